Context: an optimization exercise on an open-source flow, tuned for small area. The choices shown serve that exercise and are no tape-out recipe. Function was checked by simulation only, so behaviour that the tests miss may differ from the original. Runs are listed by start time; runs that overlapped did not see each other's results, and the first one shown may already differ from the original design. The series may have gaps, and a smaller design here may also do less where the tests do not look. No driver is modelled on the clock port, so clocking that relies on it looks cheaper here than on a real chip.

### flow/design.v
module registro #(
    parameter DATA_WIDTH = 8
) (
    input  wire [DATA_WIDTH-1:0] D,
    input  wire                  clk,
    input  wire                  ena,
    input  wire                  reset_n,
    output reg  [DATA_WIDTH-1:0] Q
);
   always @(posedge clk) begin
      if (!reset_n)
        Q <= {DATA_WIDTH{1'b0}};
      else if (ena)
        Q <= D;
   end
endmodule
module registro8 (
    input  wire [7:0] D,
    input  wire       clk,
    input  wire       ena,
    input  wire       reset_n,
    output reg  [7:0] Q
);
   always @(posedge clk) begin
      if (!reset_n)
        Q <= 8'h00;
      else if (ena)
        Q <= D;
   end
endmodule
module codificador (
    input  wire [7:0] input_,
    output wire       output_
);
   wire [3:0] sum;
   assign sum = {3'b000, input_[0]} + {3'b000, input_[1]} + {3'b000, input_[2]} +
                {3'b000, input_[3]} + {3'b000, input_[4]} + {3'b000, input_[5]} +
                {3'b000, input_[6]} + {3'b000, input_[7]};
   assign output_ = ~sum[0];
endmodule
module contador104us #(
    parameter DATA_WIDTH = 8,
    parameter MAX_NUM    = 157
) (
    input  wire clk,
    input  wire ena,
    input  wire reset_n,
    output wire out_cont
);
   wire [DATA_WIDTH-1:0] s1, s2, s3;
   wire                  s4;
   registro #(.DATA_WIDTH(DATA_WIDTH))
     f1 (.D(s2), .clk(clk), .ena(ena), .reset_n(reset_n), .Q(s1));
   assign s4 = (s1 == MAX_NUM) ? 1'b1 : 1'b0;
   assign s2 = s4 ? {DATA_WIDTH{1'b0}} : s3;
   assign s3 = s1 + 1'b1;
   assign out_cont = s4;
endmodule
module usart_trans_sm (
    input  wire       clk,
    input  wire       reset_n,
    input  wire       ena_in,
    input  wire       in_cont,
    output reg        ena_cont,
    output reg  [3:0] control_mux
);
   localparam IDLE  = 4'd0;
   localparam START = 4'd1;
   localparam D0    = 4'd2;
   localparam D1    = 4'd3;
   localparam D2    = 4'd4;
   localparam D3    = 4'd5;
   localparam D4    = 4'd6;
   localparam D5    = 4'd7;
   localparam D6    = 4'd8;
   localparam D7    = 4'd9;
   localparam P     = 4'd10;
   reg [3:0] CS, NS;
   always @(posedge clk) begin
      if (!reset_n)
        CS <= IDLE;
      else
        CS <= NS;
   end
   always @(*) begin
      case (CS)
        IDLE:    NS = ena_in  ? START : IDLE;
        START:   NS = in_cont ? D0    : START;
        D0:      NS = in_cont ? D1    : D0;
        D1:      NS = in_cont ? D2    : D1;
        D2:      NS = in_cont ? D3    : D2;
        D3:      NS = in_cont ? D4    : D3;
        D4:      NS = in_cont ? D5    : D4;
        D5:      NS = in_cont ? D6    : D5;
        D6:      NS = in_cont ? D7    : D6;
        D7:      NS = in_cont ? P     : D7;
        P:       NS = in_cont ? IDLE  : P;
        default: NS = IDLE;
      endcase
   end
   always @(*) begin
      case (CS)
        IDLE:    begin ena_cont = 1'b0; control_mux = 4'b0000; end
        START:   begin ena_cont = 1'b1; control_mux = 4'b0001; end
        D0:      begin ena_cont = 1'b1; control_mux = 4'b0010; end
        D1:      begin ena_cont = 1'b1; control_mux = 4'b0011; end
        D2:      begin ena_cont = 1'b1; control_mux = 4'b0100; end
        D3:      begin ena_cont = 1'b1; control_mux = 4'b0101; end
        D4:      begin ena_cont = 1'b1; control_mux = 4'b0110; end
        D5:      begin ena_cont = 1'b1; control_mux = 4'b0111; end
        D6:      begin ena_cont = 1'b1; control_mux = 4'b1000; end
        D7:      begin ena_cont = 1'b1; control_mux = 4'b1001; end
        P:       begin ena_cont = 1'b1; control_mux = 4'b1010; end
        default: begin ena_cont = 1'b0; control_mux = 4'b0000; end
      endcase
   end
endmodule
module usart_trans #(
    parameter DATA_WIDTH = 7,
    parameter MAX_NUM    = 105
) (
    input  wire [7:0] data_in,
    input  wire       ena_in,
    input  wire       clk,
    input  wire       reset_n,
    output reg        data_out
);
   wire [7:0] s1;
   wire [3:0] s2;
   wire       s3, s4, s5;
   wire       start = 1'b0;
   wire       idle  = 1'b1;
   registro8 f1 (.D(data_in), .clk(clk), .ena(ena_in), .reset_n(reset_n), .Q(s1));
   codificador f2 (.input_(s1), .output_(s5));
   usart_trans_sm f3 (.clk(clk), .reset_n(reset_n), .ena_in(ena_in), .in_cont(s4),
                      .ena_cont(s3), .control_mux(s2));
   contador104us #(.DATA_WIDTH(DATA_WIDTH), .MAX_NUM(MAX_NUM))
     f4 (.clk(clk), .ena(s3), .reset_n(reset_n), .out_cont(s4));
   always @(*) begin
      case (s2)
        4'b0000: data_out = idle;
        4'b0001: data_out = start;
        4'b0010: data_out = s1[0];
        4'b0011: data_out = s1[1];
        4'b0100: data_out = s1[2];
        4'b0101: data_out = s1[3];
        4'b0110: data_out = s1[4];
        4'b0111: data_out = s1[5];
        4'b1000: data_out = s1[6];
        4'b1001: data_out = s1[7];
        4'b1010: data_out = s5;
        default: data_out = idle;
      endcase
   end
endmodule
module avr109rx (
		 input rst,
		 input clk,
		 output[7:0] rx_data,
		 output rx_avail,
		 input rxd,
		 input rx_enabled
		 );
   parameter CLK_FREQUENCY = 1000000;
   parameter BAUD_RATE = 19200;
   function integer log2;
      input integer value;
      begin
         value = value-1;
         for (log2=0; value>0; log2=log2+1)
           value = value>>1;
      end
   endfunction
   localparam BAUDDIV = (CLK_FREQUENCY / BAUD_RATE);
   localparam LOG2_BAUDDIV = log2(BAUDDIV);
   reg [7:0] rxshift_d, rxshift_q;
   reg 	     rx_active_d, rx_active_q;
   reg 	     rx_done_d, rx_done_q;
   reg [3:0] rxcnt_d,   rxcnt_q;
   reg [LOG2_BAUDDIV-1:0] rxbaud_d, rxbaud_q;
   assign rx_data = rxshift_q;
   assign rx_avail = rx_done_q;
   always @(*) begin
      rx_active_d = rx_active_q;
      rx_done_d = 1'b0;
      if (rx_active_q) begin
	 rxshift_d = rxshift_q;
	 rxcnt_d = rxcnt_q;
	 if (rxbaud_q == BAUDDIV-1) begin
	    if (rxcnt_q == 9) begin
	       if (rxd) begin
		  rx_active_d = 1'b0;
		  rx_done_d = 1'b1;
	       end
	    end else begin
	       rxshift_d = {rxd, rxshift_q[7:1]};
	       rxcnt_d = rxcnt_q + 1;
	    end
	    rxbaud_d = 0;
	 end else begin
	    rxbaud_d = rxbaud_q + 1;
	 end
      end else begin
	 rxshift_d = {8{1'b0}};
	 rxcnt_d = 0;
	 rxbaud_d = BAUDDIV/2;
	 if (~rxd) begin
	    rx_active_d = 1'b1;
	 end
      end
   end
   always @(posedge clk) begin
      if (rst | ~rx_enabled) begin
	 rxshift_q <= {8{1'b0}};
	 rx_active_q <= 1'b0;
	 rx_done_q <= 1'b0;
	 rxcnt_q <= 0;
	 rxbaud_q <= 0;
      end else begin
	 rxshift_q <= rxshift_d;
	 rx_active_q <= rx_active_d;
	 rx_done_q <= rx_done_d;
	 rxcnt_q <= rxcnt_d;
	 rxbaud_q <= rxbaud_d;
      end
   end
endmodule  
module avr109tx (
		 input rst,
		 input clk,
		 input[7:0] tx_data,
		 input tx_avail,
		 output txd,
		 output tx_ready
		 );
   parameter CLK_FREQUENCY = 1000000;
   parameter BAUD_RATE = 19200;
   function integer log2;
      input integer value;
      begin
         value = value-1;
         for (log2=0; value>0; log2=log2+1)
           value = value>>1;
      end
   endfunction
   localparam BAUDDIV = (CLK_FREQUENCY / BAUD_RATE);
   localparam LOG2_BAUDDIV = log2(BAUDDIV);
   reg [8:0] 		txshift_d, txshift_q;
   reg [3:0] 	   txcnt_d, txcnt_q;
   reg		   tx_active_d, tx_active_q;
   reg [LOG2_BAUDDIV-1:0] txbaud_d, txbaud_q;
   assign txd = txshift_q[0];
   assign tx_ready = ~tx_active_q;
   always @(*) begin
      txshift_d = txshift_q;
      txcnt_d = txcnt_q;
      tx_active_d = tx_active_q;
      txbaud_d = txbaud_q;
      if (tx_active_q) begin
	 if (txbaud_q == BAUDDIV-1) begin
	    txshift_d = {1'b1, txshift_q[8:1]};
	    if (txcnt_q == 9)
	       tx_active_d = 0;
	    txcnt_d = txcnt_q + 1;
	    txbaud_d = 0;
	 end else begin
	    txbaud_d = txbaud_q + 1;
	 end
      end else if (tx_avail) begin
	 txshift_d = {tx_data, 1'b0};
	 txcnt_d = 0;
	 txbaud_d = 0;
	 tx_active_d = 1;
      end
   end
   always @(posedge clk) begin
      if (rst) begin
	 txshift_q <= 9'b111111111;
	 txcnt_q <= 4'b0;
	 tx_active_q <= 1'b0;
	 txbaud_q <= {LOG2_BAUDDIV{1'b0}};
      end else begin
	 txshift_q <= txshift_d;
	 txcnt_q <= txcnt_d;
	 tx_active_q <= tx_active_d;
	 txbaud_q <= txbaud_d;
      end
   end
endmodule  
module avr109 (
	       input rst,
	       input clk,
	       input rxd,
	       output txd,
	       output intercept_mode,
	       output prog_mode,
	       output[15:0] prog_addr,
	       output[15:0] prog_data,
	       input[15:0] prog_data_in,
	       output prog_low,
	       output prog_high,
	       output[7:0] debug
	       );
   parameter CLK_FREQUENCY = 1000000;
   parameter BAUD_RATE = 9600;
   parameter VERSION_HIGH = "1";
   parameter VERSION_LOW = "0";
   reg 	     tx_avail_d, tx_avail_q;
   reg [7:0] tx_data_d, tx_data_q;
   reg [4:0] state_d, state_q;
   reg [7:0] cnt_d, cnt_q;
   reg [15:0] addr_d, addr_q;
   reg 	      prog_strobe;
   reg        prog_mode_d, prog_mode_q;
   wire       tx_ready;
   wire       rx_avail;
   wire [7:0] rx_data;
   wire       rx_enabled;
   wire       send_ok;
   assign     prog_addr = {1'b0,addr_q[15:1]};
   assign     prog_data = {rx_data,rx_data};
   assign     prog_mode = prog_mode_q;
   assign     prog_low = prog_strobe & ~addr_q[0];
   assign     prog_high = prog_strobe & addr_q[0];
   assign     send_ok = tx_ready & ~tx_avail_q;
   assign debug = {intercept_mode, rxd, txd, state_q};
   localparam STATE_INACTIVE    = 0;
   localparam STATE_ATTACHING   = 1;
   localparam STATE_IDLE        = 2;
   localparam STATE_BAD_COMMAND = 3;
   localparam STATE_GET_V_HIGH  = 4;
   localparam STATE_GET_V_LOW   = 5;
   localparam STATE_SEND_Y      = 6;
   localparam STATE_GET_BS_Y    = 7;
   localparam STATE_GET_BS_HI   = 8;
   localparam STATE_GET_BS_LO   = 9;
   localparam STATE_SEND_00     = 10;
   localparam STATE_IGNORE_DATA = 11;
   localparam STATE_ACK_CMD     = 12;
   localparam STATE_SET_ADDR_HI = 13;
   localparam STATE_SET_ADDR_LO = 14;
   localparam STATE_SET_CNT_HI  = 16;
   localparam STATE_SET_CNT_LO  = 17;
   localparam STATE_CHECK_FLASH = 18;
   localparam STATE_PROG_GET    = 19;
   localparam STATE_PROG_PUT    = 20;
   localparam STATE_EXIT1       = 21;
   localparam STATE_EXIT2       = 22;
   localparam STATE_SET_CNT_HI2  = 24;
   localparam STATE_SET_CNT_LO2  = 25;
   localparam STATE_CHECK_FLASH2 = 26;
   localparam STATE_READ_GET    = 27;
   localparam STATE_READ_PUT    = 28;
	assign     intercept_mode = (state_q >= STATE_IDLE);
   avr109tx #(.CLK_FREQUENCY(CLK_FREQUENCY), .BAUD_RATE(BAUD_RATE))
            avr109tx_inst(.rst(rst), .clk(clk),
			  .tx_data(tx_data_q), .tx_avail(tx_avail_q),
			  .txd(txd), .tx_ready(tx_ready));
   avr109rx #(.CLK_FREQUENCY(CLK_FREQUENCY), .BAUD_RATE(BAUD_RATE))
            avr109rx_inst(.rst(rst), .clk(clk),
			  .rx_data(rx_data), .rx_avail(rx_avail),
			  .rxd(rxd), .rx_enabled(rx_enabled));
   assign rx_enabled = 1'b1;
   always @(*) begin
      tx_avail_d = 0;
      tx_data_d = 8'h00;
      state_d = state_q;
      cnt_d = cnt_q;
      addr_d = addr_q;
      prog_strobe = 1'b0;
      prog_mode_d = prog_mode_q;
      case (state_q)
	STATE_INACTIVE: begin
	   cnt_d = 0;
	   prog_mode_d = 0;
	   if (rx_avail & (rx_data == 8'h1b))
	     state_d = STATE_ATTACHING;
	end
	STATE_ATTACHING: begin
	   if (rx_avail) begin
	      if (rx_data != ((cnt_q&1)? 8'h1b : 8'haa))
		state_d = STATE_INACTIVE;
	      else begin
		 cnt_d[2:0] = cnt_q[2:0] + 1;
		 if (cnt_q[2:0] == 5)
		   state_d = STATE_IDLE;
	      end
	   end
	end
	STATE_IDLE: begin
	   if (rx_avail) begin
	      case (rx_data)
		8'h0a, 8'h1b: ;
		8'h41: state_d = STATE_SET_ADDR_HI;
		8'h42: state_d = STATE_SET_CNT_HI;
		8'h45: state_d = STATE_EXIT1;
		8'h4c: begin
		   prog_mode_d = 1'b0;
		   state_d = STATE_ACK_CMD;
		end
		8'h50: begin
		   prog_mode_d = 1'b1;
		   state_d = STATE_ACK_CMD;
		end
		8'h54: state_d = STATE_IGNORE_DATA;
		8'h56: state_d = STATE_GET_V_HIGH;
		8'h61: state_d = STATE_SEND_Y;
		8'h62: state_d = STATE_GET_BS_Y;
		8'h67: state_d = STATE_SET_CNT_HI2;
		8'h74: state_d = STATE_SEND_00;
		default: state_d = STATE_BAD_COMMAND;
	      endcase  
	   end
	end
	STATE_BAD_COMMAND: begin
	   if (send_ok) begin
	      tx_data_d = 8'h3f;
	      tx_avail_d = 1'b1;
	      state_d = STATE_IDLE;
	   end
	end
	STATE_GET_V_HIGH: begin
	   if (send_ok) begin
	      tx_data_d = VERSION_HIGH;
	      tx_avail_d = 1'b1;
	      state_d = STATE_GET_V_LOW;
	   end
	end
	STATE_GET_V_LOW: begin
	   if (send_ok) begin
	      tx_data_d = VERSION_LOW;
	      tx_avail_d = 1'b1;
	      state_d = STATE_IDLE;
	   end
	end
	STATE_SEND_Y: begin
	   if (send_ok) begin
	      tx_data_d = 8'h59;
	      tx_avail_d = 1'b1;
	      state_d = STATE_IDLE;
	   end
	end
	STATE_GET_BS_Y: begin
	   if (send_ok) begin
	      tx_data_d = 8'h59;
	      tx_avail_d = 1'b1;
	      state_d = STATE_GET_BS_HI;
	   end
	end
	STATE_GET_BS_HI: begin
	   if (send_ok) begin
	      tx_data_d = 8'h00;
	      tx_avail_d = 1'b1;
	      state_d = STATE_GET_BS_LO;
	   end
	end
	STATE_GET_BS_LO: begin
	   if (send_ok) begin
	      tx_data_d = 8'hff;
	      tx_avail_d = 1'b1;
	      state_d = STATE_IDLE;
	   end
	end
	STATE_SEND_00: begin
	   if (send_ok) begin
	      tx_data_d = 8'h00;
	      tx_avail_d = 1'b1;
	      state_d = STATE_IDLE;
	   end
	end
	STATE_IGNORE_DATA: begin
	   if (rx_avail)
	     state_d = STATE_ACK_CMD;
	end
	STATE_ACK_CMD: begin
	   if (send_ok) begin
	      tx_data_d = 8'h0d;
	      tx_avail_d = 1'b1;
	      state_d = STATE_IDLE;
	   end
	end
	STATE_SET_ADDR_HI: begin
	   if (rx_avail) begin
	      addr_d[15:8] = rx_data;
	      state_d = STATE_SET_ADDR_LO;
	   end
	end
	STATE_SET_ADDR_LO: begin
	   if (rx_avail) begin
	      addr_d[7:0] = rx_data;
	      state_d = STATE_ACK_CMD;
	   end
	end
	STATE_SET_CNT_HI: begin
	   if (rx_avail) begin
	      if (rx_data == 0)
		state_d = STATE_SET_CNT_LO;
	      else
		state_d = STATE_BAD_COMMAND;
	   end
	end
	STATE_SET_CNT_LO: begin
	   if (rx_avail) begin
	      cnt_d = rx_data;
	      state_d = STATE_CHECK_FLASH;
	   end
	end
	STATE_CHECK_FLASH: begin
	   if (rx_avail) begin
	      if (rx_data == 8'h46)
		state_d = (cnt_q == 0? STATE_ACK_CMD : STATE_PROG_GET);
	      else
		state_d = STATE_BAD_COMMAND;
	   end
	end
	STATE_PROG_GET: begin
	   if (rx_avail) begin
	      cnt_d = cnt_q - 1;
	      state_d = STATE_PROG_PUT;
	      prog_strobe = 1'b1;
	   end
	end
	STATE_PROG_PUT: begin
	   addr_d = addr_q + 1;
	   state_d = (cnt_q == 0? STATE_ACK_CMD : STATE_PROG_GET);
	end
	STATE_SET_CNT_HI2: begin
	   if (rx_avail) begin
	      if (rx_data == 0)
		state_d = STATE_SET_CNT_LO2;
	      else
		state_d = STATE_BAD_COMMAND;
	   end
	end
	STATE_SET_CNT_LO2: begin
	   if (rx_avail) begin
	      cnt_d = rx_data;
	      state_d = STATE_CHECK_FLASH2;
	   end
	end
	STATE_CHECK_FLASH2: begin
	   if (rx_avail) begin
	      if (rx_data == 8'h46)
		state_d = (cnt_q == 0? STATE_IDLE : STATE_READ_GET);
	      else
		state_d = STATE_BAD_COMMAND;
	   end
	end
	STATE_READ_GET: begin
	   tx_data_d = (addr_q[0]? prog_data_in[15:8]:prog_data_in[7:0]);
	   if (send_ok) begin
	      tx_avail_d = 1'b1;
	      cnt_d = cnt_q - 1;
	      state_d = STATE_READ_PUT;
	   end
	end
	STATE_READ_PUT: begin
	   addr_d = addr_q + 1;
	   state_d = (cnt_q == 0? STATE_IDLE : STATE_READ_GET);
	end
	STATE_EXIT1: begin
	   if (send_ok) begin
	      tx_data_d = 8'h0d;
	      tx_avail_d = 1'b1;
	      state_d = STATE_EXIT2;
	   end
	end
	STATE_EXIT2: begin
	   if (send_ok)
	     state_d = STATE_INACTIVE;
	end
      endcase  
   end
   always @(posedge clk) begin
      if (rst) begin
	 tx_avail_q <= 1'b0;
	 tx_data_q <= 8'h00;
	 state_q <= STATE_INACTIVE;
	 cnt_q <= 0;
	 addr_q <= 0;
	 prog_mode_q <= 1'b0;
      end else begin
	 tx_avail_q <= tx_avail_d;
	 tx_data_q <= tx_data_d;
	 state_q <= state_d;
	 cnt_q <= cnt_d;
	 addr_q <= addr_d;
	 prog_mode_q <= prog_mode_d;
      end
   end
endmodule  
module AVR_109 (
    input  wire [7:0]  data_in,
    input  wire        ena_in,
    input  wire        clk,
    input  wire        reset_n,
    input  wire [15:0] prog_data_in,
    output wire        prog_mode,
    output wire [15:0] prog_addr,
    output wire [15:0] prog_data,
    output wire        prog_low,
    output wire        prog_high,
    output wire        txd,
    output wire        intercept_mode,
    output wire [7:0]  debug
);
   wire s1, s2;
   usart_trans f1 (.data_in(data_in), .ena_in(ena_in), .clk(clk), .reset_n(reset_n),
                   .data_out(s1));
   assign s2 = ~reset_n;
   avr109 f2 (.rst(s2), .clk(clk), .rxd(s1), .txd(txd), .intercept_mode(intercept_mode),
              .prog_mode(prog_mode), .prog_addr(prog_addr), .prog_data(prog_data),
              .prog_data_in(prog_data_in), .prog_low(prog_low), .prog_high(prog_high),
              .debug(debug));
endmodule
### flow/constraint.sdc
create_clock -name core_clock -period 4.0 [get_ports {clk}]
set_input_delay 0.8000 -clock core_clock [delete_from_list [all_inputs] [get_ports {clk}]]
set_output_delay 0.8000 -clock core_clock [all_outputs]
set_load 0.01 [all_outputs]
### flow/run.sh
#!/bin/bash
# synth_recipe.tcl (not shown) runs the flow's synth.tcl, then flattens the netlist and writes it again
# the make line also repeats each setting of config.mk as NAME=value (left out here)
make -C /OpenROAD-flow-scripts/flow DESIGN_CONFIG=/design/flow/config.mk WORK_HOME=/design/flow/orfs CLKGATE_MAP_FILE= SYNTH_SCRIPT=/design/flow/synth_recipe.tcl finish
### flow/config.mk
export PLATFORM = sky130hd
export DESIGN_NAME = AVR_109
export DESIGN_NICKNAME = AVR_109
export VERILOG_FILES = /design/flow/design.v
export SDC_FILE = /design/flow/constraint.sdc
export NUM_CORES = 4
export LEC_CHECK = 0
export CAP_MARGIN = 20
export CORE_MARGIN = 2
export CORE_UTILIZATION = 40
export SLEW_MARGIN = 20
==> impl_metrics.json, run 1 <==
{
  "grt_pass1_wl_um": 28000,
  "top_usage_layer": "met2",
  "cts.sinks": 105,
  "drt_iter0_markers": 516,
  "grtUsageMet2": 0.301,
  "slew_headroom": 0.425,
  "grt_usage": 0.195,
  "worst_slew_pin_slew_ps": 854,
  "synth_warnings": 7,
  "die_area_um2": 17500,
  "skew_ps": 8.13,
  "row_count": 46,
  "hold_viol": 0,
  "use_met3": 0.0323,
  "wl_per_cell_um": 16.0,
  "die_x_um": 132,
  "gp_congestion": 0.961,
  "cts_max_path_buffers": 2,
  "avgSynthCellArea_um2": 7.77,
  "clock-root-buffer": "clkbuf_16",
  "ys_types": 82,
  "post-cts-setup-buffers": 0,
  "syn-num-nets": 888,
  "port_buffers": 70,
  "ctsResizeCount": 0,
  "synth.top_cells.by_area": "dfxtp_1, nand2_1, a21oi_1, nor2_1, o21ai_0",
  "syn_to_final_growth_pct": 13.7,
  "finalCritPeriodShare": 0.755,
  "cts_hold_buf": 0,
  "critical_path.startpoint_type": "flop",
  "grt_pass1_vias": 5429,
  "synthFlopType": "dfxtp_1",
  "synthMostInstantiatedCell": "dfxtp_1",
  "synth_edf_count": 0,
  "rsz0062_at_grt": "false",
  "grt_max_degree": 35,
  "die_h_um": 132,
  "antenna_cells": 0,
  "status": "no timing/DRC/antenna violations",
  "clk_pin_slew_ps": 70,
  "final_core_util": 0.468,
  "drive_gt1_frac": 0.0683,
  "synth_area_um2": 6590,
  "nNetsFinal": 899,
  "synthArstFlopShare": 0,
  "setup_violations": 0,
  "period_needed_ps": 3020,
  "fin_hold_ws_ps": 452,
  "start_util": 0.412,
  "criticalPathCategory": "reg2out",
  "hold_path.class": "reg2reg",
  "cp_data_required_time_ps": 3200,
  "fmax_mhz": 331,
  "drc": 0,
  "antenna_found_initial": 0,
  "htreeDepth": 3,
  "synth_area_leader_cell": "dfxtp_1",
  "nFillCells": 1630,
  "ioPinCount": 72,
  "end_kind": "output pin",
  "dr.pass1.iters": 5,
  "core_area_um2": 16000,
  "synth_cells": 848,
  "viasPerCell": 5.63,
  "tritoncts": "done",
  "tns_ps": 0,
  "yosysSeqAreaShare": 0.319,
  "arrival_ps": 2220,
  "drv_slew": 0,
  "cap_violations": 0,
  "vias": 6079,
  "worst_skew_pair.late_latency_ps": 360,
  "grt_overflow": 0,
  "yosys-top-cells-count": "dfxtp_1, nand2_1, nor2_1, a21oi_1, o21ai_0",
  "dp_hpwl_um": 12200,
  "ant_nets": 0,
  "drt_wl_total_um": 17200,
  "ys_ff_latch": 105,
  "cts_buffers": 9,
  "crit_path_max_fanout": 10,
  "synth_top_area_frac": 0.319,
  "gr-usage-met1": 0.274
}
-- flip-flops by register name, indices dropped and copies added (netlist names), 5 cells and up --
| signal | flops |
|---|---|
| f2.avr109rx_inst.rxshift_q | 8 |
| f1.f4.f1.Q | 7 |
| f2.avr109rx_inst.rxbaud_q | 7 |
| f2.tx_data_q | 8 |
| f2.addr_q | 16 |
| f2.avr109tx_inst.txbaud_q | 7 |
| f2.cnt_q | 8 |
| f2.avr109tx_inst.txshift_q | 9 |
| f1.f1.Q | 8 |
| f2.state_q | 5 |
-- cell families after synthesis --
kind of cell             Yosys count  synth area share
multiplexers                      29            0.0458
XOR/XNOR                          25            0.0332
AND/OR/NAND/NOR                  343             0.265
flip-flops                       105             0.319
adder cells (fa/ha/maj)           13            0.0247
buffers and inverters            105            0.0841
AO/OA/AOI/OAI                    227             0.227
other                              1          0.000569
-- stage by stage --
step           std cells  cell area (um^2)  setup slack, ps
2_1_floorplan        848              6590             1520
3_3_place_gp        1064              7190             1390
3_5_place_dp        1064              7190             1340
4_1_cts             1080              7490              980
5_1_grt             1080              7490              880
6_report            1080              7490              981
-- layer usage --
layer,part of all wire,up-vias
li1,-,3059
met1,0.49,2839
met2,0.44,147
met3,0.046,34
met4,0.023,0
met5,0,-
-- worst paths after layout --
kind	start	end	slack, ps	depth (start not counted)
setup / recovery	f2.state_q[0]	prog_high	980	4
hold reg to reg	f2.avr109tx_inst.txcnt_q[3]	f2.avr109tx_inst.txcnt_q[3]	450	1
hold / removal	f2.avr109tx_inst.txcnt_q[3]	f2.avr109tx_inst.txcnt_q[3]	450	1
setup reg to reg	f2.state_q[0]	f2.addr_q[7]	1270	7
-- layout make-up --
| cell class | instances | area, um^2 | area share |
|---|---|---|---|
| timing repair buffer | 85 | 813 | 0.109 |
| multi-input combinational | 638 | 3930 | 0.525 |
| tap | 216 | 270 | 0.0361 |
| inverter | 20 | 75.1 | 0.0100 |
| sequential | 105 | 2100 | 0.281 |
| clock buffer | 13 | 270 | 0.0361 |
| clock inverter | 3 | 28.8 | 0.00384 |
-- cell usage in the layout, fill, tap and decap left out, types with 6 or more instances in the layout --
| cell type | count |
|---|---|
| a21oi_1 | 72 |
| dfxtp_1 | 105 |
| mux2_2 | 9 |
| a211oi_1 | 11 |
| nand2b_1 | 13 |
| nor2b_1 | 8 |
| nand4_1 | 9 |
| xor2_1 | 13 |
| inv_1 | 19 |
| and3_1 | 8 |
| nand2_1 | 100 |
| xnor2_1 | 12 |
| clkbuf_16 | 9 |
| a22oi_1 | 8 |
| a31oi_1 | 10 |
| o21ai_0 | 47 |
| o22ai_1 | 10 |
| buf_4 | 15 |
| o211ai_1 | 14 |
| nor3_1 | 21 |
| ha_1 | 13 |
| nor4_1 | 6 |
| o31ai_1 | 8 |
| mux2i_1 | 20 |
| clkdlybuf4s50_1 | 70 |
| nand3_1 | 40 |
| nor2_1 | 82 |
| nand3b_1 | 7 |
-- critical path, stage by stage, from the launching register on --
cell	delay, ps
dfxtp_1	340
nand2_1	210
or2_1	420
nor4b_1	290
clkdlybuf4s50_1	590
Power of run 1 is not shown: the default activity estimate is doubtful for this run.
==> run 2, diff against run 1 <==
==> flow/design.v (replaced) <==
module AVR_109 (
    input  wire [7:0]  data_in,
    input  wire        ena_in,
    input  wire        clk,
    input  wire        reset_n,
    input  wire [15:0] prog_data_in,
    output wire        prog_mode,
    output wire [15:0] prog_addr,
    output wire [15:0] prog_data,
    output wire        prog_low,
    output wire        prog_high,
    output wire        txd,
    output wire        intercept_mode,
    output wire [7:0]  debug
);
   wire       rst = ~reset_n;
   wire       line, rx_avail, tx_idle, tx_avail;
   wire [7:0] rx_data, tx_data;
   wire [4:0] state;
   ut  u_ut  (.clk(clk), .rst(rst), .ena_in(ena_in), .data_in(data_in), .line(line));
   rxu u_rx  (.clk(clk), .rst(rst), .line(line), .rx_avail(rx_avail), .rx_data(rx_data));
   txu u_tx  (.clk(clk), .rst(rst), .tx_avail_d(tx_avail), .tx_data_d(tx_data),
              .txd(txd), .tx_idle(tx_idle));
   eng u_eng (.clk(clk), .rst(rst), .rx_avail(rx_avail), .rx_data(rx_data), .tx_idle(tx_idle),
              .prog_data_in(prog_data_in), .prog_mode(prog_mode), .prog_addr(prog_addr),
              .prog_low(prog_low), .prog_high(prog_high), .st(state),
              .intercept_mode(intercept_mode), .tx_avail_d(tx_avail), .tx_data_d(tx_data));
   assign prog_data = {rx_data, rx_data};
   assign debug     = {intercept_mode, line, txd, state};
endmodule
module ut(input clk, input rst, input ena_in, input [7:0] data_in, output reg line);
   reg [7:0] ut_data;
   reg [3:0] ut_cs;
   reg [6:0] ut_cnt;
   wire      ut_wrap = (ut_cnt == 7'd105);
   always @(posedge clk)
      if (ena_in) ut_data <= data_in;
   always @(posedge clk) begin
      if (rst)
         ut_cs <= 4'd0;
      else if (ut_cs == 4'd0)
         ut_cs <= {3'b000, ena_in};
      else if (ut_wrap)
         ut_cs <= (ut_cs == 4'd10) ? 4'd0 : ut_cs + 4'd1;
      ut_cnt <= (ut_cs == 4'd0 || ut_wrap) ? 7'd0 : ut_cnt + 7'd1;
   end
   always @(*) begin
      case (ut_cs)
        4'd0:    line = 1'b1;
        4'd1:    line = 1'b0;
        4'd2:    line = ut_data[0];
        4'd3:    line = ut_data[1];
        4'd4:    line = ut_data[2];
        4'd5:    line = ut_data[3];
        4'd6:    line = ut_data[4];
        4'd7:    line = ut_data[5];
        4'd8:    line = ut_data[6];
        4'd9:    line = ut_data[7];
        4'd10:   line = ~^ut_data;
        default: line = 1'b1;
      endcase
   end
endmodule
module rxu(input clk, input rst, input line, output rx_avail, output [7:0] rx_data);
   reg       rx_active;
   reg [9:0] rx_sr;
   reg [6:0] rx_baud;
   wire      rx_tick  = (rx_baud == 7'd103);
   assign rx_avail = ~rx_active & ~rx_baud[2];
   assign rx_data = rx_sr[9:2];
   always @(posedge clk) begin
      if (rst) begin
         rx_active  <= 1'b0;
         rx_baud[2] <= 1'b1;
      end else if (!rx_active) begin
         rx_active  <= ~line;
         rx_baud[2] <= 1'b1;
      end else begin
         if (rx_tick && rx_sr[0] && line)
            rx_active <= 1'b0;
         rx_baud[2] <= rx_tick ? 1'b0 : rx_baud[2] ^ (&rx_baud[1:0]);
      end
   end
   always @(posedge clk) begin
      if (!rx_active) begin
         rx_sr <= 10'b10_0000_0000;
         {rx_baud[6:3], rx_baud[1:0]} <= {4'b0110, 2'b00};
      end else begin
         if (rx_tick && !rx_sr[0])
            rx_sr <= {line, rx_sr[9:1]};
         if (rx_tick)
            {rx_baud[6:3], rx_baud[1:0]} <= 6'd0;
         else
            {rx_baud[6:3], rx_baud[1:0]} <= {rx_baud[6:3] + {3'd0, &rx_baud[2:0]}, rx_baud[1:0] + 2'd1};
      end
   end
endmodule
module txu(input clk, input rst, input tx_avail_d, input [7:0] tx_data_d, output txd, output tx_idle);
   reg [9:0] tx_sr;
   reg [6:0] tx_baud;
   reg       tx_pend;
   wire      tx_hi0   = ~|tx_sr[9:1];
   assign    tx_idle  = tx_hi0 & ~tx_sr[0];
   wire      tx_tick  = (tx_baud == 7'd103);
   assign    txd = tx_sr[0] | tx_hi0 | tx_pend;
   always @(posedge clk) begin
      tx_pend <= tx_avail_d;
      tx_baud <= (tx_pend || tx_idle || tx_tick) ? 7'd0 : tx_baud + 7'd1;
      if (rst)
         tx_sr <= 10'd0;
      else if (tx_avail_d)
         tx_sr <= {1'b1, tx_data_d, 1'b0};
      else if (tx_tick)
         tx_sr <= {1'b0, tx_sr[9:1]};
   end
endmodule
module eng(input clk, input rst, input rx_avail, input [7:0] rx_data, input tx_idle, input [15:0] prog_data_in, output prog_mode, output [15:0] prog_addr, output prog_low, output prog_high, output [4:0] st, output intercept_mode, output reg tx_avail_d, output reg [7:0] tx_data_d);
   reg [4:0]  s;
   reg [4:0]  s_n;
   reg [7:0]  cnt;
   reg [15:0] addr;
   reg        pm;
   wire A = rx_avail, K = tx_idle;
   wire [7:0] r = rx_data;
   wire cz = (cnt == 8'd0);
   assign st = s;
   assign prog_addr = {1'b0, addr[15:1]};
   assign prog_mode = pm;
   assign intercept_mode = s[4] | s[3] | s[2] | s[1];
   wire s_inact = (s == 5'd0);
   wire s_att   = (s == 5'd1);
   wire s_idle  = (s == 5'd2);
   wire s_ahi   = (s == 5'd13);
   wire s_alo   = (s == 5'd14);
   wire s_clo   = (s == 5'd17) | (s == 5'd25);
   wire s_pget  = (s == 5'd19);
   wire s_put   = (s == 5'd20) | (s == 5'd28);
   wire s_rget  = (s == 5'd27);
   wire is1b = (r == 8'h1b);
   wire isaa = (r == 8'haa);
   wire is00 = (r == 8'h00);
   wire is46 = (r == 8'h46);
   wire att_ok = cnt[0] ? isaa : is1b;      
   wire strobe = s_pget & A;
   assign prog_low  = strobe & ~addr[0];
   assign prog_high = strobe & addr[0];
   wire inc = s_put;
   wire ldhi = s_ahi & A, ldlo = s_alo & A;
   reg  [15:0] t;
   integer i;
   always @(*) begin
      t[0] = inc;
      for (i = 1; i < 16; i = i + 1) t[i] = t[i-1] & addr[i-1];
   end
   wire [15:0] addr_n = {ldhi ? r : addr[15:8] ^ t[15:8], ldlo ? r : addr[7:0] ^ t[7:0]};
   wire dec = (s_att & A & att_ok) | strobe | (s_rget & K);
   wire ldc = s_clo & A;
   reg  [7:0] b;
   always @(*) begin
      b[0] = dec;
      for (i = 1; i < 8; i = i + 1) b[i] = b[i-1] & ~cnt[i-1];
   end
   wire [7:0] cnt_n = s_inact ? 8'd5 : ldc ? r : cnt ^ b;
   always @(*) begin
      s_n = s;
      tx_avail_d = 1'b0;
      case (s)
        5'd0:  if (A & is1b) s_n = 5'd1;
        5'd1:  if (A) s_n = ~att_ok ? 5'd0 : cz ? 5'd2 : 5'd1;
        5'd2:  if (A) case (r)
                        8'h0a, 8'h1b: ;
                        8'h41: s_n = 5'd13;
                        8'h42: s_n = 5'd16;
                        8'h45: s_n = 5'd21;
                        8'h4c, 8'h50: s_n = 5'd12;
                        8'h54: s_n = 5'd11;
                        8'h56: s_n = 5'd4;
                        8'h61: s_n = 5'd6;
                        8'h62: s_n = 5'd7;
                        8'h67: s_n = 5'd24;
                        8'h74: s_n = 5'd10;
                        default: s_n = 5'd3;
                      endcase
        5'd3, 5'd5, 5'd6, 5'd9, 5'd10, 5'd12:
               if (K) begin s_n = 5'd2; tx_avail_d = 1'b1; end
        5'd4, 5'd7, 5'd8, 5'd21, 5'd27:
               if (K) begin s_n = s + 5'd1; tx_avail_d = 1'b1; end
        5'd22: if (K) s_n = 5'd0;
        5'd11: if (A) s_n = 5'd12;
        5'd13, 5'd17, 5'd19, 5'd25: if (A) s_n = s + 5'd1;
        5'd14: if (A) s_n = 5'd12;
        5'd16, 5'd24: if (A) s_n = is00 ? s + 5'd1 : 5'd3;
        5'd18: if (A) s_n = ~is46 ? 5'd3 : cz ? 5'd12 : 5'd19;
        5'd26: if (A) s_n = ~is46 ? 5'd3 : cz ? 5'd2 : 5'd27;
        5'd20: s_n = cz ? 5'd12 : 5'd19;
        5'd28: s_n = cz ? 5'd2 : 5'd27;
        default: ;
      endcase
   end
   always @(*) begin
      case (s)
        5'd3:  tx_data_d = 8'h3f;
        5'd4:  tx_data_d = 8'h31;
        5'd5:  tx_data_d = 8'h30;
        5'd6, 5'd7: tx_data_d = 8'h59;
        5'd9:  tx_data_d = 8'hff;
        5'd12, 5'd21: tx_data_d = 8'h0d;
        5'd27: tx_data_d = addr[0] ? prog_data_in[15:8] : prog_data_in[7:0];
        default: tx_data_d = 8'h00;
      endcase
   end
   wire pm_n = s_inact ? 1'b0 : (s_idle & A & (r == 8'h50)) ? 1'b1 : (s_idle & A & (r == 8'h4c)) ? 1'b0 : pm;
   always @(posedge clk) begin
      cnt <= cnt_n;
      if (rst) begin
         s <= 5'd0; addr <= 16'd0; pm <= 1'b0;
      end else begin
         s <= s_n; addr <= addr_n; pm <= pm_n;
      end
   end
endmodule
==> flow/flow/run.sh (new file) <==
#!/bin/bash
# Standard ORFS layout with two changes: port buffers use the smallest buffer
# (buf_1) and the clock tree uses clkbuf_8 without dummy loads.
set -euo pipefail
bash standard.sh synth > synth.log 2>&1
bash standard.sh \
  'BUFFER_PORTS_ARGS=-buffer_cell sky130_fd_sc_hd__buf_1' \
  'CTS_ARGS=-sink_clustering_enable -repair_clock_nets -buf_list sky130_fd_sc_hd__clkbuf_8 -dont_use_dummy_load -sink_clustering_size 30' \
  finish > layout.log 2>&1
==> flow/standard.sh (new file) <==
#!/bin/bash
# synth_recipe.tcl (not shown) runs the flow's synth.tcl, then flattens the netlist and writes it again
# the make line also repeats each setting of config.mk as NAME=value (left out here)
make -C /OpenROAD-flow-scripts/flow DESIGN_CONFIG=/design/flow/config.mk WORK_HOME=/design/flow/orfs CLKGATE_MAP_FILE= SYNTH_SCRIPT=/design/flow/synth_recipe.tcl "${@:-finish}"
removed: flow/run.sh
==> run 2 against run 1 <==
Net effect:
- critical endpoint is now u_eng.addr[15]
- critical path depth is 16 higher
- still clean on timing, DRC and antenna
- global-route usage is 1.5 points lower
- clock skew grew 20 ps
==> impl_metrics.json, run 2 <==
{
  "r2r_slack_ps": 160,
  "ant_nets": 0,
  "grt_max_degree": 33,
  "synth_warnings": 4,
  "htreeDepth": 3,
  "ioPinCount": 72,
  "post-cts-setup-buffers": 0,
  "cts.sinks": 85,
  "antenna_cells": 0,
  "vias": 4566,
  "layout_commonest_cell": "dfxtp_1",
  "worst_slew_pin_slew_ps": 1020,
  "gp_congestion": 0.890,
  "final_cell_mix": "dfxtp_1, buf_1, nor2_1",
  "fmax_mhz": 260,
  "synth.top_cells.by_area": "dfxtp_1, ha_1, mux2i_1, buf_4, nor2_1",
  "synthMostInstantiatedCell": "dfxtp_1",
  "die_x_um": 121,
  "slew_headroom": 0.318,
  "wl_per_cell_um": 15.6,
  "start_util": 0.412,
  "finalCritPeriodShare": 0.960,
  "fin_hold_ws_ps": 433,
  "nFillCells": 1335,
  "yosysSeqAreaShare": 0.324,
  "worst_skew_pair.late_latency_ps": 380,
  "multi_input_area_um2": 3260,
  "drc": 0,
  "antenna_found_initial": 0,
  "clock-root-buffer": "clkbuf_8",
  "grt_usage": 0.180,
  "drt_wl_total_um": 13000,
  "crit_path_max_fanout": 2,
  "synth_area_leader_cell": "dfxtp_1",
  "criticalPathCategory": "reg2reg",
  "core_area_um2": 13300,
  "hold_viol": 0,
  "yosys-top-cells-count": "dfxtp_1, nor2_1, mux2i_1, nand2_1, buf_4",
  "die_h_um": 121,
  "cap_violations": 0,
  "grt_pass1_vias": 4324,
  "port_buffers": 70,
  "ys_ff_latch": 85,
  "dp_hpwl_um": 9500,
  "arrival_ps": 4100,
  "avgSynthCellArea_um2": 8.60,
  "ff_latch_area_um2": 1790,
  "cp_data_required_time_ps": 4250,
  "largest_reg_flops": 16,
  "synth_cells": 639,
  "synth_area_um2": 5500,
  "viasPerCell": 5.46,
  "setup_violations": 0,
  "grt_overflow": 0,
  "reg2reg_to": "u_eng.addr[15]",
  "placed_cell_area_um2": 5690,
  "clk_pin_slew_ps": 80,
  "hold_path.class": "reg2reg",
  "hold_depth": 1,
  "die_area_um2": 14700,
  "fin_area_um2": 5880,
  "reg2regPathDepth": 20,
  "nNetsFinal": 723,
  "critical_path.startpoint_type": "flop",
  "syn-num-nets": 699,
  "drive_gt1_frac": 0.0938,
  "status": "no timing/DRC/antenna violations",
  "synthFlopType": "dfxtp_1",
  "worstHoldStart": "u_rx.rx_baud[0]",
  "end_kind": "flop",
  "holdPathEnd": "u_rx.rx_baud[0]",
  "reg.largest.list": "u_eng.addr: 16 flops, u_rx.rx_sr: 10 flops, u_tx.tx_sr: 10 flops",
  "layoutNonFillerInstCount": 837,
  "dr.pass1.iters": 5,
  "synth_top_area_frac": 0.281,
  "synth_edf_count": 8,
  "syn_to_final_growth_pct": 6.99,
  "synthArstFlopShare": 0,
  "regMostFlops": "u_eng.addr",
  "period_needed_ps": 3840,
  "row_count": 42,
  "dp.cells": 828,
  "cts_buffers": 9,
  "drv_slew": 0,
  "drt_iter0_markers": 363,
  "reg2reg_from": "u_eng.s[1]",
  "ys_types": 75,
  "grt_pass1_wl_um": 21100,
  "tritoncts": "done",
  "cts_max_path_buffers": 2,
  "skew_ps": 28.0
}
==> run 2: cells by family (layout without fill, tap and decap cells) <==
group                    Yosys count  count (layout)  share of synthesized area
multiplexers                      45              45                     0.0849
AO/OA/AOI/OAI                    120             120                      0.150
adder cells (fa/ha/maj)           33              33                     0.0751
other                              1               1                   0.000682
AND/OR/NAND/NOR                  234             234                      0.231
buffers and inverters             96             118                     0.0940
flip-flops                        85              85                      0.324
XOR/XNOR                          25              25                     0.0398
==> run 2: worst max-delay path by stage <==
stage	slack [ps]	start	endpoint	depth (start not counted)
after global placement	80	u_eng.s[0]	u_eng.addr[15]	20
after CTS	4	u_eng.s[0]	u_eng.addr[14]	20
after detailed placement	-80	u_eng.s[0]	u_eng.addr[15]	20
final	160	u_eng.s[1]	u_eng.addr[15]	20
after floorplan	4	u_eng.s[0]	u_eng.addr[15]	21
after global routing	-4	u_eng.s[1]	u_eng.addr[15]	20
==> run 2: critical path, cell delays in order, from the launching register on <==
cell	delay, ps
dfxtp_2	330
inv_1	60
ha_2	190
and3_4	180
ha_1	200
ha_2	170
ha_2	160
ha_1	170
ha_1	180
ha_1	180
ha_1	180
ha_2	170
ha_1	180
ha_1	180
ha_1	190
ha_2	180
ha_4	160
ha_4	160
ha_4	150
xnor2_2	130
a211oi_2	230
==> run 2: metal layers <==
metal,routed length [um],share of wire,track usage
met2,6210,0.48,0.297
met5,0,0,0
met4,249,0.019,0.0704
met3,604,0.046,0.0329
met1,5980,0.46,0.234
==> run 2: area by class of cell <==
class,instances,share of cell area
Clock buffer,9,0.0211
Tap cell,176,0.0375
Timing Repair Buffer,90,0.0702
Sequential cell,85,0.304
Inverter,19,0.0121
Multi-Input combinational cell,458,0.555
==> run 2: stage by stage <==
stage | setup slack (ps) | util | setup TNS, ps
after CTS | 4.49 | 0.436 | 0
after floorplan | 3.55 | - | 0
after detailed placement | -76.9 | 0.426 | -96.6
final | 158 | 0.440 | 0
after global placement | 79.0 | 0.426 | 0
after global routing | -3.52 | 0.440 | -3.52
==> run 2: what timing repair did <==
item,4_1_cts,5_1_grt
pin swaps,2,2
endpoints found under the setup margin,2,2
hold buffers,0,0
gates resized for setup,3,12
Power of run 2 is not shown: the default activity estimate is doubtful for this run.
==> run 3, diff against run 2 <==
==> flow/flow/run.sh (replaced) <==
#!/bin/bash
# Layout flow: the standard ORFS flow with three changes.
#  1. After the standard synthesis, the combinational logic of its netlist is
#     re-mapped by Yosys/ABC with an area-oriented script (resyn.tcl,
#     resyn.abc). Every register instance keeps its name and cell type.
#  2. Port buffers use the smallest buffer, buf_1.
#  3. The clock tree is built from clkbuf_8 without dummy loads.
set -euo pipefail
W=$(pwd)
R=$W/orfs/results/$FLOW_PLATFORM/AVR_109/base
bash standard.sh synth > synth.log 2>&1
cp $R/1_2_yosys.v $W/std_1_2_yosys.v
RESYN_LIB=$FLOW_HOME/platforms/$FLOW_PLATFORM/lib/sky130_fd_sc_hd__tt_025C_1v80.lib \
RESYN_NET=$W/std_1_2_yosys.v RESYN_OUT=$W/resyn_1_2_yosys.v RESYN_ABC=$W/flow/resyn.abc \
RESYN_DONT_USE="sky130_fd_sc_hd__lpflow_bleeder_1 sky130_fd_sc_hd__lpflow_clkbufkapwr_1 sky130_fd_sc_hd__lpflow_clkbufkapwr_16 sky130_fd_sc_hd__lpflow_clkbufkapwr_2 sky130_fd_sc_hd__lpflow_clkbufkapwr_4 sky130_fd_sc_hd__lpflow_clkbufkapwr_8 sky130_fd_sc_hd__lpflow_clkinvkapwr_1 sky130_fd_sc_hd__lpflow_clkinvkapwr_16 sky130_fd_sc_hd__lpflow_clkinvkapwr_2 sky130_fd_sc_hd__lpflow_clkinvkapwr_4 sky130_fd_sc_hd__lpflow_clkinvkapwr_8 sky130_fd_sc_hd__lpflow_decapkapwr_12 sky130_fd_sc_hd__lpflow_decapkapwr_3 sky130_fd_sc_hd__lpflow_decapkapwr_4 sky130_fd_sc_hd__lpflow_decapkapwr_6 sky130_fd_sc_hd__lpflow_decapkapwr_8 sky130_fd_sc_hd__lpflow_inputiso0n_1 sky130_fd_sc_hd__lpflow_inputiso0p_1 sky130_fd_sc_hd__lpflow_inputiso1n_1 sky130_fd_sc_hd__lpflow_inputiso1p_1 sky130_fd_sc_hd__lpflow_inputisolatch_1 sky130_fd_sc_hd__lpflow_isobufsrc_1 sky130_fd_sc_hd__lpflow_isobufsrc_16 sky130_fd_sc_hd__lpflow_isobufsrc_2 sky130_fd_sc_hd__lpflow_isobufsrc_4 sky130_fd_sc_hd__lpflow_isobufsrc_8 sky130_fd_sc_hd__lpflow_isobufsrckapwr_16 sky130_fd_sc_hd__lpflow_lsbuf_lh_hl_isowell_tap_1 sky130_fd_sc_hd__lpflow_lsbuf_lh_hl_isowell_tap_2 sky130_fd_sc_hd__lpflow_lsbuf_lh_hl_isowell_tap_4 sky130_fd_sc_hd__lpflow_lsbuf_lh_isowell_4 sky130_fd_sc_hd__lpflow_lsbuf_lh_isowell_tap_1 sky130_fd_sc_hd__lpflow_lsbuf_lh_isowell_tap_2 sky130_fd_sc_hd__lpflow_lsbuf_lh_isowell_tap_4 sky130_fd_sc_hd__probe_p_8 sky130_fd_sc_hd__probec_p_8 " \
  yosys -c $W/flow/resyn.tcl > resyn.log 2>&1
cp $W/resyn_1_2_yosys.v $R/1_2_yosys.v
rm -f $R/1_synth.odb
bash standard.sh \
  'BUFFER_PORTS_ARGS=-buffer_cell sky130_fd_sc_hd__buf_1' \
  'CTS_ARGS=-sink_clustering_enable -repair_clock_nets -buf_list sky130_fd_sc_hd__clkbuf_8 -dont_use_dummy_load -sink_clustering_size 30' \
  finish > layout.log 2>&1
==> flow/flow/resyn.abc (new file) <==
strash
balance -l; resub -K 6 -l; rewrite -l; resub -K 6 -N 2 -l; refactor -l; resub -K 8 -l; balance -l; resub -K 8 -N 2 -l; rewrite -l; resub -K 10 -l; rewrite -z -l; resub -K 10 -N 2 -l; balance -l; resub -K 12 -l; refactor -z -l; resub -K 12 -N 2 -l; rewrite -z -l; balance -l
&get -n
&fraig -x
&put
balance -l; resub -K 6 -l; rewrite -l; resub -K 6 -N 2 -l; refactor -l; resub -K 8 -l; balance -l; resub -K 8 -N 2 -l; rewrite -l; resub -K 10 -l; rewrite -z -l; resub -K 10 -N 2 -l; balance -l; resub -K 12 -l; refactor -z -l; resub -K 12 -N 2 -l; rewrite -z -l; balance -l
dch -f
amap
strash
dch -f
amap
topo
==> flow/flow/resyn.tcl (new file) <==
# Re-map the combinational logic of ORFS's synthesis netlist with a stronger
# ABC script. Registers (and their instance names) are kept as they are.
yosys -import
set lib $::env(RESYN_LIB)
set net $::env(RESYN_NET)
set out $::env(RESYN_OUT)
set abcs $::env(RESYN_ABC)
read_liberty -ignore_miss_func $lib
foreach m [list sky130_fd_sc_hd__dfxtp_1 sky130_fd_sc_hd__edfxtp_1 sky130_fd_sc_hd__dfxtp_2 sky130_fd_sc_hd__dfxtp_4 sky130_fd_sc_hd__dfrtp_1 sky130_fd_sc_hd__dfstp_1] {
  setattr -mod -set blackbox 1 $m
}
read_verilog $net
hierarchy -top AVR_109
flatten
yosys rename -hide w:_*_.*
opt -purge
set du {}
foreach c $::env(RESYN_DONT_USE) { lappend du -dont_use $c }
abc -liberty $lib {*}$du -script $abcs
setundef -zero
splitnets
opt_clean -purge
hilomap -singleton -hicell sky130_fd_sc_hd__conb_1 HI -locell sky130_fd_sc_hd__conb_1 LO
insbuf -buf sky130_fd_sc_hd__buf_1 A X
opt_clean -purge
select AVR_109
write_verilog -noattr -nohex -nodec -selected $out
select -clear
tee -o /dev/stdout stat
==> run 3 against run 2 <==
Net effect:
- clock skew fell by 10 ps
- critical path depth fell by 4
- flip-flop and latch count did not move
- critical path type is now reg2out
- first-iteration DRC count fell by 24%
- worst setup slack improved by 27 ps
- wire length fell by 0.56%
- global-route usage rose by 4.0 points
- utilization rose by 5.6 points
- still clean
- register-to-register slack improved by 30 ps
==> impl_metrics.json, run 3 <==
{
  "ff_latch_area_um2": 1790,
  "gp_congestion": 1.01,
  "cts_hold_buf": 0,
  "final_cell_mix": "nor2_1, dfxtp_1, buf_1",
  "synth_area_um2": 4400,
  "layoutNonFillerInstCount": 830,
  "die_area_um2": 11800,
  "rsz0062_at_grt": "true",
  "largest_reg_flops": 16,
  "regMostFlops": "u_eng.addr",
  "finalCritPeriodShare": 0.954,
  "status": "no timing/DRC/antenna violations",
  "drt_iter0_markers": 275,
  "grt_max_degree": 31,
  "worst_slew_pin_slew_ps": 966,
  "placed_cell_area_um2": 5020,
  "cts.sinks": 85,
  "wl_per_cell_um": 15.6,
  "end_kind": "output pin",
  "crit_path_max_fanout": 8,
  "ioPinCount": 72,
  "grt_pass1_wl_um": 20100,
  "drt_wl_total_um": 13000,
  "fin_area_um2": 5360,
  "viasPerCell": 5.60,
  "synth_warnings": 4,
  "dr.pass1.iters": 5,
  "fmax_mhz": 262,
  "clk_pin_slew_ps": 80,
  "start_util": 0.407,
  "dp.cells": 813,
  "core_area_um2": 10800,
  "setup_violations": 0,
  "syn-num-nets": 625,
  "drc": 0,
  "hold_path.class": "reg2reg",
  "port_buffers": 70,
  "htreeDepth": 3,
  "drive_gt1_frac": 0.133,
  "cp_data_required_time_ps": 3200,
  "critical_path.startpoint_type": "flop",
  "cts_buffers": 9,
  "nFillCells": 1084,
  "synth_cells": 598,
  "slew_headroom": 0.354,
  "arrival_ps": 3020,
  "cts_max_path_buffers": 2,
  "avgSynthCellArea_um2": 7.35,
  "nNetsFinal": 719,
  "dp_hpwl_um": 9580,
  "row_count": 38,
  "die_h_um": 109,
  "syn_to_final_growth_pct": 21.8,
  "cap_violations": 0,
  "clock-root-buffer": "clkbuf_8",
  "ant_nets": 0,
  "grt_overflow": 0,
  "criticalPathCategory": "reg2out",
  "hold_viol": 0,
  "tritoncts": "done",
  "die_x_um": 109,
  "grt_usage": 0.221,
  "skew_ps": 17.7,
  "drv_slew": 0,
  "worst_skew_pair.late_latency_ps": 380,
  "antenna_found_initial": 0,
  "period_needed_ps": 3820,
  "layout_commonest_cell": "nor2_1",
  "multi_input_area_um2": 2420,
  "antenna_cells": 0,
  "grt_pass1_vias": 4209,
  "reg.largest.list": "u_eng.addr: 16 flops, u_rx.rx_sr: 10 flops, u_tx.tx_sr: 10 flops",
  "vias": 4649
}
[run 3: worst max-delay path, stage by stage, from the launching register on]
cell and delay, ps:
dfxtp_4 390, buf_4 150, nor4_2 380, o21ai_2 120, and2_4 160, nand2_2 80
nor3_4 50, nor3_2 170, o21ai_1 100, o21ai_1 120, nor3_1 60, nor4_1 190
nor2_1 110, nor2_2 170, buf_4 130, o21a_1 110, buf_2 130
[run 3: final cells by class]
class | count | share of cell area
Timing Repair Buffer | 120 | 0.119
Inverter | 53 | 0.0388
Clock buffer | 9 | 0.0231
Multi-Input combinational cell | 423 | 0.452
Tap cell | 140 | 0.0327
Sequential cell | 85 | 0.334
[run 3: final timing paths]
kind / slack (ps) / cells after the start / end / start
setup / recovery: 180 / 16 / prog_high / u_eng.s[4]
hold / removal: 450 / 1 / u_ut.ut_cnt[0] / u_ut.ut_cnt[0]
setup reg to reg: 190 / 22 / u_eng.cnt[7] / u_eng.s[4]
hold reg to reg: 450 / 1 / u_ut.ut_cnt[0] / u_ut.ut_cnt[0]
[run 3: stage by stage]
| stage | worst slack (ps) | hold slack [ps] | utilization | setup TNS (ps) |
|---|---|---|---|---|
| after floorplan | 6.02 | 410 | - | 0 |
| after global placement | -247 | 419 | 0.465 | -1070 |
| after detailed placement | -53.0 | 438 | 0.465 | -144 |
| after CTS | 5.58 | 455 | 0.479 | 0 |
| after global routing | -29.2 | 483 | 0.496 | -29.2 |
| final | 185 | 447 | 0.496 | 0 |
[run 3: timing repair]
action	in CTS	in global routing
gates cloned	0	0
setup endpoints to repair	7	19
pin swaps	3	10
resized for setup	10	39
setup buffers	0	8
[run 3: metal layers]
metal	GRT usage	share of wire	vias to the layer above
met5	0	0	-
met4	0.0998	0.025	0
met3	0.0400	0.046	26
met2	0.375	0.47	141
met1	0.272	0.46	2143
li1	-	-	2339
Power of run 3 is not shown: the default activity estimate is doubtful for this run.
==> run 4, diff against run 3 <==
--- a/flow/design.v
+++ b/flow/design.v
@@ -31,8 +31,8 @@
 module ut(input clk, input rst, input ena_in, input [7:0] data_in, output reg line);
    reg [7:0] ut_data;
    reg [3:0] ut_cs;
-   reg [6:0] ut_cnt;
-   wire      ut_wrap = (ut_cnt == 7'd105);
+   reg [6:0] ut_cnt;                  
+   wire      ut_wrap = (ut_cnt == 7'd81);    
    always @(posedge clk)
       if (ena_in) ut_data <= data_in;
    always @(posedge clk) begin
@@ -42,7 +42,7 @@
          ut_cs <= {3'b000, ena_in};
       else if (ut_wrap)
          ut_cs <= (ut_cs == 4'd10) ? 4'd0 : ut_cs + 4'd1;
-      ut_cnt <= (ut_cs == 4'd0 || ut_wrap) ? 7'd0 : ut_cnt + 7'd1;
+      ut_cnt <= (ut_cs == 4'd0 || ut_wrap) ? 7'd0 : {ut_cnt[5:0], ~(ut_cnt[6] ^ ut_cnt[5])};
    end
    always @(*) begin
       case (ut_cs)
@@ -65,34 +65,26 @@
    reg       rx_active;
    reg [9:0] rx_sr;
    reg [6:0] rx_baud;
-   wire      rx_tick  = (rx_baud == 7'd103);
-   assign rx_avail = ~rx_active & ~rx_baud[2];
-   assign rx_data = rx_sr[9:2];
-   always @(posedge clk) begin
-      if (rst) begin
-         rx_active  <= 1'b0;
-         rx_baud[2] <= 1'b1;
-      end else if (!rx_active) begin
-         rx_active  <= ~line;
-         rx_baud[2] <= 1'b1;
-      end else begin
-         if (rx_tick && rx_sr[0] && line)
-            rx_active <= 1'b0;
-         rx_baud[2] <= rx_tick ? 1'b0 : rx_baud[2] ^ (&rx_baud[1:0]);
-      end
-   end
-   always @(posedge clk) begin
-      if (!rx_active) begin
+   wire      rx_tick = (rx_baud == 7'd52);
+   assign rx_avail = ~rx_active & ~rx_baud[3];
+   assign rx_data  = rx_sr[9:2];
+   always @(posedge clk) begin
+      if (rst)
+         rx_active <= 1'b0;
+      else if (!rx_active)
+         rx_active <= ~line;
+      else if (rx_tick && rx_sr[0] && line)
+         rx_active <= 1'b0;
+      if (rst || !rx_active)
+         rx_baud <= 7'd88;
+      else if (rx_tick)
+         rx_baud <= 7'd0;
+      else
+         rx_baud <= {rx_baud[5:0], ~(rx_baud[6] ^ rx_baud[5])};
+      if (!rx_active)
          rx_sr <= 10'b10_0000_0000;
-         {rx_baud[6:3], rx_baud[1:0]} <= {4'b0110, 2'b00};
-      end else begin
-         if (rx_tick && !rx_sr[0])
-            rx_sr <= {line, rx_sr[9:1]};
-         if (rx_tick)
-            {rx_baud[6:3], rx_baud[1:0]} <= 6'd0;
-         else
-            {rx_baud[6:3], rx_baud[1:0]} <= {rx_baud[6:3] + {3'd0, &rx_baud[2:0]}, rx_baud[1:0] + 2'd1};
-      end
+      else if (rx_tick && !rx_sr[0])
+         rx_sr <= {line, rx_sr[9:1]};
    end
 endmodule
 module txu(input clk, input rst, input tx_avail_d, input [7:0] tx_data_d, output txd, output tx_idle);
@@ -101,11 +93,11 @@
    reg       tx_pend;
    wire      tx_hi0   = ~|tx_sr[9:1];
    assign    tx_idle  = tx_hi0 & ~tx_sr[0];
-   wire      tx_tick  = (tx_baud == 7'd103);
+   wire      tx_tick  = (tx_baud == 7'd52);    
    assign    txd = tx_sr[0] | tx_hi0 | tx_pend;
    always @(posedge clk) begin
       tx_pend <= tx_avail_d;
-      tx_baud <= (tx_pend || tx_idle || tx_tick) ? 7'd0 : tx_baud + 7'd1;
+      tx_baud <= (tx_pend || tx_idle || tx_tick) ? 7'd0 : {tx_baud[5:0], ~(tx_baud[6] ^ tx_baud[5])};
       if (rst)
          tx_sr <= 10'd0;
       else if (tx_avail_d)
@@ -146,56 +138,62 @@
    assign prog_high = strobe & addr[0];
    wire inc = s_put;
    wire ldhi = s_ahi & A, ldlo = s_alo & A;
-   reg  [15:0] t;
+   reg  [15:0] c, t;                   
    integer i;
    always @(*) begin
-      t[0] = inc;
-      for (i = 1; i < 16; i = i + 1) t[i] = t[i-1] & addr[i-1];
+      c[0] = 1'b1;
+      for (i = 1; i < 16; i = i + 1) c[i] = c[i-1] & addr[i-1];
+      t = inc ? c : 16'd0;
    end
    wire [15:0] addr_n = {ldhi ? r : addr[15:8] ^ t[15:8], ldlo ? r : addr[7:0] ^ t[7:0]};
    wire dec = (s_att & A & att_ok) | strobe | (s_rget & K);
    wire ldc = s_clo & A;
-   reg  [7:0] b;
-   always @(*) begin
-      b[0] = dec;
-      for (i = 1; i < 8; i = i + 1) b[i] = b[i-1] & ~cnt[i-1];
+   reg  [7:0] z, b;                    
+   always @(*) begin
+      z[0] = 1'b1;
+      for (i = 1; i < 8; i = i + 1) z[i] = z[i-1] & ~cnt[i-1];
+      b = dec ? z : 8'd0;
    end
    wire [7:0] cnt_n = s_inact ? 8'd5 : ldc ? r : cnt ^ b;
-   always @(*) begin
-      s_n = s;
-      tx_avail_d = 1'b0;
+   reg [4:0] nx;
+   reg       adv;
+   always @(*) begin
       case (s)
-        5'd0:  if (A & is1b) s_n = 5'd1;
-        5'd1:  if (A) s_n = ~att_ok ? 5'd0 : cz ? 5'd2 : 5'd1;
-        5'd2:  if (A) case (r)
-                        8'h0a, 8'h1b: ;
-                        8'h41: s_n = 5'd13;
-                        8'h42: s_n = 5'd16;
-                        8'h45: s_n = 5'd21;
-                        8'h4c, 8'h50: s_n = 5'd12;
-                        8'h54: s_n = 5'd11;
-                        8'h56: s_n = 5'd4;
-                        8'h61: s_n = 5'd6;
-                        8'h62: s_n = 5'd7;
-                        8'h67: s_n = 5'd24;
-                        8'h74: s_n = 5'd10;
-                        default: s_n = 5'd3;
+        5'd0:  adv = A & is1b;
+        5'd1:  adv = A;
+        5'd2:  adv = A & ~((r == 8'h0a) | is1b);
+        5'd3, 5'd4, 5'd5, 5'd6, 5'd7, 5'd8, 5'd9, 5'd10, 5'd12, 5'd21, 5'd22, 5'd27: adv = K;
+        5'd20, 5'd28: adv = 1'b1;
+        default: adv = A;
+      endcase
+      tx_avail_d = K & ((s >= 5'd3 && s <= 5'd10) || s == 5'd12 || s == 5'd21 || s == 5'd27);
+      case (s)
+        5'd0:  nx = 5'd1;
+        5'd1:  nx = ~att_ok ? 5'd0 : cz ? 5'd2 : 5'd1;
+        5'd2:  case (r)
+                        8'h41: nx = 5'd13;
+                        8'h42: nx = 5'd16;
+                        8'h45: nx = 5'd21;
+                        8'h4c, 8'h50: nx = 5'd12;
+                        8'h54: nx = 5'd11;
+                        8'h56: nx = 5'd4;
+                        8'h61: nx = 5'd6;
+                        8'h62: nx = 5'd7;
+                        8'h67: nx = 5'd24;
+                        8'h74: nx = 5'd10;
+                        default: nx = 5'd3;
                       endcase
-        5'd3, 5'd5, 5'd6, 5'd9, 5'd10, 5'd12:
-               if (K) begin s_n = 5'd2; tx_avail_d = 1'b1; end
-        5'd4, 5'd7, 5'd8, 5'd21, 5'd27:
-               if (K) begin s_n = s + 5'd1; tx_avail_d = 1'b1; end
-        5'd22: if (K) s_n = 5'd0;
-        5'd11: if (A) s_n = 5'd12;
-        5'd13, 5'd17, 5'd19, 5'd25: if (A) s_n = s + 5'd1;
-        5'd14: if (A) s_n = 5'd12;
-        5'd16, 5'd24: if (A) s_n = is00 ? s + 5'd1 : 5'd3;
-        5'd18: if (A) s_n = ~is46 ? 5'd3 : cz ? 5'd12 : 5'd19;
-        5'd26: if (A) s_n = ~is46 ? 5'd3 : cz ? 5'd2 : 5'd27;
-        5'd20: s_n = cz ? 5'd12 : 5'd19;
-        5'd28: s_n = cz ? 5'd2 : 5'd27;
-        default: ;
-      endcase
+        5'd3, 5'd5, 5'd6, 5'd9, 5'd10, 5'd12: nx = 5'd2;
+        5'd22: nx = 5'd0;
+        5'd11, 5'd14: nx = 5'd12;
+        5'd16, 5'd24: nx = is00 ? s + 5'd1 : 5'd3;
+        5'd18: nx = ~is46 ? 5'd3 : cz ? 5'd12 : 5'd19;
+        5'd26: nx = ~is46 ? 5'd3 : cz ? 5'd2 : 5'd27;
+        5'd20: nx = cz ? 5'd12 : 5'd19;
+        5'd28: nx = cz ? 5'd2 : 5'd27;
+        default: nx = s + 5'd1;
+      endcase
+      s_n = adv ? nx : s;
    end
    always @(*) begin
       case (s)
--- a/flow/flow/run.sh
+++ b/flow/flow/run.sh
@@ -1,7 +1,7 @@
 #!/bin/bash
 # Layout flow: the standard ORFS flow with three changes.
 #  1. After the standard synthesis, the combinational logic of its netlist is
-#     re-mapped by Yosys/ABC with an area-oriented script (resyn.tcl,
+#     re-mapped by Yosys/ABC with an area-oriented script under a delay target (resyn.tcl,
 #     resyn.abc). Every register instance keeps its name and cell type.
 #  2. Port buffers use the smallest buffer, buf_1.
 #  3. The clock tree is built from clkbuf_8 without dummy loads.
--- a/flow/flow/resyn.abc
+++ b/flow/flow/resyn.abc
@@ -5,8 +5,10 @@
 &put
 balance -l; resub -K 6 -l; rewrite -l; resub -K 6 -N 2 -l; refactor -l; resub -K 8 -l; balance -l; resub -K 8 -N 2 -l; rewrite -l; resub -K 10 -l; rewrite -z -l; resub -K 10 -N 2 -l; balance -l; resub -K 12 -l; refactor -z -l; resub -K 12 -N 2 -l; rewrite -z -l; balance -l
 dch -f
-amap
+map -D 2000
+mfs2 -a
 strash
 dch -f
-amap
+map -D 2000
 topo
+stime -p
==> run 4 against run 3 <==
Net effect:
- still clean
- global-route usage decreased by 1.3 points
- die area increased by 0.33%
- worst setup slack gained 500 ps
- wire length is 10% lower
- sequential share of layout area is 3.2 points higher
- critical path type is now reg2reg
- largest cell class unchanged
- highest routed layer unchanged
==> impl_metrics.json, run 4 <==
{
  "status": "no timing/DRC/antenna violations",
  "crit_path_max_fanout": 12,
  "nFillCells": 1137,
  "ff_latch_area_um2": 1780,
  "setup_violations": 0,
  "criticalPathCategory": "reg2reg",
  "die_h_um": 109,
  "drt_iter0_markers": 194,
  "reg.largest.list": "u_eng.addr: 16 flops, u_rx.rx_sr: 10 flops, u_tx.tx_sr: 10 flops",
  "end_kind": "flop",
  "start_util": 0.409,
  "grt_usage": 0.208,
  "vias": 4395,
  "wl_per_cell_um": 13.9,
  "fmax_mhz": 302,
  "antenna_cells": 0,
  "skew_ps": 25.0,
  "htreeDepth": 3,
  "viasPerCell": 5.24,
  "tns_ps": 0,
  "critical_path.startpoint_type": "flop",
  "fin_area_um2": 4870,
  "cts_hold_buf": 0,
  "cts_buffers": 9,
  "dr.pass1.iters": 5,
  "die_x_um": 109,
  "period_needed_ps": 3320,
  "ant_nets": 0,
  "multi_input_area_um2": 2100,
  "drv_slew": 0,
  "slew_headroom": 0.336,
  "hold_path.class": "reg2reg",
  "placed_cell_area_um2": 4750,
  "avgSynthCellArea_um2": 6.78,
  "regMostFlops": "u_eng.addr",
  "die_area_um2": 11900,
  "final_core_util": 0.451,
  "layout_commonest_cell": "nor2_1",
  "largest_reg_flops": 16,
  "cap_violations": 0,
  "syn_to_final_growth_pct": 10.4,
  "synth_area_um2": 4410,
  "grt_max_degree": 22,
  "cts.sinks": 85,
  "drive_gt1_frac": 0.0330,
  "post-cts-setup-buffers": 0,
  "cts_max_path_buffers": 2,
  "fin_hold_ws_ps": 395,
  "row_count": 38,
  "hold_viol": 0,
  "synth_warnings": 4,
  "syn-num-nets": 678,
  "antenna_found_initial": 0,
  "ioPinCount": 72,
  "final_cell_mix": "nor2_1, clkinv_1, dfxtp_1",
  "worst_slew_pin_slew_ps": 992,
  "port_buffers": 70,
  "worst_skew_pair.late_latency_ps": 350,
  "gp_congestion": 0.958,
  "tritoncts": "done",
  "cp_data_required_time_ps": 4270,
  "synth_cells": 651,
  "nNetsFinal": 727,
  "arrival_ps": 3580,
  "grt_overflow": 0,
  "ctsResizeCount": 0,
  "dp_hpwl_um": 8900,
  "drt_wl_total_um": 11700,
  "drc": 0,
  "clock-root-buffer": "clkbuf_8",
  "core_area_um2": 10800,
  "clk_pin_slew_ps": 90,
  "finalCritPeriodShare": 0.829,
  "grt_pass1_wl_um": 19400,
  "rsz0062_at_grt": "false",
  "grt_pass1_vias": 4160
}
[run 4: layout make-up]
cell class                      count  area share
Clock buffer                        9      0.0254
Timing Repair Buffer               75      0.0616
Multi-Input combinational cell    425       0.431
Tap cell                          140      0.0360
Sequential cell                    85       0.366
Inverter                          104      0.0801
[run 4: final timing paths]
check / startpoint / end / slack [ps] / cells after the start
setup / recovery: u_eng.s[0] / u_tx.tx_sr[6] / 680 / 16
hold / removal: u_ut.ut_cnt[2] / u_ut.ut_cnt[3] / 400 / 2
setup reg to reg: u_eng.s[0] / u_tx.tx_sr[6] / 680 / 16
hold reg to reg: u_ut.ut_cnt[2] / u_ut.ut_cnt[3] / 400 / 2
[run 4: critical path, stage by stage (launching register included)]
cell	delay, ps
dfxtp_1	560
nand2_1	170
nor2_1	310
nor2_1	100
nand2_1	100
nor3_1	50
nor2_1	170
nand2_1	150
o31ai_1	140
a21oi_1	120
a21oi_1	210
clkinv_1	130
nor3_1	210
a21oi_1	170
nor2_1	410
o211ai_1	160
o21ai_0	100
[run 4: layer usage]
| metal | vias to the layer above | share of wire | global-route usage |
|---|---|---|---|
| met3 | 21 | 0.059 | 0.0389 |
| li1 | 2259 | - | - |
| met1 | 1993 | 0.48 | 0.281 |
| met2 | 122 | 0.44 | 0.328 |
| met5 | - | 0 | 0 |
| met4 | 0 | 0.020 | 0.0797 |
[run 4: metrics by stage]
| step | setup slack (ps) | instances |
|---|---|---|
| after floorplan | 1320 | 651 |
| after global placement | 763 | 829 |
| after detailed placement | 758 | 829 |
| after CTS | 737 | 838 |
| after global routing | 200 | 838 |
| final | 684 | 838 |
Power of run 4 is not shown: the default activity estimate is doubtful for this run.
==> run 5, diff against run 4 <==
--- a/flow/flow/run.sh
+++ b/flow/flow/run.sh
@@ -1,10 +1,4 @@
 #!/bin/bash
-# Layout flow: the standard ORFS flow with three changes.
-#  1. After the standard synthesis, the combinational logic of its netlist is
-#     re-mapped by Yosys/ABC with an area-oriented script under a delay target (resyn.tcl,
-#     resyn.abc). Every register instance keeps its name and cell type.
-#  2. Port buffers use the smallest buffer, buf_1.
-#  3. The clock tree is built from clkbuf_8 without dummy loads.
 set -euo pipefail
 W=$(pwd)
 R=$W/orfs/results/$FLOW_PLATFORM/AVR_109/base
@@ -18,5 +12,6 @@
 rm -f $R/1_synth.odb
 bash standard.sh \
   'BUFFER_PORTS_ARGS=-buffer_cell sky130_fd_sc_hd__buf_1' \
+  "POST_CTS_TCL=$W/flow/post_cts.tcl" \
   'CTS_ARGS=-sink_clustering_enable -repair_clock_nets -buf_list sky130_fd_sc_hd__clkbuf_8 -dont_use_dummy_load -sink_clustering_size 30' \
   finish > layout.log 2>&1
==> flow/flow/post_cts.tcl (new file) <==
set limit 0.110
set_propagated_clock [all_clocks]
proc max_clk_slew {} {
  estimate_parasitics -placement
  set mx 0
  foreach p [get_pins -hierarchical */CLK] {
    foreach k {slew_max_rise slew_max_fall} {
      set s [get_property $p $k]
      if {$s > $mx} {set mx $s}
    }
  }
  return $mx
}
set base [max_clk_slew]
puts "post_cts: max clock-pin slew before $base"
foreach inst [[ord::get_db_block] getInsts] {
  set name [$inst getName]
  if {![string match "clkbuf_*_clk" $name]} { continue }
  set orig [[$inst getMaster] getName]
  foreach c {sky130_fd_sc_hd__clkbuf_2 sky130_fd_sc_hd__clkbuf_4} {
    if {$c == $orig} { break }
    replace_cell [get_cells $name] $c
    set s [max_clk_slew]
    if {$s <= $limit} {
      puts "post_cts: $name $orig -> $c (max slew $s)"
      break
    }
    replace_cell [get_cells $name] $orig
  }
}
detailed_placement
puts "post_cts: max clock-pin slew after [max_clk_slew]"
==> flow/flow/resyn.abc (replaced) <==
strash
&get -n
&deepsyn -T 30
&put
dch -f
amap
topo
--- a/flow/config.mk
+++ b/flow/config.mk
@@ -7,5 +7,5 @@
 export LEC_CHECK = 0
 export CAP_MARGIN = 20
 export CORE_MARGIN = 2
-export CORE_UTILIZATION = 40
+export CORE_UTILIZATION = 65
 export SLEW_MARGIN = 20
==> run 5 against run 4 <==
Net effect:
- still clean
- cell count shrank 23%
- sequential share of layout area rose by 4.4 points
- synthesized area shrank 9.8%
- synthesized cell count down 20%
- design area fell by 11%
- first-iteration DRC count increased by 120%
- global-route usage is 8.5 points higher
- die area fell by 43%
- fmax decreased by 12%
- hold slack improved by 27 ps
- critical endpoint is now prog_low
==> impl_metrics.json, run 5 <==
{
  "status": "no timing/DRC/antenna violations",
  "worst_skew_pair.late_latency_ps": 530,
  "grt_overflow": 0,
  "layout_commonest_cell": "dfxtp_1",
  "grt_pass1_vias": 3369,
  "regMostFlops": "u_eng.addr",
  "period_needed_ps": 3770,
  "avgSynthCellArea_um2": 7.60,
  "gp_congestion": 0.993,
  "slew_headroom": 0.406,
  "grt_usage": 0.293,
  "skew_ps": 29.9,
  "finalCritPeriodShare": 0.943,
  "grt_max_degree": 15,
  "cap_violations": 0,
  "viasPerCell": 6.14,
  "fmax_mhz": 265,
  "core_area_um2": 5920,
  "tns_ps": 0,
  "antenna_cells": 0,
  "nNetsFinal": 602,
  "drive_gt1_frac": 0.0297,
  "crit_path_max_fanout": 8,
  "end_kind": "output pin",
  "port_buffers": 70,
  "largest_reg_flops": 16,
  "hold_viol": 0,
  "grt_pass1_wl_um": 15000,
  "worst_slew_pin_slew_ps": 883,
  "drv_slew": 0,
  "die_x_um": 82.3,
  "final_cell_mix": "dfxtp_1, nor2_1, clkinv_1",
  "die_area_um2": 6770,
  "setup_violations": 0,
  "ioPinCount": 72,
  "vias": 3980,
  "drt_wl_total_um": 9940,
  "r2r_slack_ps": 380,
  "drc": 0,
  "wl_per_cell_um": 15.3,
  "syn-num-nets": 551,
  "rsz0062_at_grt": "false",
  "cp_data_required_time_ps": 3200,
  "die_h_um": 82.3,
  "criticalPathCategory": "reg2out",
  "tritoncts": "done",
  "synth_cells": 524,
  "arrival_ps": 2970,
  "row_count": 28,
  "slowest_stage": "dfxtp_1",
  "dp_hpwl_um": 7400,
  "reg.largest.list": "u_eng.addr: 16 flops, u_rx.rx_sr: 10 flops, u_tx.tx_sr: 10 flops",
  "cts.sinks": 85,
  "synth_warnings": 4,
  "slowest_delay_ps": 510,
  "synth_area_um2": 3980,
  "critical_path.startpoint_type": "flop",
  "syn_to_final_growth_pct": 9.37,
  "ant_nets": 0,
  "clk_pin_slew_ps": 90,
  "start_util": 0.672,
  "crit_chain": "buf_4, nor2_1, a21oi_1, nor2_1, clkinv_1, nand2_1, a221oi_1, nand2_1, nor2_1, nand4_1, nor2_1, buf_1",
  "drt_iter0_markers": 421,
  "hold_path.class": "reg2reg",
  "crit_path_frequent_cell": "nor2_1",
  "dr.pass1.iters": 6,
  "antenna_found_initial": 0
}
[run 5: per-layer routing]
| metal | share of wire | GRT usage | up-vias |
|---|---|---|---|
| met4 | 0.028 | 0.132 | 0 |
| met1 | 0.42 | 0.375 | 1789 |
| li1 | - | - | 1918 |
| met5 | 0 | 0 | - |
| met2 | 0.45 | 0.470 | 230 |
| met3 | 0.096 | 0.0674 | 43 |
[run 5: final cells by class]
cell class	instances	area (um^2)
inverters	72	270
clock buffers	9	96.3
flip-flops and latches	85	1780
fillers	468	1570
well taps	75	93.8
repair buffers	77	315
multi-input cells	330	1800
[run 5: worst paths after layout]
check	start	to	cells after the start
setup / recovery	u_eng.s[0]	prog_low	12
setup reg to reg	u_eng.s[2]	u_eng.addr[15]	29
hold / removal	u_ut.ut_cnt[2]	u_ut.ut_cnt[3]	2
hold reg to reg	u_ut.ut_cnt[2]	u_ut.ut_cnt[3]	2
[run 5: worst max-delay path: cells and delay by family, from the launching register on]
kind                   cells  cell delay (ps)
AND/OR/NAND/NOR            7             1010
AO/OA/AOI/OAI              2              480
buffers and inverters      3              480
flip-flops                 1              510
[run 5: stage by stage]
stage / setup slack (ps) / hold slack [ps] / instance area [um^2] / instances / util
3_5_place_dp: 413 / 417 / 4250 / 639 / 0.718
5_1_grt: 8.16 / 422 / 4350 / 648 / 0.735
2_1_floorplan: 975 / 402 / 3980 / 524 / -
6_report: 229 / 422 / 4350 / 648 / 0.735
3_3_place_gp: 567 / 409 / 4250 / 639 / 0.718
Power of run 5 is not shown: the default activity estimate is doubtful for this run.
==> run 6, diff against run 5 <==
--- a/flow/flow/run.sh
+++ b/flow/flow/run.sh
@@ -5,7 +5,7 @@
 bash standard.sh synth > synth.log 2>&1
 cp $R/1_2_yosys.v $W/std_1_2_yosys.v
 RESYN_LIB=$FLOW_HOME/platforms/$FLOW_PLATFORM/lib/sky130_fd_sc_hd__tt_025C_1v80.lib \
-RESYN_NET=$W/std_1_2_yosys.v RESYN_OUT=$W/resyn_1_2_yosys.v RESYN_ABC=$W/flow/resyn.abc \
+RESYN_NOINSBUF=1 RESYN_NET=$W/std_1_2_yosys.v RESYN_OUT=$W/resyn_1_2_yosys.v RESYN_ABC=$W/flow/resyn.abc \
 RESYN_DONT_USE="sky130_fd_sc_hd__lpflow_bleeder_1 sky130_fd_sc_hd__lpflow_clkbufkapwr_1 sky130_fd_sc_hd__lpflow_clkbufkapwr_16 sky130_fd_sc_hd__lpflow_clkbufkapwr_2 sky130_fd_sc_hd__lpflow_clkbufkapwr_4 sky130_fd_sc_hd__lpflow_clkbufkapwr_8 sky130_fd_sc_hd__lpflow_clkinvkapwr_1 sky130_fd_sc_hd__lpflow_clkinvkapwr_16 sky130_fd_sc_hd__lpflow_clkinvkapwr_2 sky130_fd_sc_hd__lpflow_clkinvkapwr_4 sky130_fd_sc_hd__lpflow_clkinvkapwr_8 sky130_fd_sc_hd__lpflow_decapkapwr_12 sky130_fd_sc_hd__lpflow_decapkapwr_3 sky130_fd_sc_hd__lpflow_decapkapwr_4 sky130_fd_sc_hd__lpflow_decapkapwr_6 sky130_fd_sc_hd__lpflow_decapkapwr_8 sky130_fd_sc_hd__lpflow_inputiso0n_1 sky130_fd_sc_hd__lpflow_inputiso0p_1 sky130_fd_sc_hd__lpflow_inputiso1n_1 sky130_fd_sc_hd__lpflow_inputiso1p_1 sky130_fd_sc_hd__lpflow_inputisolatch_1 sky130_fd_sc_hd__lpflow_isobufsrc_1 sky130_fd_sc_hd__lpflow_isobufsrc_16 sky130_fd_sc_hd__lpflow_isobufsrc_2 sky130_fd_sc_hd__lpflow_isobufsrc_4 sky130_fd_sc_hd__lpflow_isobufsrc_8 sky130_fd_sc_hd__lpflow_isobufsrckapwr_16 sky130_fd_sc_hd__lpflow_lsbuf_lh_hl_isowell_tap_1 sky130_fd_sc_hd__lpflow_lsbuf_lh_hl_isowell_tap_2 sky130_fd_sc_hd__lpflow_lsbuf_lh_hl_isowell_tap_4 sky130_fd_sc_hd__lpflow_lsbuf_lh_isowell_4 sky130_fd_sc_hd__lpflow_lsbuf_lh_isowell_tap_1 sky130_fd_sc_hd__lpflow_lsbuf_lh_isowell_tap_2 sky130_fd_sc_hd__lpflow_lsbuf_lh_isowell_tap_4 sky130_fd_sc_hd__probe_p_8 sky130_fd_sc_hd__probec_p_8 " \
   yosys -c $W/flow/resyn.tcl > resyn.log 2>&1
 cp $W/resyn_1_2_yosys.v $R/1_2_yosys.v
--- a/flow/flow/resyn.tcl
+++ b/flow/flow/resyn.tcl
@@ -21,7 +21,7 @@
 splitnets
 opt_clean -purge
 hilomap -singleton -hicell sky130_fd_sc_hd__conb_1 HI -locell sky130_fd_sc_hd__conb_1 LO
-insbuf -buf sky130_fd_sc_hd__buf_1 A X
+if {![info exists ::env(RESYN_NOINSBUF)]} { insbuf -buf sky130_fd_sc_hd__buf_1 A X }
 opt_clean -purge
 select AVR_109
 write_verilog -noattr -nohex -nodec -selected $out
--- a/flow/config.mk
+++ b/flow/config.mk
@@ -8,4 +8,5 @@
 export CAP_MARGIN = 20
 export CORE_MARGIN = 2
 export CORE_UTILIZATION = 65
+export GPL_TIMING_DRIVEN = 0
 export SLEW_MARGIN = 20
==> run 6 against run 5 <==
Net effect:
- still clean on timing, DRC and antenna
- non-clock buffer count decreased by 7
- critical path depth decreased by 3
- wire length increased by 2.1%
- synthesized area decreased by 3.5%
- cell count decreased by 1.5%
- global-route usage increased by 2.9 points
- flip-flop and latch count unchanged
- via count increased by 0.45%
- clock-buffer cell count unchanged
- first-iteration DRC count decreased by 18%
- synthesized cell count decreased by 7.1%
- largest cell class unchanged
==> impl_metrics.json, run 6 <==
{
  "setup_violations": 0,
  "viasPerCell": 6.27,
  "avgSynthCellArea_um2": 7.89,
  "regMostFlops": "u_eng.addr",
  "r2r_slack_ps": 460,
  "drt_iter0_markers": 345,
  "period_needed_ps": 3610,
  "end_kind": "output pin",
  "multi_input_area_um2": 1800,
  "hold_depth": 2,
  "reg2reg_to": "u_eng.addr[15]",
  "grt_pass1_vias": 3612,
  "synth_warnings": 4,
  "setup_slack_ps": 391,
  "worstHoldStart": "u_ut.ut_cnt[4]",
  "die_h_um": 80.9,
  "final_cell_mix": "nor2_1, dfxtp_1, clkinv_1, buf_1, nand2_1",
  "layout_commonest_cell": "nor2_1",
  "criticalPathCategory": "reg2out",
  "slew_headroom": 0.416,
  "fmax_mhz": 277,
  "antenna_found_initial": 0,
  "skew_ps": 35.0,
  "placed_cell_area_um2": 4190,
  "cts.sinks": 85,
  "grt_pass1_wl_um": 16300,
  "dr.pass1.iters": 5,
  "worst_skew_pair.late_latency_ps": 510,
  "rsz0062_at_grt": "false",
  "wl_per_cell_um": 15.9,
  "crit_path_start": "u_eng.s[3]",
  "reg2regPathDepth": 29,
  "antenna_cells": 0,
  "drt_wl_total_um": 10100,
  "arrival_ps": 2810,
  "drv_slew": 0,
  "die_area_um2": 6540,
  "drive_gt1_frac": 0.0283,
  "ant_nets": 0,
  "synth_area_um2": 3840,
  "grt_usage": 0.321,
  "crit_path_max_fanout": 7,
  "row_count": 27,
  "hold_path.class": "reg2reg",
  "crit_chain": "clkinv_1, nor2_2, nor4_1, a221oi_1, nand2_1, nor2_1, nand4_1, nor2_1, buf_1",
  "synth_cells": 487,
  "largest_reg_flops": 16,
  "dp_hpwl_um": 7320,
  "start_util": 0.685,
  "gp_congestion": 0.967,
  "crit_path_frequent_cell": "nor2_1",
  "finalCritPeriodShare": 0.902,
  "status": "no timing/DRC/antenna violations",
  "ioPinCount": 72,
  "tns_ps": 0,
  "grt_max_degree": 17,
  "ff_latch_area_um2": 1790,
  "reg.largest.list": "u_eng.addr: 16 flops, u_rx.rx_sr: 10 flops, u_tx.tx_sr: 10 flops",
  "syn_to_final_growth_pct": 12.1,
  "worst_slew_pin_slew_ps": 868,
  "die_x_um": 80.9,
  "hold_viol": 0,
  "holdPathEnd": "u_ut.ut_cnt[5]",
  "cap_violations": 0,
  "slowest_stage": "dfxtp_1",
  "critical_path.startpoint_type": "flop",
  "tritoncts": "done",
  "clk_pin_slew_ps": 100,
  "fin_area_um2": 4300,
  "nNetsFinal": 595,
  "core_area_um2": 5610,
  "place_ws_ps": 237,
  "drc": 0,
  "grt_overflow": 0,
  "vias": 3998,
  "cp_data_required_time_ps": 3200,
  "reg2reg_from": "u_eng.s[4]",
  "slowest_delay_ps": 460,
  "port_buffers": 70,
  "syn-num-nets": 514,
  "nFillCells": 452
}
run 6: worst max path at each step:
stage                           endpoint  slack [ps]  depth (start not counted)
after global routing      u_eng.addr[15]          90                         29
after global placement    u_eng.addr[15]         470                         29
after detailed placement  u_eng.addr[15]         240                         29
after floorplan           u_eng.addr[15]         830                         29
final                           prog_low         390                          9
run 6: layer usage:
metal,part of all wire,GRT usage,vias up,wire (um)
met5,0,0,-,0
met4,0.031,0.176,0,310
met3,0.084,0.0567,35,847
met2,0.47,0.533,239,4800
met1,0.41,0.396,1811,4180
li1,-,-,1913,-
run 6: area by class of cell:
cell class / instances / area share
inverter: 72 / 0.0645
multi-input combinational: 330 / 0.418
sequential: 85 / 0.415
timing repair buffer: 70 / 0.0610
clock buffer: 9 / 0.0209
tap: 72 / 0.0209
run 6: worst max-delay path: cells and delay by family (launching register included):
family / cells / cell delay, ps
simple gates: 6 / 1140
flops: 1 / 460
buf+inv: 2 / 430
compound gates: 1 / 280
run 6: stage by stage:
step,cells,util,hold slack (ps)
floorplan,487,-,402
finish,638,0.768,402
global route,638,0.768,427
detailed placement,629,0.748,420
global placement,629,0.748,412
Power of run 6 is not shown: the default activity estimate is doubtful for this run.
==> run 7, diff against run 6 <==
==> flow/flow/run.sh (replaced) <==
#!/bin/bash
set -euo pipefail
W=$(pwd)
R=$W/orfs/results/$FLOW_PLATFORM/AVR_109/base
bash standard.sh synth > synth.log 2>&1
cp $R/1_2_yosys.v $W/std_1_2_yosys.v
LIB=$FLOW_HOME/platforms/$FLOW_PLATFORM/lib/sky130_fd_sc_hd__tt_025C_1v80.lib
# ABC's deep synthesis is randomised: run it with four seeds at once and keep
# the smallest netlist.
for S in 0 1 2 3; do
  sed "s/&deepsyn /\&deepsyn -S $S /" $W/flow/resyn.abc > $W/resyn_$S.abc
  RESYN_LIB=$LIB RESYN_NOINSBUF=1 RESYN_NET=$W/std_1_2_yosys.v RESYN_OUT=$W/resyn_$S.v \
  RESYN_ABC=$W/resyn_$S.abc \
  RESYN_DONT_USE="sky130_fd_sc_hd__lpflow_bleeder_1 sky130_fd_sc_hd__lpflow_clkbufkapwr_1 sky130_fd_sc_hd__lpflow_clkbufkapwr_16 sky130_fd_sc_hd__lpflow_clkbufkapwr_2 sky130_fd_sc_hd__lpflow_clkbufkapwr_4 sky130_fd_sc_hd__lpflow_clkbufkapwr_8 sky130_fd_sc_hd__lpflow_clkinvkapwr_1 sky130_fd_sc_hd__lpflow_clkinvkapwr_16 sky130_fd_sc_hd__lpflow_clkinvkapwr_2 sky130_fd_sc_hd__lpflow_clkinvkapwr_4 sky130_fd_sc_hd__lpflow_clkinvkapwr_8 sky130_fd_sc_hd__lpflow_decapkapwr_12 sky130_fd_sc_hd__lpflow_decapkapwr_3 sky130_fd_sc_hd__lpflow_decapkapwr_4 sky130_fd_sc_hd__lpflow_decapkapwr_6 sky130_fd_sc_hd__lpflow_decapkapwr_8 sky130_fd_sc_hd__lpflow_inputiso0n_1 sky130_fd_sc_hd__lpflow_inputiso0p_1 sky130_fd_sc_hd__lpflow_inputiso1n_1 sky130_fd_sc_hd__lpflow_inputiso1p_1 sky130_fd_sc_hd__lpflow_inputisolatch_1 sky130_fd_sc_hd__lpflow_isobufsrc_1 sky130_fd_sc_hd__lpflow_isobufsrc_16 sky130_fd_sc_hd__lpflow_isobufsrc_2 sky130_fd_sc_hd__lpflow_isobufsrc_4 sky130_fd_sc_hd__lpflow_isobufsrc_8 sky130_fd_sc_hd__lpflow_isobufsrckapwr_16 sky130_fd_sc_hd__lpflow_lsbuf_lh_hl_isowell_tap_1 sky130_fd_sc_hd__lpflow_lsbuf_lh_hl_isowell_tap_2 sky130_fd_sc_hd__lpflow_lsbuf_lh_hl_isowell_tap_4 sky130_fd_sc_hd__lpflow_lsbuf_lh_isowell_4 sky130_fd_sc_hd__lpflow_lsbuf_lh_isowell_tap_1 sky130_fd_sc_hd__lpflow_lsbuf_lh_isowell_tap_2 sky130_fd_sc_hd__lpflow_lsbuf_lh_isowell_tap_4 sky130_fd_sc_hd__probe_p_8 sky130_fd_sc_hd__probec_p_8 " \
    yosys -c $W/flow/resyn.tcl > resyn_$S.log 2>&1 &
done
wait
best=""; best_area=""
for S in 0 1 2 3; do
  [[ -s $W/resyn_$S.v ]] || continue
  a=$(python3 $W/flow/area.py $LIB $W/resyn_$S.v) || continue
  echo "seed $S area $a" >> resyn_pick.log
  if [[ -z "$best" ]] || python3 -c "import sys; sys.exit(0 if $a < $best_area else 1)"; then
    best=$S; best_area=$a
  fi
done
echo "picked seed $best" >> resyn_pick.log
cp $W/resyn_$best.v $W/resyn_1_2_yosys.v
cp $W/resyn_1_2_yosys.v $R/1_2_yosys.v
rm -f $R/1_synth.odb
bash standard.sh \
  'BUFFER_PORTS_ARGS=-buffer_cell sky130_fd_sc_hd__buf_1' \
  "POST_CTS_TCL=$W/flow/post_cts.tcl" \
  'CTS_ARGS=-sink_clustering_enable -repair_clock_nets -buf_list sky130_fd_sc_hd__clkbuf_8 -dont_use_dummy_load -sink_clustering_size 30' \
  finish > layout.log 2>&1
==> flow/flow/area.py (new file) <==
#!/usr/bin/env python3
"""Print the total standard-cell area of a gate-level Verilog netlist.
usage: area.py LIBERTY NETLIST"""
import re, sys
lib = open(sys.argv[1]).read()
area = {m.group(1): float(m.group(2)) for m in re.finditer(
    r'cell\s*\(\s*"?(\w+)"?\s*\)\s*\{.*?area\s*:\s*([\d.]+)', lib, re.S)}
net = open(sys.argv[2]).read()
print(sum(area.get(c, 0.0) for c in re.findall(r'^\s*(sky130_\w+)\s+\S+\s*\(', net, re.M)))
==> run 7 against run 6 <==
Net effect:
- still clean
- critical path depth rose by 19
- utilization fell by 1.9 points
- worst setup slack got worse by 21 ps
- via count is 0.93% higher
- clock-buffer cell count unchanged
- synthesized cell count rose by 3.1%
- non-clock buffer count is 4 higher
- clock skew increased by 0.95 ps
- sequential share of layout area down 0.65 points
- critical endpoint is now u_eng.addr[15]
==> impl_metrics.json, run 7 <==
{
  "antenna_found_initial": 0,
  "reg2regPathDepth": 28,
  "cts.sinks": 85,
  "synth_area_um2": 3880,
  "hold_depth": 2,
  "fin_hold_ws_ps": 399,
  "arrival_ps": 4050,
  "grt_usage": 0.311,
  "hold_path.class": "reg2reg",
  "critical_path.startpoint_type": "flop",
  "end_kind": "flop",
  "hold_viol": 0,
  "row_count": 28,
  "layout_commonest_cell": "nor2_1",
  "reg.largest.list": "u_eng.addr: 16 flops, u_rx.rx_sr: 10 flops, u_tx.tx_sr: 10 flops",
  "use_met3": 0.0478,
  "wl_per_cell_um": 15.2,
  "largest_reg_flops": 16,
  "grt_pass1_wl_um": 15900,
  "avgSynthCellArea_um2": 7.73,
  "drt_wl_total_um": 10000,
  "criticalPathCategory": "reg2reg",
  "antenna_cells": 0,
  "ioPinCount": 72,
  "grt_pass1_vias": 3505,
  "crit_buf_inv": 11,
  "crit_path_max_fanout": 10,
  "worst_skew_pair.late_latency_ps": 530,
  "cp.depth": 28,
  "cap_violations": 0,
  "finalCritPeriodShare": 0.907,
  "die_area_um2": 6600,
  "slew_headroom": 0.487,
  "ant_nets": 0,
  "setup_violations": 0,
  "syn-num-nets": 529,
  "place_ws_ps": 91.1,
  "worst_slew_pin_slew_ps": 763,
  "crit_path_frequent_cell": "clkinv_1",
  "syn_to_final_growth_pct": 12.9,
  "die_x_um": 81.3,
  "status": "no timing/DRC/antenna violations",
  "grt_max_degree": 16,
  "vias": 4035,
  "nFillCells": 458,
  "slowest_delay_ps": 450,
  "start_util": 0.663,
  "nNetsFinal": 614,
  "core_area_um2": 5850,
  "tns_ps": 0,
  "skew_ps": 35.9,
  "clk_pin_slew_ps": 100,
  "top_usage_layer": "met2",
  "gr-usage-met1": 0.411,
  "viasPerCell": 6.11,
  "cpLargestDelayFamily": "simple AND/OR/NAND/NOR gates",
  "grtUsageMet2": 0.514,
  "regMostFlops": "u_eng.addr",
  "drt_iter0_markers": 430,
  "fmax_mhz": 276,
  "port_buffers": 70,
  "crit_path_start": "u_eng.s[4]",
  "reg2reg_to": "u_eng.addr[15]",
  "final_cell_mix": "nor2_1, dfxtp_1, buf_1",
  "dr.pass1.iters": 6,
  "reg2reg_from": "u_eng.s[4]",
  "period_needed_ps": 3630,
  "slowest_stage": "dfxtp_2",
  "synth_warnings": 4,
  "drive_gt1_frac": 0.0325,
  "drc": 0,
  "die_h_um": 81.3,
  "gp_congestion": 0.978,
  "setup_slack_ps": 370,
  "tritoncts": "done",
  "cp_data_required_time_ps": 4420,
  "worstSetupEndpoint": "u_eng.addr[15]",
  "drv_slew": 0,
  "r2r_slack_ps": 370,
  "dp_hpwl_um": 7390,
  "grt_overflow": 0,
  "synth_cells": 502,
  "rsz0062_at_grt": "false"
}
==> run 7: per-stage QoR <==
step / area (um^2) / cells / utilization
final: 4380 / 660 / 0.749
after floorplan: 3880 / 502 / -
after detailed placement: 4240 / 647 / 0.724
after global placement: 4240 / 647 / 0.724
after global routing: 4380 / 660 / 0.749
==> run 7: tightest hold or removal path, delay by kind of cell, from the launching register on <==
family	cells	cell delay, ps
buffers and inverters	1	50
DFF	1	310
and+or+nand+nor	1	40
==> run 7: area by class of cell <==
cell class,count,area [um^2],share of cell area
Sequential cell,85,1790,0.408
Timing Repair Buffer,74,293,0.0669
Tap cell,75,93.8,0.0214
Multi-Input combinational cell,346,1830,0.419
Inverter,71,274,0.0626
Clock buffer,9,96.3,0.0220
==> run 7: routing by layer <==
layer | part of all wire | vias up
met4 | 0.020 | 0
met2 | 0.47 | 206
met1 | 0.44 | 1846
li1 | - | 1955
met3 | 0.075 | 28
met5 | 0 | -
==> run 7: worst min path at each step <==
stage                               start              end
after floorplan           u_rx.rx_baud[0]  u_rx.rx_baud[1]
after global placement    u_tx.tx_baud[0]  u_tx.tx_baud[1]
after detailed placement   u_ut.ut_cnt[2]   u_ut.ut_cnt[3]
after global routing      u_tx.tx_baud[6]  u_tx.tx_baud[0]
final                      u_ut.ut_cnt[3]   u_ut.ut_cnt[4]
Power of run 7 is not shown: the default activity estimate is doubtful for this run.
==> run 8, diff against run 7 <==
--- a/flow/design.v
+++ b/flow/design.v
@@ -90,14 +90,18 @@
 module txu(input clk, input rst, input tx_avail_d, input [7:0] tx_data_d, output txd, output tx_idle);
    reg [9:0] tx_sr;
    reg [6:0] tx_baud;
-   reg       tx_pend;
+   wire      tx_pend  = (tx_baud == 7'd64);   
    wire      tx_hi0   = ~|tx_sr[9:1];
    assign    tx_idle  = tx_hi0 & ~tx_sr[0];
    wire      tx_tick  = (tx_baud == 7'd52);    
    assign    txd = tx_sr[0] | tx_hi0 | tx_pend;
    always @(posedge clk) begin
-      tx_pend <= tx_avail_d;
-      tx_baud <= (tx_pend || tx_idle || tx_tick) ? 7'd0 : {tx_baud[5:0], ~(tx_baud[6] ^ tx_baud[5])};
+      if (tx_avail_d)
+         tx_baud <= 7'd64;
+      else if (tx_idle || tx_tick)
+         tx_baud <= 7'd0;
+      else
+         tx_baud <= {tx_baud[5:0], ~(tx_baud[6] ^ tx_baud[5])};
       if (rst)
          tx_sr <= 10'd0;
       else if (tx_avail_d)
@@ -154,7 +158,7 @@
       for (i = 1; i < 8; i = i + 1) z[i] = z[i-1] & ~cnt[i-1];
       b = dec ? z : 8'd0;
    end
-   wire [7:0] cnt_n = s_inact ? 8'd5 : ldc ? r : cnt ^ b;
+   wire [7:0] cnt_n = s_inact ? {cnt[7:3] ^ b[7:3], 3'd5} : ldc ? r : cnt ^ b;
    reg [4:0] nx;
    reg       adv;
    always @(*) begin
@@ -169,7 +173,7 @@
       tx_avail_d = K & ((s >= 5'd3 && s <= 5'd10) || s == 5'd12 || s == 5'd21 || s == 5'd27);
       case (s)
         5'd0:  nx = 5'd1;
-        5'd1:  nx = ~att_ok ? 5'd0 : cz ? 5'd2 : 5'd1;
+        5'd1:  nx = ~att_ok ? 5'd0 : z[3] ? 5'd2 : 5'd1;
         5'd2:  case (r)
                         8'h41: nx = 5'd13;
                         8'h42: nx = 5'd16;
==> run 8 against run 7 <==
Net effect:
- still clean on timing, DRC and antenna
- global-route usage up 0.46 points
- cell count down 0.61%
- clock skew down 3.9 ps
- synthesized area down 0.55%
- clock-buffer cell count unchanged
- synthesized cell count unchanged
- register-to-register slack worse by 20 ps
- worst setup slack worse by 22 ps
- wire length up 1.1%
- hold slack better by 26 ps
- flip-flop and latch count down 1
- sequential share of layout area about the same
- critical path type unchanged
- critical endpoint unchanged
- highest routed layer unchanged
==> impl_metrics.json, run 8 <==
{
  "setup_slack_ps": 349,
  "crit_path_frequent_cell": "clkinv_1",
  "synth_cells": 502,
  "drt_iter0_markers": 387,
  "synth_warnings": 4,
  "worstHoldStart": "data_in[7]",
  "status": "no timing/DRC/antenna violations",
  "hold_viol": 0,
  "slew_headroom": 0.496,
  "cp_data_required_time_ps": 4430,
  "grt_overflow": 0,
  "grt_pass1_vias": 3582,
  "holdPathEnd": "u_ut.ut_data[7]",
  "setup_violations": 0,
  "vias": 4009,
  "regMostFlops": "u_eng.addr",
  "reg2reg_from": "u_eng.s[2]",
  "grt_max_degree": 20,
  "criticalPathCategory": "reg2reg",
  "antenna_found_initial": 0,
  "cts.sinks": 84,
  "hold_path.class": "in2reg",
  "nNetsFinal": 610,
  "ant_nets": 0,
  "die_h_um": 81.1,
  "period_needed_ps": 3650,
  "viasPerCell": 6.11,
  "syn-num-nets": 529,
  "tritoncts": "done",
  "drive_gt1_frac": 0.0258,
  "gp_congestion": 0.932,
  "reg.largest.list": "u_eng.addr: 16 flops, u_rx.rx_sr: 10 flops, u_tx.tx_sr: 10 flops",
  "worst_slew_pin_slew_ps": 749,
  "arrival_ps": 4080,
  "hold_depth": 1,
  "slowest_delay_ps": 450,
  "dp_hpwl_um": 7500,
  "die_x_um": 81.1,
  "skew_ps": 32.1,
  "layout_commonest_cell": "clkinv_1",
  "reg2reg_to": "u_eng.addr[15]",
  "drt_wl_total_um": 10100,
  "final_cell_mix": "clkinv_1, dfxtp_1, nor2_1",
  "start_util": 0.664,
  "place_ws_ps": -52.6,
  "row_count": 28,
  "port_buffers": 70,
  "avgSynthCellArea_um2": 7.69,
  "drc": 0,
  "reg2regPathDepth": 26,
  "cap_violations": 0,
  "syn_to_final_growth_pct": 12.2,
  "slowest_stage": "dfxtp_4",
  "rsz0062_at_grt": "false",
  "r2r_slack_ps": 350,
  "grt_usage": 0.315,
  "fmax_mhz": 274,
  "critical_path.startpoint_type": "flop",
  "grt_pass1_wl_um": 16000,
  "crit_path_max_fanout": 12,
  "drv_slew": 0,
  "core_area_um2": 5820,
  "finalCritPeriodShare": 0.913,
  "die_area_um2": 6570,
  "worst_skew_pair.late_latency_ps": 540,
  "ioPinCount": 72,
  "end_kind": "flop",
  "dr.pass1.iters": 5,
  "wl_per_cell_um": 15.4,
  "synth_area_um2": 3860,
  "clk_pin_slew_ps": 100,
  "antenna_cells": 0,
  "largest_reg_flops": 16
}
[run 8: per-layer routing]
layer | global-route usage | wire length (um) | vias up | part of all wire
met5 | 0 | 0 | - | 0
met3 | 0.0767 | 843 | 25 | 0.083
met2 | 0.531 | 4890 | 188 | 0.48
met1 | 0.399 | 4230 | 1851 | 0.42
li1 | - | - | 1945 | -
met4 | 0.100 | 160 | 0 | 0.016
[run 8: worst max path at each step]
stage                          start             end  slack (ps)  cells after the start
final                     u_eng.s[2]  u_eng.addr[15]         350                     26
after global routing      u_eng.s[2]  u_eng.addr[15]         0.4                     26
after floorplan           u_eng.s[2]  u_eng.addr[15]         690                     26
after global placement    u_eng.s[2]  u_eng.addr[15]         110                     26
after detailed placement  u_eng.s[2]  u_eng.addr[15]         -50                     26
[run 8: final cells by class]
class	instances	area, um^2
Sequential cell	84	1770
Inverter	76	289
Tap cell	75	93.8
Multi-Input combinational cell	342	1830
Timing Repair Buffer	70	263
Clock buffer	9	90.1
Fill cell	485	1490
[run 8: worst max-delay path, delay by kind of cell (launching register included)]
kind	cells	cell delay, ps
compound gates	1	230
buf+inv	10	940
flops	1	450
simple gates	15	1920
[run 8: through the flow]
stage	area (um^2)	hold slack [ps]	TNS (ps)	cells	utilization
floorplan	3860	402	0	502	-
global placement	4220	404	0	647	0.725
detailed placement	4220	420	-52.6	647	0.725
global route	4330	394	0	656	0.744
finish	4330	425	0	656	0.744
Power of run 8 is not shown: the default activity estimate is doubtful for this run.
==> run 9, diff against run 8 <==
==> flow/flow/run.sh (replaced) <==
#!/bin/bash
set -euo pipefail
W=$(pwd)
R=$W/orfs/results/$FLOW_PLATFORM/AVR_109/base
bash standard.sh synth > synth.log 2>&1
cp $R/1_2_yosys.v $W/std_1_2_yosys.v
LIB=$FLOW_HOME/platforms/$FLOW_PLATFORM/lib/sky130_fd_sc_hd__tt_025C_1v80.lib
# ABC's deep synthesis is randomised: try four seeds, each with and without a
# final don't-care (mfs2) pass, four at a time, and keep the smallest netlist.
try() {  # try NAME SCRIPT SEED
  sed "s/&deepsyn /\\&deepsyn -S $3 /" $W/flow/$2 > $W/resyn_$1.abc
  RESYN_LIB=$LIB RESYN_NOINSBUF=1 RESYN_NET=$W/std_1_2_yosys.v RESYN_OUT=$W/resyn_$1.v \
  RESYN_ABC=$W/resyn_$1.abc \
  RESYN_DONT_USE="sky130_fd_sc_hd__lpflow_bleeder_1 sky130_fd_sc_hd__lpflow_clkbufkapwr_1 sky130_fd_sc_hd__lpflow_clkbufkapwr_16 sky130_fd_sc_hd__lpflow_clkbufkapwr_2 sky130_fd_sc_hd__lpflow_clkbufkapwr_4 sky130_fd_sc_hd__lpflow_clkbufkapwr_8 sky130_fd_sc_hd__lpflow_clkinvkapwr_1 sky130_fd_sc_hd__lpflow_clkinvkapwr_16 sky130_fd_sc_hd__lpflow_clkinvkapwr_2 sky130_fd_sc_hd__lpflow_clkinvkapwr_4 sky130_fd_sc_hd__lpflow_clkinvkapwr_8 sky130_fd_sc_hd__lpflow_decapkapwr_12 sky130_fd_sc_hd__lpflow_decapkapwr_3 sky130_fd_sc_hd__lpflow_decapkapwr_4 sky130_fd_sc_hd__lpflow_decapkapwr_6 sky130_fd_sc_hd__lpflow_decapkapwr_8 sky130_fd_sc_hd__lpflow_inputiso0n_1 sky130_fd_sc_hd__lpflow_inputiso0p_1 sky130_fd_sc_hd__lpflow_inputiso1n_1 sky130_fd_sc_hd__lpflow_inputiso1p_1 sky130_fd_sc_hd__lpflow_inputisolatch_1 sky130_fd_sc_hd__lpflow_isobufsrc_1 sky130_fd_sc_hd__lpflow_isobufsrc_16 sky130_fd_sc_hd__lpflow_isobufsrc_2 sky130_fd_sc_hd__lpflow_isobufsrc_4 sky130_fd_sc_hd__lpflow_isobufsrc_8 sky130_fd_sc_hd__lpflow_isobufsrckapwr_16 sky130_fd_sc_hd__lpflow_lsbuf_lh_hl_isowell_tap_1 sky130_fd_sc_hd__lpflow_lsbuf_lh_hl_isowell_tap_2 sky130_fd_sc_hd__lpflow_lsbuf_lh_hl_isowell_tap_4 sky130_fd_sc_hd__lpflow_lsbuf_lh_isowell_4 sky130_fd_sc_hd__lpflow_lsbuf_lh_isowell_tap_1 sky130_fd_sc_hd__lpflow_lsbuf_lh_isowell_tap_2 sky130_fd_sc_hd__lpflow_lsbuf_lh_isowell_tap_4 sky130_fd_sc_hd__probe_p_8 sky130_fd_sc_hd__probec_p_8 " \
    yosys -c $W/flow/resyn.tcl > resyn_$1.log 2>&1
}
for S in 0 1 2 3; do try p$S resyn.abc $S & done; wait
for S in 0 1 2 3; do try m$S resyn_mfs.abc $S & done; wait
best=""; best_area=""
for N in p0 p1 p2 p3 m0 m1 m2 m3; do
  [[ -s $W/resyn_$N.v ]] || continue
  a=$(python3 $W/flow/area.py $LIB $W/resyn_$N.v) || continue
  echo "$N area $a" >> resyn_pick.log
  if [[ -z "$best" ]] || python3 -c "import sys; sys.exit(0 if $a < $best_area else 1)"; then
    best=$N; best_area=$a
  fi
done
echo "picked $best" >> resyn_pick.log
cp $W/resyn_$best.v $W/resyn_1_2_yosys.v
cp $W/resyn_1_2_yosys.v $R/1_2_yosys.v
rm -f $R/1_synth.odb
bash standard.sh \
  'BUFFER_PORTS_ARGS=-buffer_cell sky130_fd_sc_hd__buf_1' \
  "POST_CTS_TCL=$W/flow/post_cts.tcl" \
  'CTS_ARGS=-sink_clustering_enable -repair_clock_nets -buf_list sky130_fd_sc_hd__clkbuf_8 -dont_use_dummy_load -sink_clustering_size 30' \
  finish > layout.log 2>&1
==> flow/flow/resyn_mfs.abc (new file) <==
strash
&get -n
&deepsyn -T 30
&put
dch -f
amap
mfs2 -a
strash
dch -f
amap
topo
==> run 9 against run 8 <==
Net effect:
- still clean on timing, DRC and antenna
- wire length shrank 3.4%
- cell count down 2.3%
- sequential share of layout area up 0.78 points
- hold slack worse by 23 ps
- non-clock buffer count unchanged
- global-route usage decreased by 0.57 points
==> impl_metrics.json, run 9 <==
{
  "status": "no timing/DRC/antenna violations",
  "hold_depth": 2,
  "port_buffers": 70,
  "worstHoldStart": "u_ut.ut_cnt[0]",
  "start_util": 0.681,
  "reg2regPathDepth": 18,
  "reg2reg_to": "u_eng.addr[15]",
  "row_count": 27,
  "syn-num-nets": 517,
  "slew_headroom": 0.446,
  "die_h_um": 80.4,
  "hold_viol": 0,
  "cpLargestDelayFamily": "simple AND/OR/NAND/NOR gates",
  "viasPerCell": 6.14,
  "criticalPathCategory": "reg2reg",
  "synth_warnings": 4,
  "drc": 0,
  "die_area_um2": 6470,
  "reg2reg_from": "u_eng.s[2]",
  "vias": 3935,
  "cap_violations": 0,
  "crit_path_max_fanout": 13,
  "grt_usage": 0.310,
  "ant_nets": 0,
  "cts.sinks": 84,
  "drive_gt1_frac": 0.0211,
  "tritoncts": "done",
  "grt_pass1_vias": 3513,
  "die_x_um": 80.4,
  "clk_pin_slew_ps": 100,
  "fin_hold_ws_ps": 402,
  "critical_path.startpoint_type": "flop",
  "reg.largest.list": "u_eng.addr: 16 flops, u_rx.rx_sr: 10 flops, u_tx.tx_sr: 10 flops",
  "antenna_cells": 0,
  "antenna_found_initial": 0,
  "avgSynthCellArea_um2": 7.75,
  "slowest_stage": "dfxtp_4",
  "syn_to_final_growth_pct": 11.8,
  "drt_wl_total_um": 9770,
  "nFillCells": 450,
  "holdPathEnd": "u_ut.ut_cnt[1]",
  "wl_per_cell_um": 15.2,
  "synth_cells": 490,
  "setup_violations": 0,
  "gp_congestion": 0.953,
  "cp_data_required_time_ps": 4410,
  "layout_commonest_cell": "nor2_1",
  "core_area_um2": 5570,
  "grt_max_degree": 21,
  "period_needed_ps": 3750,
  "final_cell_mix": "nor2_1, dfxtp_1, buf_1",
  "drv_slew": 0,
  "ioPinCount": 72,
  "worst_slew_pin_slew_ps": 823,
  "crit_chain": "clkinv_1, nor2_2, clkinv_1, nor2_1, and3_1, nand2_1, clkinv_1, nand2_1, clkinv_1, and3_1, and2_0, and3_1, and2_0, and3_1, and3_1, and2_0, nor2_1, o32ai_1",
  "fmax_mhz": 267,
  "r2r_slack_ps": 250,
  "grt_pass1_wl_um": 15500,
  "arrival_ps": 4170,
  "end_kind": "flop",
  "slowest_delay_ps": 450,
  "crit_buf_inv": 4,
  "grt_overflow": 0,
  "synth_area_um2": 3800,
  "regMostFlops": "u_eng.addr",
  "dp_hpwl_um": 7200,
  "finalCritPeriodShare": 0.938,
  "hold_path.class": "reg2reg",
  "skew_ps": 28.5,
  "worst_skew_pair.late_latency_ps": 510,
  "crit_path_frequent_cell": "and3_1",
  "drt_iter0_markers": 377,
  "largest_reg_flops": 16,
  "dr.pass1.iters": 5,
  "nNetsFinal": 598
}
-- run 9: metrics by stage --
stage,TNS [ps],setup slack [ps],util,instances,cell area [um^2]
floorplan,0,693,-,490,3800
global placement,0,153,0.745,632,4150
detailed placement,-73.1,-73.1,0.745,632,4150
global route,-0.474,-0.474,0.762,641,4250
finish,0,248,0.762,641,4250
-- run 9: area by class of cell --
type / instances / area, um^2 / area share
Clock buffer: 9 / 83.8 / 0.0197
Tap cell: 72 / 90.1 / 0.0212
Sequential cell: 84 / 1770 / 0.416
Timing Repair Buffer: 70 / 263 / 0.0619
Inverter: 58 / 218 / 0.0513
Multi-Input combinational cell: 348 / 1830 / 0.430
-- run 9: worst register-to-register path: cells and delay by family, from the launching register on --
| family | cells | cell delay [ps] |
|---|---|---|
| buffers and inverters | 4 | 460 |
| flip-flops | 1 | 450 |
| AND/OR/NAND/NOR | 13 | 2480 |
| AO/OA/AOI/OAI | 1 | 270 |
-- run 9: how the worst max path moves through the flow --
stage | from | to | slack [ps] | cells past startpoint
after floorplan | u_eng.s[2] | u_eng.addr[15] | 690 | 18
after global placement | u_eng.s[2] | u_eng.addr[15] | 150 | 18
after detailed placement | u_eng.s[2] | u_eng.addr[15] | -70 | 18
after global routing | u_eng.s[1] | u_eng.s[4] | -0.5 | 14
final | u_eng.s[2] | u_eng.addr[15] | 250 | 18
-- run 9: metal layers --
| metal | global-route usage | share of wire |
|---|---|---|
| met5 | 0 | 0 |
| met4 | 0.141 | 0.022 |
| met3 | 0.0618 | 0.083 |
| met2 | 0.517 | 0.47 |
| met1 | 0.386 | 0.42 |
Power of run 9 is not shown: the default activity estimate is doubtful for this run.
==> run 10, diff against run 9 <==
--- a/flow/flow/run.sh
+++ b/flow/flow/run.sh
@@ -5,7 +5,7 @@
 bash standard.sh synth > synth.log 2>&1
 cp $R/1_2_yosys.v $W/std_1_2_yosys.v
 LIB=$FLOW_HOME/platforms/$FLOW_PLATFORM/lib/sky130_fd_sc_hd__tt_025C_1v80.lib
-# ABC's deep synthesis is randomised: try four seeds, each with and without a
+# ABC's deep synthesis is randomised: try eight seeds, each with and without a
 # final don't-care (mfs2) pass, four at a time, and keep the smallest netlist.
 try() {  # try NAME SCRIPT SEED
   sed "s/&deepsyn /\\&deepsyn -S $3 /" $W/flow/$2 > $W/resyn_$1.abc
@@ -16,8 +16,10 @@
 }
 for S in 0 1 2 3; do try p$S resyn.abc $S & done; wait
 for S in 0 1 2 3; do try m$S resyn_mfs.abc $S & done; wait
+for S in 4 5 6 7; do try p$S resyn.abc $S & done; wait
+for S in 4 5 6 7; do try m$S resyn_mfs.abc $S & done; wait
 best=""; best_area=""
-for N in p0 p1 p2 p3 m0 m1 m2 m3; do
+for N in p0 p1 p2 p3 p4 p5 p6 p7 m0 m1 m2 m3 m4 m5 m6 m7; do
   [[ -s $W/resyn_$N.v ]] || continue
   a=$(python3 $W/flow/area.py $LIB $W/resyn_$N.v) || continue
   echo "$N area $a" >> resyn_pick.log
==> run 10 against run 9 <==
Net effect:
- die area did not move
- still clean on timing, DRC and antenna
- critical endpoint unchanged
- fmax unchanged
- highest routed layer unchanged
- first-iteration DRC count unchanged
==> impl_metrics.json, run 10 <==
{
  "drv_slew": 0,
  "use_met3": 0.0618,
  "grt_usage": 0.310,
  "fin_area_um2": 4250,
  "reg.largest.list": "u_eng.addr: 16 flops, u_rx.rx_sr: 10 flops, u_tx.tx_sr: 10 flops",
  "die_area_um2": 6470,
  "fin_hold_ws_ps": 402,
  "drive_gt1_frac": 0.0211,
  "die_x_um": 80.4,
  "cap_violations": 0,
  "synth_cells": 490,
  "start_util": 0.681,
  "row_count": 27,
  "viasPerCell": 6.14,
  "core_area_um2": 5570,
  "setup_violations": 0,
  "end_kind": "flop",
  "vias": 3935,
  "drc": 0,
  "final_core_util": 0.762,
  "final_cell_mix": "nor2_1, dfxtp_1, buf_1",
  "hold_path.class": "reg2reg",
  "synth_warnings": 4,
  "hold_viol": 0,
  "worst_skew_pair.late_latency_ps": 510,
  "die_h_um": 80.4,
  "critical_path.startpoint_type": "flop",
  "placed_cell_area_um2": 4150,
  "nNetsFinal": 598,
  "drt_iter0_markers": 377,
  "port_buffers": 70,
  "status": "no timing/DRC/antenna violations",
  "grtUsageMet2": 0.517,
  "tritoncts": "done",
  "skew_ps": 28.5,
  "grt_max_degree": 21,
  "grt_overflow": 0,
  "syn_to_final_growth_pct": 11.8,
  "dr.pass1.iters": 5,
  "clk_pin_slew_ps": 100,
  "grt_pass1_wl_um": 15500,
  "antenna_found_initial": 0,
  "grt_pass1_vias": 3513,
  "wl_per_cell_um": 15.2,
  "gp_congestion": 0.953,
  "layout_commonest_cell": "nor2_1",
  "fmax_mhz": 267,
  "antenna_cells": 0,
  "synth_area_um2": 3800,
  "regMostFlops": "u_eng.addr",
  "syn-num-nets": 517,
  "top_usage_layer": "met2",
  "ioPinCount": 72,
  "largest_reg_flops": 16,
  "gr-usage-met1": 0.386,
  "cts.sinks": 84,
  "avgSynthCellArea_um2": 7.75,
  "arrival_ps": 4170,
  "crit_path_max_fanout": 13,
  "period_needed_ps": 3750,
  "slew_headroom": 0.446,
  "dp_hpwl_um": 7200,
  "r2r_slack_ps": 250,
  "ant_nets": 0,
  "cp_data_required_time_ps": 4410,
  "worst_slew_pin_slew_ps": 823,
  "tns_ps": 0,
  "finalCritPeriodShare": 0.938,
  "drt_wl_total_um": 9770,
  "criticalPathCategory": "reg2reg"
}
run 10: final timing paths:
| check | start | to | cells after the start |
|---|---|---|---|
| worst max-delay path | u_eng.s[2] | u_eng.addr[15] | 18 |
| worst min-delay path | u_ut.ut_cnt[0] | u_ut.ut_cnt[1] | 2 |
| worst max register to register | u_eng.s[2] | u_eng.addr[15] | 18 |
| worst min register to register | u_ut.ut_cnt[0] | u_ut.ut_cnt[1] | 2 |
run 10: critical path, stage by stage, from the launching register on:
cell and delay, ps:
dfxtp_4 450, clkinv_1 180, nor2_2 250, clkinv_1 150, nor2_1 250, and3_1 240
nand2_1 70, clkinv_1 50, nand2_1 60, clkinv_1 80, and3_1 210, and2_0 210
and3_1 250, and2_0 200, and3_1 240, and3_1 240, and2_0 190, nor2_1 60
o32ai_1 270
run 10: metrics by stage:
stage	setup WS (ps)	cells
2_1_floorplan	693	490
3_3_place_gp	153	632
3_5_place_dp	-73.1	632
5_1_grt	-0.474	641
6_report	248	641
run 10: layer usage:
layer | vias up | part of all wire
li1 | 1934 | -
met1 | 1763 | 0.42
met4 | 0 | 0.022
met2 | 213 | 0.47
met3 | 25 | 0.083
met5 | - | 0
run 10: cell type report:
| cell class | count | area, um^2 |
|---|---|---|
| repair buffers | 70 | 263 |
| multi-input cells | 348 | 1830 |
| well taps | 72 | 90.1 |
| flip-flops and latches | 84 | 1770 |
| clock buffers | 9 | 83.8 |
| fillers | 450 | 1330 |
| inverters | 58 | 218 |
Power of run 10 is not shown: the default activity estimate is doubtful for this run.

## separate check: timing with driven ports
How much do the figures lean on ideal ports? The routed layouts below were timed once more, with nothing changed but the port constraints. Step 1 sets driving cells, clkbuf_16 on the clock port and buf_2 on the other inputs (assumed; they add their load-dependent delay and slew). Step 2 moves the port delays by t, midway between the first and last clock arrival at a register: inputs arrive t later, outputs are due t later. That takes back most of the time a late clock gives input paths. Three values: no drivers, after step 1, after step 2; two values: the first two.
run	t, ns	setup slack, ns	hold WS [ns]
run 1	0.393	0.981 / 0.940 / 1.272	0.452 / 0.452 / 0.452
run 2	0.397	0.158 / 0.158 / 0.158	0.433 / 0.433 / 0.433
run 3	0.403	0.185 / 0.149 / 0.192	0.447 / 0.447 / 0.447
run 4	0.370	0.684 / 0.684 / 0.684	0.395 / 0.395 / 0.395
run 5	0.547	0.229 / 0.201 / 0.380	0.422 / 0.422 / 0.422
run 6	0.519	0.391 / 0.361 / 0.456	0.402 / 0.402 / 0.402
run 7	0.541	0.370 / 0.370 / 0.370	0.399 / 0.399 / 0.399
run 8	0.553	0.349 / 0.349 / 0.349	0.425 / 0.419 / 0.426
run 9	0.529	0.248 / 0.248 / 0.248	0.402 / 0.402 / 0.402
run 10	0.529	0.248 / 0.248 / 0.248	0.402 / 0.402 / 0.402
After both steps every run listed still meets setup and hold.
